From an optimization exercise on the open Yosys and OpenROAD flow, aimed at small area, a short achievable clock period and few clock cycles; shortcuts taken in it are not production practice.
Function was checked by simulation only, so behaviour that the tests miss may differ from the original.
The runs stand in the order in which they began. Some may have run side by side, so a run need not build on the results above it, and the first need not be the original design.
Not every run is shown, and edits may drop behaviour that the tests do not exercise.

## flow/design.v

```verilog
module processor (clk,rst,imem_addr,imem_data,dmem_addr,dmem_wdata,dmem_we,dmem_re,dmem_rdata,stat);
    input clk;
    input rst;                   
    output [7:0] imem_addr;      
    input [79:0] imem_data;      
    output [7:0] dmem_addr;
    output [63:0] dmem_wdata;
    output dmem_we;
    output dmem_re;
    input [63:0] dmem_rdata;
    output [3:0] stat;           
    reg [63:0] F_predPC;
    wire [63:0] f_predPC,f_pc;
    wire [0:3] D_stat,E_stat,M_stat,W_stat,m_stat;
    wire [3:0] D_icode,E_icode,M_icode,W_icode;
    wire [3:0] D_ifun,E_ifun;
    wire [3:0] D_rA,D_rB;
    wire [63:0] D_valC,D_valP;
    wire [3:0] d_srcA,d_srcB;
    wire [63:0] E_valC,E_valA,E_valB,e_valE;
    wire [63:0] M_valE,M_valA,m_valM;
    wire [63:0] W_valE,W_valM;
    wire [3:0] E_dstE,E_dstM,E_srcA,E_srcB,e_dstE;
    wire [3:0] M_dstE,M_dstM;
    wire [3:0] W_dstE,W_dstM;
    wire M_cnd;
    wire e_cnd;
    wire F_stall,D_stall,D_bubble,E_bubble,M_bubble,W_stall,set_cc;
    fetch fetch(clk,rst,F_predPC,M_icode,M_cnd,M_valA,W_icode,W_valM,imem_data,D_stall,D_bubble,
                f_pc,f_predPC,D_stat,D_icode,D_ifun,D_rA,D_rB,D_valC,D_valP);
    decode decode (clk,rst,D_icode,D_ifun,D_rA,D_rB,D_stat,D_valC,D_valP,E_bubble,W_stat,e_dstE,M_dstE,M_dstM,W_dstE,W_dstM,e_valE,M_valE,m_valM,W_valE,W_valM,E_stat,E_icode,E_ifun,E_valC,E_valA,E_valB,E_dstE,E_dstM,E_srcA,E_srcB,d_srcA,d_srcB);
    execute execute(clk,rst,E_icode,E_ifun,E_valC,E_valA,E_valB,E_dstE,E_dstM,E_stat,set_cc,M_bubble,M_stat,M_icode,M_cnd,M_valE,M_valA,M_dstE,M_dstM,e_dstE,e_valE,e_cnd);
    memory memory (clk,rst,M_stat,M_icode,M_valE,M_valA,M_dstE,M_dstM,W_stall,dmem_addr,dmem_wdata,dmem_we,dmem_re,dmem_rdata,W_stat,W_icode,W_valE,W_valM,W_dstE,W_dstM,m_valM,m_stat);
    pipe_control pipe_control (m_stat,W_stat,D_icode,E_icode,M_icode,d_srcA,d_srcB,E_dstM,e_cnd,F_stall,D_stall,D_bubble,E_bubble,M_bubble,W_stall,set_cc);
    assign imem_addr = f_pc[7:0];
    assign stat = W_stat;
    always @(posedge clk)
    begin
        if(rst)
            F_predPC <= 64'd0;
        else if(!F_stall)
            F_predPC <= f_predPC;
    end
endmodule
module fetch(clk,rst,F_predPC,M_icode,M_cnd,M_valA,W_icode,W_valM,imem_data,D_stall,D_bubble,
             f_pc,f_predPC,D_stat,D_icode,D_ifun,D_rA,D_rB,D_valC,D_valP);
input clk;
input rst;
input [63:0] F_predPC;  
input M_cnd;
input [3:0] M_icode,W_icode;
input [63:0] M_valA,W_valM;
input [79:0] imem_data;
input D_stall;  
input D_bubble;  
output reg [63:0] f_pc;
output reg [63:0] f_predPC;   
output reg [0:3] D_stat;  
output reg [3:0] D_icode,D_ifun;
output reg [3:0] D_rA,D_rB;
output reg [63:0] D_valC,D_valP;
reg [3:0] icode,ifun;
reg [3:0] rA,rB;
reg [63:0] valC,valP;
reg memory_error, instr_valid;
reg [0:3] stat;
reg [0:79] instr;
always @(*) begin
    if(M_icode==4'h7 && !M_cnd)  
        f_pc = M_valA;
    else if(W_icode==4'h9)  
        f_pc = W_valM;
    else  
        f_pc = F_predPC;
end
always @(*)
begin
    instr = imem_data;
    memory_error = (f_pc > 64'd255);
    instr_valid = 1'b1;
    icode = instr[0:3];
    ifun = instr[4:7];
    if(memory_error)
    begin
        icode = 4'h1;
        ifun = 4'h0;
    end
    rA = 4'hF;
    rB = 4'hF;
    valC = 64'd0;
    valP = f_pc + 64'd1;
    f_predPC = valP;
    case(icode)
    4'b0000:  
    begin
        valP = f_pc;
        f_predPC = valP;
    end
    4'b0001:  
    begin
        valP = f_pc + 64'd1;
        f_predPC = valP;
    end
    4'b0010:  
    begin
        rA = instr[8:11];
        rB = instr[12:15];
        valP = f_pc + 64'd2;
        f_predPC = valP;
    end
    4'b0011:  
    begin
        rA = instr[8:11];
        rB = instr[12:15];
        valC = instr[16:79];
        valP = f_pc + 64'd10;
        f_predPC = valP;
    end
    4'b0100:  
    begin
        rA = instr[8:11];
        rB = instr[12:15];
        valC = instr[16:79];
        valP = f_pc + 64'd10;
        f_predPC = valP;
    end
    4'b0101:  
    begin
        rA = instr[8:11];
        rB = instr[12:15];
        valC = instr[16:79];
        valP = f_pc + 64'd10;
        f_predPC = valP;
    end
    4'b0110:  
    begin
        rA = instr[8:11];
        rB = instr[12:15];
        valP = f_pc + 64'd2;
        f_predPC = valP;
    end
    4'b0111:  
    begin
        valC = instr[8:71];
        valP = f_pc + 64'd9;
        f_predPC = valC;  
    end
    4'b1000:  
    begin
        valC = instr[8:71];
        valP = f_pc + 64'd9;
        f_predPC = valC;
    end
    4'b1001:  
    begin
        valP = f_pc + 64'd1;
        f_predPC = valP;
    end
    4'hA:  
    begin
        rA = instr[8:11];
        rB = instr[12:15];
        valP = f_pc + 64'd2;
        f_predPC = valP;
    end
    4'hB:  
    begin
        rA = instr[8:11];
        rB = instr[12:15];
        valP = f_pc + 64'd2;
        f_predPC = valP;
    end
    default:
        instr_valid = 1'b0;
    endcase
    if(memory_error)  
        stat = 4'b0010;
    else if(instr_valid==1'b0)  
        stat = 4'b0001;
    else if(icode==4'b0000)  
        stat = 4'b0100;
    else             
        stat = 4'b1000;
end
always @(posedge clk)
begin
    if(rst || D_bubble)  
    begin
        D_icode <= 4'b0001;
        D_ifun <= 4'b0000;
        D_stat <= 4'b1000;  
    end
    else if(!D_stall)
    begin
        D_icode <= icode;
        D_ifun <= ifun;
        D_stat <= stat;
    end
end
always @(posedge clk)
begin
    if(!D_stall)
    begin
        D_rA <= rA;
        D_rB <= rB;
        D_valC <= valC;
        D_valP <= valP;
    end
end
endmodule
module decode (clk,rst,D_icode,D_ifun,D_rA,D_rB,D_stat,D_valC,D_valP,E_bubble,W_stat,e_dstE,M_dstE,M_dstM,W_dstE,W_dstM,e_valE,M_valE,m_valM,W_valE,W_valM,E_stat,E_icode,E_ifun,E_valC,E_valA,E_valB,E_dstE,E_dstM,E_srcA,E_srcB,d_srcA,d_srcB);
input clk;
input rst;
input [3:0] D_icode,D_ifun,D_rA,D_rB;
input [63:0] D_valC,D_valP;
input E_bubble;
input [0:3] D_stat;  
input [0:3] W_stat;
input [3:0] e_dstE,M_dstE,M_dstM,W_dstE,W_dstM;
input [63:0] e_valE,M_valE,m_valM,W_valE,W_valM;
output reg [0:3] E_stat;
output reg [3:0] E_icode,E_ifun;
output reg [63:0] E_valC,E_valA,E_valB;
output reg [3:0] E_dstE,E_dstM,E_srcA,E_srcB;
output reg [3:0] d_srcA,d_srcB;
reg [63:0] register_memory[0:14];
reg [3:0] d_dstE,d_dstM;
reg [63:0] d_rvalA,d_rvalB;
reg [63:0] d_valA,d_valB;
integer i;
always @(*)begin
    d_srcA = 4'hF;
    d_srcB = 4'hF;
    d_dstE = 4'hF;
    d_dstM = 4'hF;
    case(D_icode)
        4'h2: begin  
          d_srcA = D_rA;
          d_dstE = D_rB;
        end
        4'h3: begin  
          d_dstE = D_rB;
        end
        4'h4: begin  
          d_srcA = D_rA;
          d_srcB = D_rB;
        end
        4'h5: begin  
          d_srcB = D_rB;
          d_dstM = D_rA;
        end
        4'h6: begin  
          d_srcA = D_rA;
          d_srcB = D_rB;
          d_dstE = D_rB;
        end
        4'h8:begin  
          d_srcB = 4;
          d_dstE = 4;
        end
        4'h9:begin  
          d_srcA = 4;
          d_srcB = 4;
          d_dstE = 4;
        end
        4'hA: begin  
          d_srcA = D_rA;
          d_srcB = 4;
          d_dstE = 4;
        end
        4'hB: begin  
          d_srcA = 4;
          d_srcB = 4;
          d_dstE = 4;
          d_dstM = D_rA;
        end
        default: begin
        end
    endcase
    d_rvalA = (d_srcA==4'hF) ? 64'd0 : register_memory[d_srcA];
    d_rvalB = (d_srcB==4'hF) ? 64'd0 : register_memory[d_srcB];
    if(D_icode==4'h7 | D_icode == 4'h8)  
      d_valA = D_valP;
    else if(d_srcA==e_dstE & e_dstE!=4'hF)
      d_valA = e_valE;
    else if(d_srcA==M_dstM & M_dstM!=4'hF)
      d_valA = m_valM;
    else if(d_srcA==M_dstE & M_dstE!=4'hF)
      d_valA = M_valE;
    else if(d_srcA==W_dstM & W_dstM!=4'hF)
      d_valA = W_valM;
    else if(d_srcA==W_dstE & W_dstE!=4'hF)
      d_valA = W_valE;
    else
      d_valA = d_rvalA;
    if(d_srcB==e_dstE & e_dstE!=4'hF)
      d_valB = e_valE;
    else if(d_srcB==M_dstM & M_dstM!=4'hF)
      d_valB = m_valM;
    else if(d_srcB==M_dstE & M_dstE!=4'hF)
      d_valB = M_valE;
    else if(d_srcB==W_dstM & W_dstM!=4'hF)
      d_valB = W_valM;
    else if(d_srcB==W_dstE & W_dstE!=4'hF)
      d_valB = W_valE;
    else
      d_valB = d_rvalB;
end
always @(posedge clk)
begin
    if(rst || E_bubble)
    begin
      E_stat <= 4'b1000;
      E_icode <= 4'b0001;
      E_ifun <= 4'b0000;
      E_dstE <= 4'hF;
      E_dstM <= 4'hF;
      E_srcA <= 4'hF;
      E_srcB <= 4'hF;
    end
    else
    begin
      E_stat <= D_stat;
      E_icode <= D_icode;
      E_ifun <= D_ifun;
      E_srcA <= d_srcA;
      E_srcB <= d_srcB;
      E_dstE <= d_dstE;
      E_dstM <= d_dstM;
    end
end
always @(posedge clk)
begin
    E_valC <= D_valC;
    E_valA <= d_valA;
    E_valB <= d_valB;
end
always @(posedge clk)
begin
    if(rst)
    begin
        register_memory[0] <= 64'd0;
        register_memory[1] <= 64'd1;
        register_memory[2] <= 64'd2;
        register_memory[3] <= 64'd3;
        register_memory[4] <= 64'd14;
        register_memory[5] <= 64'd0;
        register_memory[6] <= 64'd0;
        register_memory[7] <= 64'd18;
        register_memory[8] <= 64'd30;
        register_memory[9] <= 64'd20;
        register_memory[10] <= 64'd22;
        register_memory[11] <= 64'd0;
        register_memory[12] <= 64'd0;
        register_memory[13] <= 64'd1;
        register_memory[14] <= 64'd10;
    end
    else if(W_stat == 4'b1000)
    begin
        for(i=0;i<15;i=i+1)
        begin
            if(W_dstM == i)
                register_memory[i] <= W_valM;
            else if(W_dstE == i)
                register_memory[i] <= W_valE;
        end
    end
end
endmodule
module execute(clk,rst,E_icode,E_ifun,E_valC,E_valA,E_valB,E_dstE,E_dstM,E_stat,set_cc,M_bubble,M_stat,M_icode,M_cnd,M_valE,M_valA,M_dstE,M_dstM,e_dstE,e_valE,e_cnd);
input clk;
input rst;
input [3:0] E_icode,E_ifun;
input [63:0] E_valA,E_valB,E_valC;
input [3:0] E_dstE,E_dstM;
input [0:3] E_stat;   
input set_cc;    
input M_bubble;  
output reg [0:3] M_stat;
output reg [3:0] M_icode;
output reg M_cnd;
output reg [63:0] M_valE,M_valA;
output reg [3:0] M_dstE,M_dstM;
output reg [3:0] e_dstE;  
output reg [63:0] e_valE;  
output reg e_cnd;
reg [2:0] CC;
wire ZF,SF,OF;
assign ZF=CC[0];
assign SF=CC[1];
assign OF=CC[2];
reg [1:0] control;  
reg signed [63:0] a;
reg signed [63:0] b;
wire signed [63:0] out;
wire overflow;
always @(*)
begin
    case (E_ifun)
        4'h0: e_cnd = 1;               
        4'h1: e_cnd = (OF^SF)|ZF;      
        4'h2: e_cnd = OF^SF;            
        4'h3: e_cnd = ZF;              
        4'h4: e_cnd = ~ZF;             
        4'h5: e_cnd = ~(SF^OF);         
        4'h6: e_cnd = ~(SF^OF)&~ZF;    
        default:
            e_cnd=0;
    endcase
    if(E_icode==2)
        e_dstE = e_cnd ? E_dstE : 4'hF;
    else
        e_dstE = E_dstE;
end
ALU alu(out,overflow,b,a,control);
always @(*)
begin
      if(E_icode == 4'b0011)  
      begin
           a=64'd0;
           b=E_valC;
           control=2'b00;
      end
      else if(E_icode==4'b0100)  
      begin
            a=E_valC;
            b=E_valB;
            control=2'b00;
      end
      else if(E_icode == 4'b0101)  
      begin
           a=E_valC;
           b=E_valB;
           control=2'b00;
      end
    else if(E_icode == 4'b0110)  
    begin
        a=E_valA;
        b=E_valB;
        control=E_ifun[1:0];  
    end
    else if(E_icode==4'b1000)  
    begin
        b=E_valB;
        a=64'd8;
        control=2'b01;
    end
    else if(E_icode==4'b1001) 
    begin
        a=64'd8;
        b=E_valB;
        control=2'b00;
    end
    else if(E_icode==4'hA) 
    begin
        b=E_valB;
        a=64'd8;
        control=2'b01;
    end
    else if(E_icode==4'hB) 
    begin
        a=64'd8;
        b=E_valB;
        control=2'b00;
    end
    else if(E_icode == 4'b0010)  
    begin
        a=E_valA;
        b=64'd0;
        control=2'b00;
    end
    else
    begin
        a=64'd0;
        b=64'd0;
        control=2'b00;
    end
    e_valE=out;
end
always @(posedge clk)
begin
    if(rst)
        CC <= 3'b000;
    else if(set_cc)
    begin
        CC[0] <= (e_valE==64'd0);  
        CC[1] <= e_valE[63];  
        CC[2] <= overflow;  
    end
end
always @(posedge clk)
begin
    if(rst || M_bubble)
    begin
        M_stat <= 4'b1000;
        M_icode <= 4'b0001;
        M_cnd <= 1'b1;
        M_dstE <= 4'hF;
        M_dstM <= 4'hF;
    end
    else
    begin
        M_stat <= E_stat;
        M_icode <= E_icode;
        M_cnd <= e_cnd;
        M_dstE <= e_dstE;
        M_dstM <= E_dstM;
    end
end
always @(posedge clk)
begin
    M_valE <= e_valE;
    M_valA <= E_valA;
end
endmodule
module memory (clk,rst,M_stat,M_icode,M_valE,M_valA,M_dstE,M_dstM,W_stall,dmem_addr,dmem_wdata,dmem_we,dmem_re,dmem_rdata,W_stat,W_icode,W_valE,W_valM,W_dstE,W_dstM,m_valM,m_stat);
input clk;
input rst;
input [0:3] M_stat;
input [3:0] M_icode;
input [63:0] M_valE,M_valA;
input [3:0] M_dstE,M_dstM;
input W_stall;
output [7:0] dmem_addr;
output [63:0] dmem_wdata;
output dmem_we;
output dmem_re;
input [63:0] dmem_rdata;
output reg [0:3] W_stat;
output reg [3:0] W_icode;
output reg [63:0] W_valE,W_valM;
output reg [3:0] W_dstE,W_dstM;
output reg [63:0] m_valM;
output reg [0:3] m_stat;
reg memory_error;  
reg check_valE,check_valA;
reg mem_read,mem_write;
reg [63:0] mem_addr;
always @(*)
begin
    check_valE = (M_icode==4'b0100 | M_icode==4'b0101 | M_icode==4'b1000 | M_icode==4'hA);
    check_valA = (M_icode==4'b1001 | M_icode==4'hB);
    mem_read = (M_icode==4'b0101 | M_icode==4'b1001 | M_icode==4'hB);
    mem_write = (M_icode==4'b0100 | M_icode==4'b1000 | M_icode==4'hA);
    mem_addr = check_valA ? M_valA : M_valE;
    memory_error = (check_valE | check_valA) & (mem_addr > 64'd255);
    if(memory_error)
        m_stat = 4'b0010;
    else
        m_stat = M_stat;
    m_valM = dmem_rdata;
end
assign dmem_addr = mem_addr[7:0];
assign dmem_wdata = M_valA;
assign dmem_we = mem_write & ~memory_error;
assign dmem_re = mem_read & ~memory_error;
always @(posedge clk)
begin
    if(rst)
    begin
        W_stat <= 4'b1000;
        W_icode <= 4'b0001;
        W_dstE <= 4'hF;
        W_dstM <= 4'hF;
    end
    else if(!W_stall)
    begin
        W_stat <= m_stat;
        W_icode <= M_icode;
        W_dstE <= M_dstE;
        W_dstM <= M_dstM;
    end
end
always @(posedge clk)
begin
    if(!W_stall)
    begin
        W_valE <= M_valE;
        W_valM <= m_valM;
    end
end
endmodule
module pipe_control (m_stat,W_stat,D_icode,E_icode,M_icode,d_srcA,d_srcB,E_dstM,e_cnd,F_stall,D_stall,D_bubble,E_bubble,M_bubble,W_stall,set_cc);
    input [0:3] m_stat,W_stat;
    input [3:0] D_icode,E_icode,M_icode;
    input [3:0] d_srcA,d_srcB,E_dstM;
    input e_cnd;
    output reg F_stall, D_stall, D_bubble, E_bubble, M_bubble, W_stall, set_cc;
    reg load_use, ret_in_pipe, mispredict, m_exc, W_exc;
    always @(*)
    begin
        load_use = (E_icode == 4'h5 | E_icode==4'hB) & (E_dstM==d_srcA | E_dstM==d_srcB);
        ret_in_pipe = (D_icode == 4'h9 | E_icode == 4'h9 | M_icode == 4'h9);
        mispredict = (E_icode == 4'h7) & ~e_cnd;
        m_exc = (m_stat != 4'b1000);
        W_exc = (W_stat != 4'b1000);
        F_stall = load_use | ret_in_pipe;
        D_stall = load_use;
        D_bubble = mispredict | (~load_use & ret_in_pipe);
        E_bubble = mispredict | load_use;
        M_bubble = m_exc | W_exc;
        W_stall = W_exc;
        set_cc = (E_icode == 4'h6) & ~m_exc & ~W_exc;
    end
endmodule
module ALU(out,overflow,a,b,control);
input signed [63:0]a;
input signed [63:0]b;
input [1:0] control;  
output reg signed [63:0]out;
output reg overflow;
wire signed [63:0] out1;
wire overflow1;
wire signed [63:0] out2;
wire overflow2;
wire signed [63:0] out3;
wire signed [63:0] out4;
add_64bit w1(out1,overflow1,a,b);
sub_64bit w2(out2,overflow2,a,b);
and_64bit w3(out3,a,b);
xor_64bit w4(out4,a,b);
always@(*)
	begin
		case(control)
			2'b00:begin  
				out = out1;
				overflow = overflow1;
			end
			2'b01:begin  
			out = out2;
			overflow = overflow2;
			end
			2'b10:begin  
			out = out3;
            overflow=0;
			end
			2'b11:begin  
			out = out4;
            overflow=0;
			end
		endcase
	end
endmodule
module add_64bit(sum,overflow,a,b);
input signed [63:0]a;
input signed [63:0]b;
output signed [63:0]sum;
output overflow;  
wire [64:0]carry;
assign carry[0]=1'b0;  
genvar count;
generate for(count=0 ;count<64;count=count+1)
begin
    add_1bit w1(sum[count],carry[count+1],a[count],b[count],carry[count]);
end
endgenerate
xor w2(overflow,carry[64],carry[63]);  
endmodule
module add_1bit(sum,carry_out,a,b,carry_in);
output sum,carry_out;
input a,b,carry_in;
wire x,y,z;
xor(sum,a,b,carry_in);
xor(x,a,b);
and(y,a,b);
and(z,x,carry_in);
or(carry_out,y,z);
endmodule
module sub_64bit(out,overflow,a,b);
input signed [63:0]a;
input signed [63:0]b;
output signed [63:0]out;
output overflow;
wire [63:0] NOT;
genvar i;
generate
    for(i=0;i<64;i=i+1)begin
        not(NOT[i],b[i]);
    end
endgenerate
wire [63:0]one =64'b1;
wire [63:0]addone;
wire temp;
add_64bit w2(addone,temp,one,NOT);
add_64bit w3(out,overflow,a,addone);
endmodule
module and_64bit(
	output signed [63:0] out, 
	input signed [63:0]a,
	input signed [63:0]b
);
genvar count;
generate for(count = 0; count<64;count=count+1)
begin
	and_1bit w1(out[count],a[count],b[count]);
end
endgenerate
endmodule
module and_1bit(out,a,b);
input a ,b ;
output reg out;
always @(a or b ) 
begin
	if (a == 1'b1) 
	begin
		if(b == 1'b1)
			out = 1'b1;
		else
			out = 1'b0;
	end
	else
		out = 1'b0;
end
endmodule
module xor_64bit(
    output signed [63:0] out,
	input signed [63:0]a,
	input signed [63:0]b
);
genvar count;
generate 
    for(count = 0; count<64;count=count+1)
	begin
		xor_1bit w1(out[count],a[count],b[count]);
	end
endgenerate
endmodule
module xor_1bit(out,a,b);
input a ,b ;
output reg out;
always @(a or b ) 
begin
    out=1'b0;
	if (a == 1'b1) 
	begin
		if(b == 1'b0)
			out = 1'b1;
		else
			out = 1'b0;
	end
	if (b == 1'b1) 
	begin
		if(a == 1'b0)
			out = 1'b1;
		else
			out = 1'b0;
	end
end
endmodule
```

## flow/run.sh

```bash
#!/bin/bash
# synth_recipe.tcl (not shown) runs the flow's synth.tcl, then flattens the netlist and writes it again
# the make line also repeats each setting of config.mk as NAME=value (left out here)
make -C /OpenROAD-flow-scripts/flow DESIGN_CONFIG=/design/flow/config.mk WORK_HOME=/design/flow/orfs CLKGATE_MAP_FILE= SYNTH_SCRIPT=/design/flow/synth_recipe.tcl finish
```

## flow/config.mk

```make
export PLATFORM = sky130hd
export DESIGN_NAME = processor
export DESIGN_NICKNAME = processor
export VERILOG_FILES = /design/flow/design.v
export SDC_FILE = /design/flow/constraint.sdc
export NUM_CORES = 8
export LEC_CHECK = 0
export CAP_MARGIN = 40
export CORE_MARGIN = 2
export CORE_UTILIZATION = 40
export SLEW_MARGIN = 40
```

## flow/constraint.sdc

```tcl
create_clock -name core_clock -period 32.0 [get_ports {clk}]
set_input_delay 6.4000 -clock core_clock [delete_from_list [all_inputs] [get_ports {clk}]]
set_output_delay 6.4000 -clock core_clock [all_outputs]
set_load 0.01 [all_outputs]
```

==> flow_metrics.py, run 1 <==
metrics = {
    "timing": {
        "setup_viol": 0,
        "period_share": 0.923,
        "slew-limit-headroom": 0.259,
        "fin_crit_ns": 29.53,
        "worst_slew_pin_slew_ns": 1.11,
        "clock_skew_ns": 0.0415,
        "fmax_ghz": 0.0339,
        "rsz0062_at_grt": "no",
        "drv_slew": 0,
        "finalHoldViolations": 0,
        "setup_tns_ns": 0,
    },
    "die": {
        "pin_count": 232,
        "die_area_um2": 241000,
        "start_util": 0.403,
        "core_um2": 235000,
        "dieWidth_um": 491,
        "rows": 178,
        "die_y_um": 491,
    },
    "clocking": {
        "cts_resized": 0,
        "cts_tree": "built",
        "cts_sinks": 1676,
        "clock_latency_ns": 0.92,
        "cts_buffer_depth": 3,
        "clk_pin_slew_ns": 0.06,
        "root_buffer": "clkbuf_16",
        "h-tree-depth": 4,
        "cts_setup_buffers": 0,
        "cts_hold_buffers": 0,
        "cts_buffers": 188,
    },
    "yosys": {
        "synth_area_um2": 94800,
        "yosysTopAreaCell": "dfxtp_1",
        "synth_async_sr_flop_share": 0,
        "syn_nets": 11100,
        "synthTopCellsByArea": "dfxtp_1, mux2i_1, edfxtp_1, a211oi_1, nor2_1",
        "synth_top_area_share": 0.298,
        "synthCells": 10700,
        "synth_seq_cells": 1676,
        "yosysWarnings": 10,
        "synth_edf_count": 264,
        "synth_flop_cell": "dfxtp_1",
        "avgSynthCellArea_um2": 8.88,
        "synth_cell_types": 103,
        "yosysSeqAreaShare": 0.382,
    },
    "grt": {
        "grt_max_degree": 129,
        "grtUsageTotal": 0.427,
        "grt-ovfl-total": 0,
        "grt_pass1_vias": 90300,
        "grt_pass1_wl_um": 736000,
        "antenna_found_initial": 65,
    },
    "run_status": {
        "status": "no timing/DRC/antenna violations",
    },
    "route": {
        "drc": 0,
        "drt-initial-drc-count": 16900,
        "dr_total_vias": 98700,
        "topRoutingLayerUsed": "met5",
        "drt-total-wl_um": 540000,
        "wl_per_cell_um": 39.7,
        "wl_met3_um": 82100,
        "ant_nets": 0,
        "routed_via_density": 7.26,
        "dr_wl_met2_um": 211000,
        "drt_pass1_iterations": 13,
        "wl_met1_um": 195000,
    },
    "worst_setup_path": {
        "cp_slowest_stage_delay_ns": 0.63,
        "cpMaxStageDelayCell": "nor4_2",
        "path_class": "reg -> reg",
        "cpMostUsedCell": "fa_1",
        "endpoint_kind": "flop",
        "crit_buf_inv": 1,
        "cp_data_arrival_time_ns": 30.33,
        "cpLargestDelayFamily": "adder cells",
        "cp.required_ns": 32.81,
        "cp_max_fo": 31,
        "start_kind": "flop",
    },
    "cells_and_area": {
        "final_common_cell": "dfxtp_1",
        "seq_area_um2": 36200,
        "nNetsFinal": 10700,
        "num-fill-cells": 22400,
        "multi_input_comb_area_um2": 53800,
        "layout_common_cells": "dfxtp_1, nor2_1, mux2i_1",
        "drive_gt1_frac": 0.0928,
        "area_growth_pct": 13.5,
    },
    "placed_design": {
        "numPortBuffers": 231,
        "place.gp.congestion": 1.01,
        "dp_hpwl_um": 348000,
    },
    "min_path": {
        "min_path_type": "reg -> reg",
    },
    "job": {
        "maxCapViolCount": 0,
    },
}
## synthesized netlist by cell type (99+ instances only)
master	instances
dfxtp_1	1412
nor2_1	1189
mux2i_1	1073
a211oi_1	1010
clkbuf_1	910
nand2_1	650
a22oi_1	479
a21oi_1	401
inv_1	294
o21ai_0	276
edfxtp_1	264
a22o_1	224
buf_1	200
nand3_1	150
nor3_1	147
ha_1	129
fa_1	124
a31oi_1	118
buf_2	114
o211ai_1	114
a221oi_1	112
a222oi_1	100
nand4_1	99
## cell type report
type,instances,area share
Clock inverter,59,0.00567
Timing Repair Buffer,626,0.0566
Sequential cell,1676,0.336
Inverter,300,0.0106
Tap cell,3150,0.0366
Multi-Input combinational cell,7461,0.500
Antenna cell,42,0.000977
Clock buffer,287,0.0531
## routing by layer
layer,vias to the layer above,global-route usage
met5,-,0.00813
met4,55,0.315
met3,2730,0.165
met2,9173,0.591
met1,47500,0.533
li1,39200,-
## metrics by stage
stage               cells  setup slack, ns  utilization  hold slack, ns  cell area [µm²]
floorplan           10700             5.09            -           0.323            94800
global route        13600             1.94        0.457           0.346           108000
finish              13600             2.47        0.457           0.341           108000
detailed placement  13200             2.82        0.428           0.328           101000
global placement    13100             2.80        0.423           0.325            99700
CTS                 13500             2.72        0.455           0.342           107000
## cells by family after synthesis
family                   share of synthesized area
AO/OA/AOI/OAI                                0.259
XOR/XNOR                                   0.00989
adder cells (fa/ha/maj)                     0.0433
buffers and inverters                       0.0629
flip-flops                                   0.382
multiplexers                                 0.122
AND/OR/NAND/NOR                              0.121
## registers in the layout, summed over array words and instances, names as in the netlist, 64 cells and up
signal,cells
execute.M_valE,64
memory.W_valE,64
fetch.D_valC,64
decode.E_valA,64
decode.E_valB,64
execute.M_valA,64
F_predPC,64
memory.W_valM,64
decode.E_valC,64
decode.register_memory,960
fetch.D_valP,64
## worst paths after layout
kind / cells after the start / slack [ns] / start / end
setup / recovery: 73 / 2.47 / decode.E_icode[2] / execute.CC[0]
hold / removal: 0 / 0.34 / fetch.D_valC[4] / decode.E_valC[4]
setup reg to reg: 73 / 2.47 / decode.E_icode[2] / execute.CC[0]
hold reg to reg: 0 / 0.34 / fetch.D_valC[4] / decode.E_valC[4]
Testbench counts, summed over its fixed seeds: cycles 44,990.
Power of run 1 is not shown: the default activity estimate is doubtful for this run.
==> run 2, diff against run 1 <==
==> flow/design.v (replaced) <==
module processor (clk,rst,imem_addr,imem_data,dmem_addr,dmem_wdata,dmem_we,dmem_re,dmem_rdata,stat);
    input clk;
    input rst;                   
    output [7:0] imem_addr;
    input [79:0] imem_data;
    output [7:0] dmem_addr;
    output [63:0] dmem_wdata;
    output dmem_we;
    output dmem_re;
    input [63:0] dmem_rdata;
    output [3:0] stat;           
    localparam [3:0] S_AOK = 4'b1000, S_HLT = 4'b0100, S_ADR = 4'b0010, S_INS = 4'b0001;
    integer i;
    reg [7:0]  pc;
    reg        pc_bad;
    reg        x_live;           
    reg [3:0]  x_stat;           
    reg        x_cmov, x_irmov, x_rm, x_mr, x_opq, x_call, x_ret, x_push, x_pop;
    reg [3:0]  x_fn;
    reg [3:0]  x_srcA, x_srcB, x_dst;
    reg        x_wmem;           
    reg [63:0] x_valC;           
    reg [8:0]  x_valP;           
    reg [2:0]  cc;               
    reg        stopped;
    reg [3:0]  stop_stat;
    reg [63:0] rf [0:14];
    reg [14:0] rf_wr;            
    function [63:0] rf_init(input integer k);
        case (k)
            1: rf_init = 64'd1;   2: rf_init = 64'd2;   3: rf_init = 64'd3;
            4: rf_init = 64'd14;  7: rf_init = 64'd18;  8: rf_init = 64'd30;
            9: rf_init = 64'd20;  10: rf_init = 64'd22; 13: rf_init = 64'd1;
            14: rf_init = 64'd10;
            default: rf_init = 64'd0;
        endcase
    endfunction
    reg [63:0] valA, valB;
    always @(*) begin
        valA = 64'd0;
        valB = 64'd0;
        for (i = 0; i < 15; i = i + 1) begin
            valA = valA | ({64{x_srcA == i}} & (rf_wr[i] ? rf[i] : rf_init(i)));
            valB = valB | ({64{x_srcB == i}} & (rf_wr[i] ? rf[i] : rf_init(i)));
        end
    end
    function cond(input [3:0] fn, input zf, input sf, input of);
        case (fn)
            4'h0: cond = 1'b1;
            4'h1: cond = (sf ^ of) | zf;
            4'h2: cond = sf ^ of;
            4'h3: cond = zf;
            4'h4: cond = ~zf;
            4'h5: cond = ~(sf ^ of);
            4'h6: cond = ~(sf ^ of) & ~zf;
            default: cond = 1'b0;
        endcase
    endfunction
    wire        x_sub = x_opq & (x_fn[1:0] == 2'd1);
    wire [63:0] aluY = x_opq ? (valA ^ {64{x_sub}}) : x_valC;
    wire [63:0] sum = valB + aluY + {63'd0, x_sub};
    reg [63:0] valE;
    always @(*) begin
        if (x_opq)
            case (x_fn[1:0])
                2'd2: valE = valB & valA;
                2'd3: valE = valB ^ valA;
                default: valE = sum;
            endcase
        else if (x_irmov)
            valE = x_valC;
        else if (x_cmov)
            valE = valA;
        else
            valE = sum;
    end
    wire n63 = x_sub ? (~valA[63] ^ (valA[62:0] == 63'd0)) : valA[63];
    wire e_zf = (valE == 64'd0);
    wire e_sf = valE[63];
    wire e_of = (x_fn[1] == 1'b0) & (n63 == valB[63]) & (sum[63] != valB[63]);
    wire [8:0]  lo_sum = {1'b0, valB[7:0]} + {1'b0, aluY[7:0]};
    wire [63:0] pr = valB ^ aluY;
    wire [63:0] gp = valB | aluY;
    wire        sum_ok = (pr[8] == lo_sum[8]) & ((pr[63:9] ^ gp[62:8]) == 55'd0);
    wire        x_addr_rsp = x_pop | x_ret;
    wire        x_memop = x_rm | x_mr | x_call | x_ret | x_push | x_pop;
    wire        addr_ok = x_addr_rsp ? (valB[63:8] == 56'd0) : sum_ok;
    wire        mem_bad = x_memop & ~addr_ok;
    wire x_go = x_live & ~stopped & (x_stat == S_AOK);
    assign dmem_addr  = x_addr_rsp ? valB[7:0] : lo_sum[7:0];
    assign dmem_wdata = x_call ? {55'd0, x_valP} : valA;
    assign dmem_we    = x_go & (x_rm | x_push | x_call) & addr_ok;
    assign dmem_re    = x_mr | x_pop | x_ret;
    wire [63:0] wval = x_wmem ? dmem_rdata : valE;
    wire        we1 = x_go & ~mem_bad & (x_dst != 4'hF) &
                      (~x_cmov | cond(x_fn, cc[2], cc[1], cc[0]));
    wire        we2 = x_go & x_pop & ~mem_bad;       
    always @(posedge clk) begin
        for (i = 0; i < 15; i = i + 1) begin
            if (we1 && x_dst == i)
                rf[i] <= wval;
            else if (i == 4 && we2)
                rf[i] <= valE;
        end
    end
    always @(posedge clk) begin
        if (rst)
            rf_wr <= 15'd0;
        else
            for (i = 0; i < 15; i = i + 1)
                if ((we1 && x_dst == i) || (i == 4 && we2))
                    rf_wr[i] <= 1'b1;
    end
    always @(posedge clk) begin
        if (rst)
            cc <= 3'b000;
        else if (x_go & x_opq)
            cc <= {e_zf, e_sf, e_of};
    end
    always @(posedge clk) begin
        if (rst) begin
            stopped <= 1'b0;
            stop_stat <= S_AOK;
        end else if (x_live & ~stopped & ((x_stat != S_AOK) | mem_bad)) begin
            stopped <= 1'b1;
            stop_stat <= (x_stat != S_AOK) ? x_stat : S_ADR;
        end
    end
    assign stat = stopped ? stop_stat : (x_live ? x_stat : S_AOK);
    assign imem_addr = pc;
    wire [3:0]  f_icode = imem_data[79:76];
    wire [3:0]  f_ifun  = imem_data[75:72];
    wire [3:0]  f_rA    = imem_data[71:68];
    wire [3:0]  f_rB    = imem_data[67:64];
    wire [63:0] f_valC  = imem_data[63:0];
    wire [63:0] f_dest  = imem_data[71:8];
    wire f_ok = ~pc_bad & (f_icode != 4'h0) & (f_icode < 4'hC);
    wire [3:0] f_stat = pc_bad ? S_ADR : (f_icode >= 4'hC) ? S_INS :
                        (f_icode == 4'h0) ? S_HLT : S_AOK;
    wire [2:0] cc_next = (x_live & x_opq) ? {e_zf, e_sf, e_of} : cc;
    wire f_taken = (f_icode == 4'h8) |
                   ((f_icode == 4'h7) & cond(f_ifun, cc_next[2], cc_next[1], cc_next[0]));
    reg [3:0] f_len;
    always @(*) begin
        case (f_icode)
            4'h2, 4'h6, 4'hA, 4'hB: f_len = 4'd2;
            4'h3, 4'h4, 4'h5: f_len = 4'd10;
            4'h7, 4'h8: f_len = 4'd9;
            default: f_len = 4'd1;
        endcase
    end
    wire [8:0] f_valP = {1'b0, pc} + {5'd0, f_len};
    always @(posedge clk) begin
        if (rst) begin
            pc <= 8'd0;
            pc_bad <= 1'b0;
        end else if (x_live & x_ret) begin
            pc <= dmem_rdata[7:0];
            pc_bad <= (dmem_rdata[63:8] != 56'd0);
        end else if (f_taken) begin
            pc <= f_dest[7:0];
            pc_bad <= (f_dest[63:8] != 56'd0);
        end else begin
            pc <= f_valP[7:0];
            pc_bad <= f_valP[8];
        end
    end
    always @(posedge clk) begin
        if (rst)
            x_live <= 1'b0;
        else
            x_live <= ~(x_live & x_ret);
    end
    always @(posedge clk) begin
        x_stat  <= f_stat;
        x_cmov  <= f_ok & (f_icode == 4'h2);
        x_irmov <= f_ok & (f_icode == 4'h3);
        x_rm    <= f_ok & (f_icode == 4'h4);
        x_mr    <= f_ok & (f_icode == 4'h5);
        x_opq   <= f_ok & (f_icode == 4'h6);
        x_call  <= f_ok & (f_icode == 4'h8);
        x_ret   <= f_ok & (f_icode == 4'h9);
        x_push  <= f_ok & (f_icode == 4'hA);
        x_pop   <= f_ok & (f_icode == 4'hB);
        x_fn    <= f_ifun;
        x_valP  <= f_valP;
        case (f_icode)
            4'h2, 4'h6: begin x_srcA <= f_rA; x_srcB <= f_rB; end
            4'h4:       begin x_srcA <= f_rA; x_srcB <= f_rB; end
            4'h5:       begin x_srcA <= 4'hF; x_srcB <= f_rB; end
            4'h8, 4'h9, 4'hB: begin x_srcA <= 4'hF; x_srcB <= 4'd4; end
            4'hA:       begin x_srcA <= f_rA; x_srcB <= 4'd4; end
            default:    begin x_srcA <= 4'hF; x_srcB <= 4'hF; end
        endcase
        case (f_icode)
            4'h2, 4'h3, 4'h6: x_dst <= f_rB;
            4'h5, 4'hB:       x_dst <= f_rA;
            4'h8, 4'h9, 4'hA: x_dst <= 4'd4;
            default:          x_dst <= 4'hF;
        endcase
        x_wmem <= (f_icode == 4'h5) | (f_icode == 4'hB);
        case (f_icode)
            4'h8, 4'hA: x_valC <= 64'hFFFF_FFFF_FFFF_FFF8;    
            4'h9, 4'hB: x_valC <= 64'd8;
            default:    x_valC <= f_valC;
        endcase
    end
endmodule
==> flow_metrics.py, run 2 <==
metrics = {
    "yosys": {
        "synthTopCellsByArea": "edfxtp_1, a22oi_1, dfxtp_1, ha_1, nand2_1",
        "yosysTopAreaCell": "edfxtp_1",
        "avgSynthCellArea_um2": 10.9,
        "synth_edf_count": 960,
        "yosysMostFrequentCell": "edfxtp_1",
        "synth_area_um2": 59800,
        "synthCells": 5509,
        "yosysSeqAreaShare": 0.528,
        "synth_top_area_share": 0.482,
        "syn_nets": 5844,
        "yosysWarnings": 2,
        "synth_cell_types": 88,
        "synth_common_cells": "edfxtp_1, a22oi_1, nand2_1",
        "synth_async_sr_flop_share": 0,
        "synth_seq_cells": 1096,
        "synth_flop_cell": "edfxtp_1",
    },
    "clocking": {
        "cts_setup_buffers": 0,
        "clk_pin_slew_ns": 0.07,
        "root_buffer": "clkbuf_16",
        "cts_tree": "built",
        "cts_buffer_depth": 3,
        "cts_resized": 0,
        "cts_hold_buffers": 0,
        "cts_sinks": 1096,
        "cts_buffers": 114,
        "h-tree-depth": 3,
        "clock_latency_ns": 0.80,
    },
    "die": {
        "die_area_um2": 153000,
        "start_util": 0.404,
        "die_y_um": 391,
        "dieWidth_um": 391,
        "rows": 141,
        "core_um2": 148000,
        "pin_count": 232,
    },
    "timing": {
        "finalHoldViolations": 0,
        "period_share": 0.480,
        "clock_skew_ns": 0.0650,
        "setup_tns_ns": 0,
        "drv_slew": 0,
        "hold_slack_ns": 0.468,
        "fmax_ghz": 0.0651,
        "rsz0062_at_grt": "no",
        "setup_viol": 0,
        "slew-limit-headroom": 0.292,
        "worst_slew_pin_slew_ns": 1.05,
        "fin_crit_ns": 15.35,
    },
    "run_status": {
        "status": "no timing/DRC/antenna violations",
    },
    "route": {
        "drt-initial-drc-count": 12700,
        "ant_nets": 0,
        "drt_pass1_iterations": 9,
        "drc": 0,
        "routed_via_density": 7.32,
        "drt-total-wl_um": 329000,
        "dr_total_vias": 56400,
        "wl_per_cell_um": 42.7,
    },
    "grt": {
        "antenna_found_initial": 36,
        "grt_pass1_wl_um": 437000,
        "grt-ovfl-total": 0,
        "grtUsageTotal": 0.417,
        "grt_pass1_vias": 51700,
        "grt_max_degree": 81,
    },
    "cells_and_area": {
        "top_regs": "rf (960), x_valC (64), rf_wr (15)",
        "largest_reg_flops": 960,
        "final_common_cell": "edfxtp_1",
        "nNetsFinal": 5997,
        "layout_common_cells": "edfxtp_1, a22oi_1, nand2_1",
        "largest_register": "rf",
        "area_growth_pct": 15.9,
        "drive_gt1_frac": 0.126,
    },
    "worst_setup_path": {
        "rr_startpoint": "x_srcA[0]",
        "critPathLaunch": "x_srcA[0]",
        "r2r_cells": 29,
        "path_class": "reg -> out",
        "cp.required_ns": 25.60,
        "start_kind": "flop",
        "r2r_setup_slack_ns": 20.24,
        "cp_max_fo": 30,
        "endpoint_kind": "output port",
        "cp_data_arrival_time_ns": 8.95,
        "reg2reg_to": "pc[1]",
    },
    "min_path": {
        "hold-path-endpoint": "stop_stat[3]",
        "min_from": "stop_stat[3]",
        "min_path_cells": 2,
        "min_path_type": "reg -> reg",
    },
    "job": {
        "maxCapViolCount": 0,
    },
    "placed_design": {
        "numPortBuffers": 231,
        "place.gp.congestion": 1.05,
        "dp_hpwl_um": 221000,
    },
}
## run 2: worst max path at each step
stage | endpoint | slack [ns] | cells past startpoint
5_1_grt | dmem_we | 16.62 | 20
3_3_place_gp | dmem_we | 17.46 | 19
3_5_place_dp | dmem_we | 17.62 | 20
6_report | dmem_we | 16.65 | 20
4_1_cts | dmem_we | 16.79 | 20
2_1_floorplan | rf[11][0] | 18.14 | 25
## run 2: metal layers
| metal | global-route usage | share of wire | vias up |
|---|---|---|---|
| met5 | 0.00861 | 0.0011 | - |
| met4 | 0.278 | 0.085 | 24 |
| met3 | 0.199 | 0.18 | 1222 |
| met2 | 0.556 | 0.38 | 5842 |
| met1 | 0.530 | 0.35 | 27400 |
| li1 | - | - | 21800 |
## run 2: area by class of cell
cell class                      count  area, µm²
Fill cell                       13500      78700
Clock buffer                      132       2930
Tap cell                         1930       2410
Inverter                          186        698
Multi-Input combinational cell   3798      26500
Antenna cell                       13       32.5
Sequential cell                  1096      31600
Clock inverter                     81        943
Timing Repair Buffer              466       4180
## run 2: cell families (layout without fill, tap and decap cells)
family | count (synthesis) | in the layout | share of synthesized area
AO/OA/AOI/OAI | 1644 | 1644 | 0.196
XOR/XNOR | 155 | 155 | 0.0227
adder cells (fa/ha/maj) | 189 | 189 | 0.0401
buffers and inverters | 615 | 865 | 0.0390
flip-flops | 1096 | 1096 | 0.528
multiplexers | 181 | 181 | 0.0330
other | 0 | 13 | 0
AND/OR/NAND/NOR | 1629 | 1629 | 0.142
## run 2: per-stage QoR
stage	util	cell area [µm²]	setup WS, ns	instances
2_1_floorplan	-	59800	18.14	5509
3_5_place_dp	0.441	65300	17.62	7472
4_1_cts	0.467	69100	16.79	7685
6_report	0.468	69300	16.65	7702
5_1_grt	0.468	69200	16.62	7690
3_3_place_gp	0.438	64900	17.46	7467
## run 2: worst max-delay path, stage by stage, from the launching register on
cell	delay, ns
dfxtp_1	0.55
and3b_1	0.88
buf_4	0.43
and2_2	0.46
buf_4	0.33
buf_4	0.67
a22oi_1	0.18
and4_1	0.23
nand4_1	0.32
xnor2_1	0.12
mux2_2	0.31
ha_1	0.47
o21ai_0	0.21
a211oi_1	0.24
o2111ai_1	0.18
nor4_1	0.36
nand3_1	0.17
or4_1	0.58
nor4b_2	0.62
o2111a_1	0.27
clkdlybuf4s50_1	0.55
Testbench counts for the RTL of run 2, summed over its fixed seeds: cycles 36,695.
Power of run 2 is not shown: the default activity estimate is doubtful for this run.
==> run 3, diff against run 2 <==
--- a/flow/design.v
+++ b/flow/design.v
@@ -16,10 +16,11 @@
     reg        x_live;           
     reg [3:0]  x_stat;           
-    reg        x_cmov, x_irmov, x_rm, x_mr, x_opq, x_call, x_ret, x_push, x_pop;
+    reg        x_cmov, x_rm, x_mr, x_opq, x_call, x_ret, x_push, x_pop;
     reg [3:0]  x_fn;
-    reg [3:0]  x_srcA, x_srcB, x_dst;
+    reg [3:0]  x_dst;
     reg        x_wmem;           
+    reg [63:0] x_valA;           
+    reg [63:0] x_valB;           
     reg [63:0] x_valC;           
-    reg [8:0]  x_valP;           
     reg [2:0]  cc;               
     reg        stopped;
@@ -27,22 +28,4 @@
     reg [63:0] rf [0:14];
     reg [14:0] rf_wr;            
-    function [63:0] rf_init(input integer k);
-        case (k)
-            1: rf_init = 64'd1;   2: rf_init = 64'd2;   3: rf_init = 64'd3;
-            4: rf_init = 64'd14;  7: rf_init = 64'd18;  8: rf_init = 64'd30;
-            9: rf_init = 64'd20;  10: rf_init = 64'd22; 13: rf_init = 64'd1;
-            14: rf_init = 64'd10;
-            default: rf_init = 64'd0;
-        endcase
-    endfunction
-    reg [63:0] valA, valB;
-    always @(*) begin
-        valA = 64'd0;
-        valB = 64'd0;
-        for (i = 0; i < 15; i = i + 1) begin
-            valA = valA | ({64{x_srcA == i}} & (rf_wr[i] ? rf[i] : rf_init(i)));
-            valB = valB | ({64{x_srcB == i}} & (rf_wr[i] ? rf[i] : rf_init(i)));
-        end
-    end
     function cond(input [3:0] fn, input zf, input sf, input of);
         case (fn)
@@ -58,42 +41,30 @@
     endfunction
     wire        x_sub = x_opq & (x_fn[1:0] == 2'd1);
-    wire [63:0] aluY = x_opq ? (valA ^ {64{x_sub}}) : x_valC;
-    wire [63:0] sum = valB + aluY + {63'd0, x_sub};
-    reg [63:0] valE;
-    always @(*) begin
-        if (x_opq)
-            case (x_fn[1:0])
-                2'd2: valE = valB & valA;
-                2'd3: valE = valB ^ valA;
-                default: valE = sum;
-            endcase
-        else if (x_irmov)
-            valE = x_valC;
-        else if (x_cmov)
-            valE = valA;
-        else
-            valE = sum;
-    end
-    wire n63 = x_sub ? (~valA[63] ^ (valA[62:0] == 63'd0)) : valA[63];
+    wire        x_usea = x_opq | x_cmov;
+    wire [63:0] aluY = x_usea ? (x_valA ^ {64{x_sub}}) : x_valC;
+    wire [63:0] sum = x_valB + aluY + {63'd0, x_sub};
+    wire [63:0] valE = (x_opq & x_fn[1]) ? (x_fn[0] ? (x_valB ^ x_valA) : (x_valB & x_valA)) : sum;
+    wire n63 = x_sub ? (~x_valA[63] ^ (x_valA[62:0] == 63'd0)) : x_valA[63];
     wire e_zf = (valE == 64'd0);
     wire e_sf = valE[63];
-    wire e_of = (x_fn[1] == 1'b0) & (n63 == valB[63]) & (sum[63] != valB[63]);
-    wire [8:0]  lo_sum = {1'b0, valB[7:0]} + {1'b0, aluY[7:0]};
-    wire [63:0] pr = valB ^ aluY;
-    wire [63:0] gp = valB | aluY;
+    wire e_of = (x_fn[1] == 1'b0) & (n63 == x_valB[63]) & (sum[63] != x_valB[63]);
+    wire [8:0]  lo_sum = {1'b0, x_valB[7:0]} + {1'b0, x_valC[7:0]};
+    wire [63:0] pr = x_valB ^ x_valC;
+    wire [63:0] gp = x_valB | x_valC;
     wire        sum_ok = (pr[8] == lo_sum[8]) & ((pr[63:9] ^ gp[62:8]) == 55'd0);
     wire        x_addr_rsp = x_pop | x_ret;
     wire        x_memop = x_rm | x_mr | x_call | x_ret | x_push | x_pop;
-    wire        addr_ok = x_addr_rsp ? (valB[63:8] == 56'd0) : sum_ok;
+    wire        addr_ok = x_addr_rsp ? (x_valB[63:8] == 56'd0) : sum_ok;
     wire        mem_bad = x_memop & ~addr_ok;
     wire x_go = x_live & ~stopped & (x_stat == S_AOK);
-    assign dmem_addr  = x_addr_rsp ? valB[7:0] : lo_sum[7:0];
-    assign dmem_wdata = x_call ? {55'd0, x_valP} : valA;
+    assign dmem_addr  = x_addr_rsp ? x_valB[7:0] : lo_sum[7:0];
+    assign dmem_wdata = x_valA;
     assign dmem_we    = x_go & (x_rm | x_push | x_call) & addr_ok;
     assign dmem_re    = x_mr | x_pop | x_ret;
     wire [63:0] wval = x_wmem ? dmem_rdata : valE;
-    wire        we1 = x_go & ~mem_bad & (x_dst != 4'hF) &
-                      (~x_cmov | cond(x_fn, cc[2], cc[1], cc[0]));
-    wire        we2 = x_go & x_pop & ~mem_bad;       
+    wire        w1 = x_go & (x_dst != 4'hF) & (~x_cmov | cond(x_fn, cc[2], cc[1], cc[0]));
+    wire        w2 = x_go & x_pop;                   
+    wire        we1 = w1 & ~mem_bad;
+    wire        we2 = w2 & ~mem_bad;
     always @(posedge clk) begin
         for (i = 0; i < 15; i = i + 1) begin
@@ -138,4 +109,29 @@
     wire [3:0] f_stat = pc_bad ? S_ADR : (f_icode >= 4'hC) ? S_INS :
                         (f_icode == 4'h0) ? S_HLT : S_AOK;
+    wire f_stack = (f_icode == 4'h8) | (f_icode == 4'h9) | (f_icode == 4'hA) | (f_icode == 4'hB);
+    wire f_usesA = (f_icode == 4'h2) | (f_icode == 4'h4) | (f_icode == 4'h6) | (f_icode == 4'hA);
+    wire f_usesB = (f_icode == 4'h4) | (f_icode == 4'h5) | (f_icode == 4'h6);
+    wire [3:0] f_srcA = f_usesA ? f_rA : 4'hF;
+    wire [3:0] f_srcB = f_stack ? 4'd4 : f_usesB ? f_rB : 4'hF;
+    function [63:0] rf_init(input integer k);
+        case (k)
+            1: rf_init = 64'd1;   2: rf_init = 64'd2;   3: rf_init = 64'd3;
+            4: rf_init = 64'd14;  7: rf_init = 64'd18;  8: rf_init = 64'd30;
+            9: rf_init = 64'd20;  10: rf_init = 64'd22; 13: rf_init = 64'd1;
+            14: rf_init = 64'd10;
+            default: rf_init = 64'd0;
+        endcase
+    endfunction
+    reg [63:0] rdA, rdB;
+    always @(*) begin
+        rdA = 64'd0;
+        rdB = 64'd0;
+        for (i = 0; i < 15; i = i + 1) begin
+            rdA = rdA | ({64{f_srcA == i}} & (rf_wr[i] ? rf[i] : rf_init(i)));
+            rdB = rdB | ({64{f_srcB == i}} & (rf_wr[i] ? rf[i] : rf_init(i)));
+        end
+    end
+    wire [63:0] fwdA = (w1 & (f_srcA == x_dst)) ? wval : (w2 & (f_srcA == 4'd4)) ? valE : rdA;
+    wire [63:0] fwdB = (w1 & (f_srcB == x_dst)) ? wval : (w2 & (f_srcB == 4'd4)) ? valE : rdB;
     wire [2:0] cc_next = (x_live & x_opq) ? {e_zf, e_sf, e_of} : cc;
     wire f_taken = (f_icode == 4'h8) |
@@ -175,5 +171,4 @@
         x_stat  <= f_stat;
         x_cmov  <= f_ok & (f_icode == 4'h2);
-        x_irmov <= f_ok & (f_icode == 4'h3);
         x_rm    <= f_ok & (f_icode == 4'h4);
         x_mr    <= f_ok & (f_icode == 4'h5);
@@ -184,13 +179,4 @@
         x_pop   <= f_ok & (f_icode == 4'hB);
         x_fn    <= f_ifun;
-        x_valP  <= f_valP;
-        case (f_icode)
-            4'h2, 4'h6: begin x_srcA <= f_rA; x_srcB <= f_rB; end
-            4'h4:       begin x_srcA <= f_rA; x_srcB <= f_rB; end
-            4'h5:       begin x_srcA <= 4'hF; x_srcB <= f_rB; end
-            4'h8, 4'h9, 4'hB: begin x_srcA <= 4'hF; x_srcB <= 4'd4; end
-            4'hA:       begin x_srcA <= f_rA; x_srcB <= 4'd4; end
-            default:    begin x_srcA <= 4'hF; x_srcB <= 4'hF; end
-        endcase
         case (f_icode)
             4'h2, 4'h3, 4'h6: x_dst <= f_rB;
@@ -200,4 +186,6 @@
         endcase
         x_wmem <= (f_icode == 4'h5) | (f_icode == 4'hB);
+        x_valA <= (f_icode == 4'h8) ? {55'd0, f_valP} : fwdA;
+        x_valB <= fwdB;
         case (f_icode)
             4'h8, 4'hA: x_valC <= 64'hFFFF_FFFF_FFFF_FFF8;    
==> flow_metrics.py, run 3 <==
metrics = {
    "worst_setup_path": {
        "start_kind": "flop",
        "cpMaxStageDelayCell": "dfxtp_1",
        "cp_slowest_stage_delay_ns": 0.92,
        "path_cells": "inv_1 -> ha_1 -> xor2_1 -> o221ai_1 -> a2111oi_0 -> nand4_1 -> nor4_1 -> a41o_1 -> and3_1 -> clkdlybuf4s50_1",
        "crit_buf_inv": 2,
        "cp.required_ns": 25.60,
        "path_class": "reg -> out",
        "endpoint_kind": "output port",
        "cpLargestDelayFamily": "compound AO/OA/AOI/OAI gates",
        "r2r_setup_slack_ns": 22.31,
        "cp_max_fo": 4,
        "cp_data_arrival_time_ns": 4.52,
    },
    "timing": {
        "setup_tns_ns": 0,
        "setup_viol": 0,
        "worst_slew_pin_slew_ns": 1.07,
        "rsz0062_at_grt": "no",
        "period_share": 0.341,
        "slew-limit-headroom": 0.286,
        "hold_slack_ns": 0.447,
        "finalHoldViolations": 0,
        "fmax_ghz": 0.0916,
        "clock_skew_ns": 0.0422,
        "drv_slew": 0,
        "fin_crit_ns": 10.92,
    },
    "cells_and_area": {
        "largest_reg_flops": 960,
        "nNetsFinal": 7156,
        "largest_register": "rf",
        "area_growth_pct": 14.7,
        "num-fill-cells": 15400,
        "drive_gt1_frac": 0.0952,
        "layout_common_cells": "nand3_1, edfxtp_1, nand2_1",
        "final_common_cell": "nand3_1",
        "stdcell_count": 9135,
    },
    "clocking": {
        "cts_hold_buffers": 0,
        "clk_pin_slew_ns": 0.06,
        "cts_buffer_depth": 3,
        "clock_latency_ns": 0.83,
        "h-tree-depth": 4,
        "cts_resized": 0,
        "cts_sinks": 1206,
        "cts_setup_buffers": 0,
        "root_buffer": "clkbuf_16",
        "cts_buffers": 131,
        "cts_tree": "built",
    },
    "placed_design": {
        "dp_hpwl_um": 244000,
        "numPlacedInstances": 8867,
        "numPortBuffers": 231,
        "place.gp.congestion": 1.02,
    },
    "grt": {
        "grt_pass1_vias": 61200,
        "grt-ovfl-total": 0,
        "antenna_found_initial": 32,
        "grtUsageTotal": 0.434,
        "grt_pass1_wl_um": 505000,
        "grt_max_degree": 122,
    },
    "yosys": {
        "yosysWarnings": 2,
        "yosysMostFrequentCell": "nand3_1",
        "avgSynthCellArea_um2": 9.70,
        "synth_seq_cells": 1206,
        "synthCells": 6811,
        "synthTopCellsByArea": "edfxtp_1, nand3_1, dfxtp_1, ha_1, nand4_1",
        "synth_common_cells": "nand3_1, edfxtp_1, clkbuf_1",
        "syn_nets": 7153,
        "synth_cell_types": 91,
        "synth_top_area_share": 0.436,
        "synth_edf_count": 960,
        "yosysSeqAreaShare": 0.511,
        "yosysTopAreaCell": "edfxtp_1",
        "synth_flop_cell": "edfxtp_1",
        "synth_async_sr_flop_share": 0,
        "synth_area_um2": 66100,
    },
    "job": {
        "maxCapViolCount": 0,
    },
    "route": {
        "ant_nets": 0,
        "dr_total_vias": 66500,
        "drt-initial-drc-count": 13700,
        "drt-total-wl_um": 377000,
        "wl_per_cell_um": 41.3,
        "drc": 0,
        "routed_via_density": 7.28,
        "drt_pass1_iterations": 9,
    },
    "die": {
        "rows": 149,
        "dieWidth_um": 410,
        "die_y_um": 410,
        "start_util": 0.402,
        "core_um2": 164000,
        "pin_count": 232,
        "die_area_um2": 168000,
    },
    "run_status": {
        "status": "no timing/DRC/antenna violations",
    },
    "min_path": {
        "min_path_type": "reg -> reg",
    },
}
==> run 3: cell families (layout without fill, tap and decap cells) <==
group / Yosys count / in the layout / share of synthesized area
and+or+nand+nor: 2812 / 2812 / 0.214
adders and majority gates: 196 / 196 / 0.0376
AOI/OAI and AO/OA: 1574 / 1574 / 0.159
other: 0 / 24 / 0
xor gates and xnor gates: 94 / 94 / 0.0125
DFF: 1206 / 1206 / 0.511
muxes: 140 / 140 / 0.0216
buffers and inverters: 789 / 900 / 0.0453
==> run 3: metrics by stage <==
step                cell area, µm²  setup slack [ns]   util
floorplan                    66100             23.00      -
global placement             71100             20.93  0.432
detailed placement           71400             20.81  0.434
CTS                          75600             21.17  0.460
global route                 75800             20.92  0.461
finish                       75800             21.08  0.461
==> run 3: layout make-up <==
class / count / area, µm² / share of cell area
antenna: 24 / 60.1 / 0.000792
sequential: 1206 / 33800 / 0.446
tap: 2189 / 2740 / 0.0361
clock buffer: 173 / 3580 / 0.0472
inverter: 206 / 773 / 0.0102
timing repair buffer: 453 / 4220 / 0.0556
clock inverter: 68 / 682 / 0.00899
multi-input combinational: 4816 / 29900 / 0.395
==> run 3: path summary, 6_finish.rpt <==
kind | cells past startpoint | start | end
setup / recovery | 10 | x_valB[45] | dmem_we
hold / removal | 2 | stop_stat[3] | stop_stat[3]
setup reg to reg | 21 | x_fn[0] | pc[2]
hold reg to reg | 2 | stop_stat[3] | stop_stat[3]
==> run 3: tightest hold or removal path, delay by kind of cell, from the launching register on <==
kind | cells | cell delay [ns]
flip-flops | 1 | 0.31
AND/OR/NAND/NOR | 2 | 0.09
==> run 3: layer usage <==
layer | global-route usage | share of wire | vias up
met4 | 0.343 | 0.10 | 26
met5 | 0 | 0.00059 | -
met3 | 0.202 | 0.16 | 1960
met2 | 0.614 | 0.40 | 6604
li1 | - | - | 26300
met1 | 0.502 | 0.33 | 31600
Testbench counts for the RTL of run 3, summed over its fixed seeds: cycles 36,695.
Power of run 3 is not shown: the default activity estimate is doubtful for this run.
==> run 4, diff against run 3 <==
--- a/flow/design.v
+++ b/flow/design.v
@@ -27,5 +27,4 @@
     reg [3:0]  stop_stat;
     reg [63:0] rf [0:14];
-    reg [14:0] rf_wr;            
     function cond(input [3:0] fn, input zf, input sf, input of);
         case (fn)
@@ -67,19 +66,23 @@
     wire        we1 = w1 & ~mem_bad;
     wire        we2 = w2 & ~mem_bad;
+    function [63:0] rf_init(input integer k);
+        case (k)
+            1: rf_init = 64'd1;   2: rf_init = 64'd2;   3: rf_init = 64'd3;
+            4: rf_init = 64'd14;  7: rf_init = 64'd18;  8: rf_init = 64'd30;
+            9: rf_init = 64'd20;  10: rf_init = 64'd22; 13: rf_init = 64'd1;
+            14: rf_init = 64'd10;
+            default: rf_init = 64'd0;
+        endcase
+    endfunction
+    wire [63:0] wd0 = wval & {64{~rst}};
+    wire [63:0] wd1 = wval | {64{rst}};
+    wire [63:0] wr4 = valE & {64{~rst}};
     always @(posedge clk) begin
         for (i = 0; i < 15; i = i + 1) begin
-            if (we1 && x_dst == i)
-                rf[i] <= wval;
+            if (rst || (we1 && x_dst == i))
+                rf[i] <= (rf_init(i) & wd1) | (~rf_init(i) & wd0);
             else if (i == 4 && we2)
-                rf[i] <= valE;
+                rf[i] <= wr4;
         end
-    end
-    always @(posedge clk) begin
-        if (rst)
-            rf_wr <= 15'd0;
-        else
-            for (i = 0; i < 15; i = i + 1)
-                if ((we1 && x_dst == i) || (i == 4 && we2))
-                    rf_wr[i] <= 1'b1;
     end
     always @(posedge clk) begin
@@ -114,13 +117,4 @@
     wire [3:0] f_srcA = f_usesA ? f_rA : 4'hF;
     wire [3:0] f_srcB = f_stack ? 4'd4 : f_usesB ? f_rB : 4'hF;
-    function [63:0] rf_init(input integer k);
-        case (k)
-            1: rf_init = 64'd1;   2: rf_init = 64'd2;   3: rf_init = 64'd3;
-            4: rf_init = 64'd14;  7: rf_init = 64'd18;  8: rf_init = 64'd30;
-            9: rf_init = 64'd20;  10: rf_init = 64'd22; 13: rf_init = 64'd1;
-            14: rf_init = 64'd10;
-            default: rf_init = 64'd0;
-        endcase
-    endfunction
     reg [63:0] rdA, rdB;
     always @(*) begin
@@ -128,6 +122,6 @@
         rdB = 64'd0;
         for (i = 0; i < 15; i = i + 1) begin
-            rdA = rdA | ({64{f_srcA == i}} & (rf_wr[i] ? rf[i] : rf_init(i)));
-            rdB = rdB | ({64{f_srcB == i}} & (rf_wr[i] ? rf[i] : rf_init(i)));
+            rdA = rdA | ({64{f_srcA == i}} & rf[i]);
+            rdB = rdB | ({64{f_srcB == i}} & rf[i]);
         end
     end
==> flow_metrics.py, run 4 <==
metrics = {
    "clocking": {
        "root_buffer": "clkbuf_16",
        "clk_pin_slew_ns": 0.07,
        "cts_setup_buffers": 0,
        "cts_resized": 0,
        "cts_sinks": 1191,
        "cts_tree": "built",
        "cts_buffer_depth": 3,
        "cts_buffers": 120,
        "clock_latency_ns": 0.80,
        "cts_hold_buffers": 0,
        "h-tree-depth": 3,
    },
    "cells_and_area": {
        "area_growth_pct": 16.1,
        "final_common_cell": "edfxtp_1",
        "largest_register": "rf",
        "nNetsFinal": 5900,
        "drive_gt1_frac": 0.118,
        "layout_common_cells": "edfxtp_1, nor2_1, nand2_1",
        "largest_reg_flops": 960,
    },
    "timing": {
        "clock_skew_ns": 0.0619,
        "rsz0062_at_grt": "no",
        "layout_setup_ws_ns": 20.65,
        "finalHoldViolations": 0,
        "fmax_ghz": 0.0881,
        "slew-limit-headroom": 0.294,
        "period_share": 0.355,
        "worst_slew_pin_slew_ns": 1.05,
        "setup_viol": 0,
        "setup_tns_ns": 0,
        "drv_slew": 0,
        "fin_crit_ns": 11.35,
        "hold_slack_ns": 0.480,
    },
    "yosys": {
        "synthCells": 5449,
        "synth_area_um2": 60900,
        "synth_top_area_share": 0.473,
        "yosysSeqAreaShare": 0.549,
        "synth_async_sr_flop_share": 0,
        "synth_flop_cell": "edfxtp_1",
        "synth_seq_cells": 1191,
        "yosysWarnings": 2,
        "synth_common_cells": "edfxtp_1, nor2_1, clkbuf_1",
        "synth_cell_types": 90,
        "synth_edf_count": 960,
        "syn_nets": 5791,
        "yosysTopAreaCell": "edfxtp_1",
        "synthTopCellsByArea": "edfxtp_1, dfxtp_1, ha_1, a22oi_1, a21oi_1",
        "avgSynthCellArea_um2": 11.2,
        "yosysMostFrequentCell": "edfxtp_1",
    },
    "route": {
        "drt_pass1_iterations": 12,
        "wl_per_cell_um": 42.4,
        "dr_total_vias": 56800,
        "drt-initial-drc-count": 12400,
        "drt-total-wl_um": 327000,
        "drc": 0,
        "routed_via_density": 7.37,
        "ant_nets": 0,
    },
    "grt": {
        "grt_pass1_wl_um": 438000,
        "grtUsageTotal": 0.404,
        "grt_max_degree": 75,
        "grt_pass1_vias": 52800,
        "antenna_found_initial": 22,
        "grt-ovfl-total": 0,
    },
    "worst_setup_path": {
        "cpMaxStageDelayCell": "dfxtp_1",
        "cp_max_fo": 4,
        "path_cells": "ha_1 -> nor2b_1 -> o21ai_0 -> a21boi_0 -> o21ai_0 -> nand2b_1 -> a21o_1 -> a21oi_1 -> xnor2_1 -> o21ai_2 -> and3_1 -> clkdlybuf4s50_1",
        "start_kind": "flop",
        "path_class": "reg -> out",
        "cp_data_arrival_time_ns": 4.95,
        "cp.required_ns": 25.60,
        "endpoint_kind": "output port",
        "cpMostUsedCell": "o21ai_0",
        "cp_slowest_stage_delay_ns": 0.65,
    },
    "job": {
        "maxCapViolCount": 0,
    },
    "placed_design": {
        "place_ws_ns": 20.84,
        "place.gp.congestion": 1.02,
        "dp_hpwl_um": 211000,
        "numPortBuffers": 231,
    },
    "die": {
        "die_y_um": 394,
        "start_util": 0.402,
        "pin_count": 232,
        "core_um2": 152000,
        "rows": 143,
        "dieWidth_um": 394,
        "die_area_um2": 156000,
    },
    "run_status": {
        "status": "no timing/DRC/antenna violations",
    },
    "min_path": {
        "min_path_type": "reg -> reg",
    },
}
[run 4: final timing paths]
kind / depth (start not counted) / endpoint / from / slack [ns]
setup / recovery: 12 / dmem_we / x_valB[2] / 20.65
hold reg to reg: 0 / x_stat[1] / pc_bad / 0.48
hold / removal: 0 / x_stat[1] / pc_bad / 0.48
setup reg to reg: 22 / pc[4] / x_opq / 23.15
[run 4: metrics by stage]
step | instances | instance area [µm²] | util
floorplan | 5449 | 60900 | -
global placement | 7460 | 66000 | 0.435
detailed placement | 7463 | 66200 | 0.437
CTS | 7692 | 70600 | 0.466
global route | 7696 | 70700 | 0.467
finish | 7713 | 70800 | 0.467
[run 4: final cells by class]
type / instances / area [µm²]
flip-flops and latches: 1191 / 33500
repair buffers: 403 / 3680
multi-input cells: 3697 / 26200
clock inverters: 72 / 862
fillers: 13800 / 80800
clock buffers: 157 / 3460
diodes: 18 / 45.0
well taps: 2030 / 2540
inverters: 145 / 544
[run 4: critical path, delay by kind of cell, from the launching register on]
kind	cells	cell delay (ns)
AO/OA/AOI/OAI	6	1.75
XOR/XNOR	1	0.33
adder cells (fa/ha/maj)	1	0.36
buffers and inverters	1	0.54
flip-flops	1	0.65
AND/OR/NAND/NOR	3	0.50
[run 4: logic make-up after synthesis]
group | after synthesis | share of synthesized area
buf+inv | 561 | 0.0351
flops | 1191 | 0.549
compound gates | 1892 | 0.229
simple gates | 1357 | 0.106
fa+ha+maj | 196 | 0.0407
xor+xnor | 92 | 0.0134
mux | 160 | 0.0272
[run 4: per-layer routing]
metal | track usage | routed length [µm]
met5 | 0.00893 | 292
met4 | 0.303 | 30700
met3 | 0.172 | 51500
met2 | 0.584 | 134000
met1 | 0.476 | 110000
Testbench counts for the RTL of run 4, summed over its fixed seeds: cycles 36,695.
Power of run 4 is not shown: the default activity estimate is doubtful for this run.
==> run 5, diff against run 4 <==
--- a/flow/design.v
+++ b/flow/design.v
@@ -17,4 +17,5 @@
     reg [3:0]  x_stat;           
     reg        x_cmov, x_rm, x_mr, x_opq, x_call, x_ret, x_push, x_pop;
+    reg        x_sub, x_and, x_xor;
     reg [3:0]  x_fn;
     reg [3:0]  x_dst;
@@ -22,34 +23,32 @@
     reg [63:0] x_valA;           
     reg [63:0] x_valB;           
-    reg [63:0] x_valC;           
-    reg [2:0]  cc;               
+    reg [63:0] x_valY;           
+    reg        cc_zf, cc_lt;     
     reg        stopped;
     reg [3:0]  stop_stat;
     reg [63:0] rf [0:14];
-    function cond(input [3:0] fn, input zf, input sf, input of);
+    function cond(input [3:0] fn, input zf, input lt);
         case (fn)
             4'h0: cond = 1'b1;
-            4'h1: cond = (sf ^ of) | zf;
-            4'h2: cond = sf ^ of;
+            4'h1: cond = lt | zf;
+            4'h2: cond = lt;
             4'h3: cond = zf;
             4'h4: cond = ~zf;
-            4'h5: cond = ~(sf ^ of);
-            4'h6: cond = ~(sf ^ of) & ~zf;
+            4'h5: cond = ~lt;
+            4'h6: cond = ~lt & ~zf;
             default: cond = 1'b0;
         endcase
     endfunction
-    wire        x_sub = x_opq & (x_fn[1:0] == 2'd1);
-    wire        x_usea = x_opq | x_cmov;
-    wire [63:0] aluY = x_usea ? (x_valA ^ {64{x_sub}}) : x_valC;
-    wire [63:0] sum = x_valB + aluY + {63'd0, x_sub};
-    wire [63:0] valE = (x_opq & x_fn[1]) ? (x_fn[0] ? (x_valB ^ x_valA) : (x_valB & x_valA)) : sum;
-    wire n63 = x_sub ? (~x_valA[63] ^ (x_valA[62:0] == 63'd0)) : x_valA[63];
-    wire e_zf = (valE == 64'd0);
-    wire e_sf = valE[63];
-    wire e_of = (x_fn[1] == 1'b0) & (n63 == x_valB[63]) & (sum[63] != x_valB[63]);
-    wire [8:0]  lo_sum = {1'b0, x_valB[7:0]} + {1'b0, x_valC[7:0]};
-    wire [63:0] pr = x_valB ^ x_valC;
-    wire [63:0] gp = x_valB | x_valC;
-    wire        sum_ok = (pr[8] == lo_sum[8]) & ((pr[63:9] ^ gp[62:8]) == 55'd0);
+    wire [63:0] sum = x_valB + x_valY + {63'd0, x_sub};
+    wire [63:0] pp = x_valB ^ x_valY;
+    wire [63:0] gg = x_valB & x_valY;
+    wire [63:0] oo = x_valB | x_valY;
+    wire [63:0] valE = x_and ? gg : x_xor ? pp : sum;
+    wire zf_sum = (pp == {oo[62:0], x_sub});
+    wire e_zf = x_and ? (gg == 64'd0) : x_xor ? (pp == 64'd0) : zf_sum;
+    wire n63 = x_sub ? (x_valY[63] ^ (&x_valY[62:0])) : x_valY[63];
+    wire e_lt = x_and ? gg[63] : x_xor ? pp[63] : ((n63 == x_valB[63]) ? x_valB[63] : sum[63]);
+    wire [8:0]  lo_sum = {1'b0, x_valB[7:0]} + {1'b0, x_valY[7:0]};
+    wire        sum_ok = (pp[8] == lo_sum[8]) & (pp[63:9] == oo[62:8]);
     wire        x_addr_rsp = x_pop | x_ret;
     wire        x_memop = x_rm | x_mr | x_call | x_ret | x_push | x_pop;
@@ -62,5 +61,5 @@
     assign dmem_re    = x_mr | x_pop | x_ret;
     wire [63:0] wval = x_wmem ? dmem_rdata : valE;
-    wire        w1 = x_go & (x_dst != 4'hF) & (~x_cmov | cond(x_fn, cc[2], cc[1], cc[0]));
+    wire        w1 = x_go & (x_dst != 4'hF) & (~x_cmov | cond(x_fn, cc_zf, cc_lt));
     wire        w2 = x_go & x_pop;                   
     wire        we1 = w1 & ~mem_bad;
@@ -87,8 +86,11 @@
     end
     always @(posedge clk) begin
-        if (rst)
-            cc <= 3'b000;
-        else if (x_go & x_opq)
-            cc <= {e_zf, e_sf, e_of};
+        if (rst) begin
+            cc_zf <= 1'b0;
+            cc_lt <= 1'b0;
+        end else if (x_go & x_opq) begin
+            cc_zf <= e_zf;
+            cc_lt <= e_lt;
+        end
     end
     always @(posedge clk) begin
@@ -112,9 +114,11 @@
     wire [3:0] f_stat = pc_bad ? S_ADR : (f_icode >= 4'hC) ? S_INS :
                         (f_icode == 4'h0) ? S_HLT : S_AOK;
-    wire f_stack = (f_icode == 4'h8) | (f_icode == 4'h9) | (f_icode == 4'hA) | (f_icode == 4'hB);
-    wire f_usesA = (f_icode == 4'h2) | (f_icode == 4'h4) | (f_icode == 4'h6) | (f_icode == 4'hA);
-    wire f_usesB = (f_icode == 4'h4) | (f_icode == 4'h5) | (f_icode == 4'h6);
-    wire [3:0] f_srcA = f_usesA ? f_rA : 4'hF;
-    wire [3:0] f_srcB = f_stack ? 4'd4 : f_usesB ? f_rB : 4'hF;
+    wire f_cmov = f_icode == 4'h2;
+    wire f_opq  = f_icode == 4'h6;
+    wire f_call = f_icode == 4'h8;
+    wire f_usesB = (f_icode == 4'h4) | (f_icode == 4'h5) | f_opq;
+    wire f_stack = f_call | (f_icode == 4'h9) | (f_icode == 4'hA) | (f_icode == 4'hB);
+    wire f_down  = f_call | (f_icode == 4'hA);
+    wire f_sub   = f_opq & (f_ifun[1:0] == 2'd1);
     reg [63:0] rdA, rdB;
     always @(*) begin
@@ -122,23 +126,27 @@
         rdB = 64'd0;
         for (i = 0; i < 15; i = i + 1) begin
-            rdA = rdA | ({64{f_srcA == i}} & rf[i]);
-            rdB = rdB | ({64{f_srcB == i}} & rf[i]);
+            rdA = rdA | ({64{f_rA == i}} & rf[i]);
+            rdB = rdB | ({64{f_rB == i}} & rf[i]);
         end
     end
-    wire [63:0] fwdA = (w1 & (f_srcA == x_dst)) ? wval : (w2 & (f_srcA == 4'd4)) ? valE : rdA;
-    wire [63:0] fwdB = (w1 & (f_srcB == x_dst)) ? wval : (w2 & (f_srcB == 4'd4)) ? valE : rdB;
-    wire [2:0] cc_next = (x_live & x_opq) ? {e_zf, e_sf, e_of} : cc;
-    wire f_taken = (f_icode == 4'h8) |
-                   ((f_icode == 4'h7) & cond(f_ifun, cc_next[2], cc_next[1], cc_next[0]));
-    reg [3:0] f_len;
+    wire [63:0] fwdA = (w1 & (f_rA == x_dst)) ? wval : (w2 & (f_rA == 4'd4)) ? valE : rdA;
+    wire [63:0] fwdB = (w1 & (f_rB == x_dst)) ? wval : (w2 & (f_rB == 4'd4)) ? valE : rdB;
+    wire [63:0] fwdS = (w1 & (x_dst == 4'd4)) ? wval : w2 ? valE : rf[4];
+    wire nz = (x_live & x_opq) ? e_zf : cc_zf;
+    wire nl = (x_live & x_opq) ? e_lt : cc_lt;
+    wire f_taken = f_call | ((f_icode == 4'h7) & cond(f_ifun, nz, nl));
+    wire [8:0] pc1  = {1'b0, pc} + 9'd1;
+    wire [8:0] pc2  = {1'b0, pc} + 9'd2;
+    wire [8:0] pc9  = {1'b0, pc} + 9'd9;
+    wire [8:0] pc10 = {1'b0, pc} + 9'd10;
+    reg  [8:0] f_valP;
     always @(*) begin
         case (f_icode)
-            4'h2, 4'h6, 4'hA, 4'hB: f_len = 4'd2;
-            4'h3, 4'h4, 4'h5: f_len = 4'd10;
-            4'h7, 4'h8: f_len = 4'd9;
-            default: f_len = 4'd1;
+            4'h2, 4'h6, 4'hA, 4'hB: f_valP = pc2;
+            4'h3, 4'h4, 4'h5: f_valP = pc10;
+            4'h7, 4'h8: f_valP = pc9;
+            default: f_valP = pc1;
         endcase
     end
-    wire [8:0] f_valP = {1'b0, pc} + {5'd0, f_len};
     always @(posedge clk) begin
         if (rst) begin
@@ -164,12 +172,15 @@
     always @(posedge clk) begin
         x_stat  <= f_stat;
-        x_cmov  <= f_ok & (f_icode == 4'h2);
+        x_cmov  <= f_ok & f_cmov;
         x_rm    <= f_ok & (f_icode == 4'h4);
         x_mr    <= f_ok & (f_icode == 4'h5);
-        x_opq   <= f_ok & (f_icode == 4'h6);
-        x_call  <= f_ok & (f_icode == 4'h8);
+        x_opq   <= f_ok & f_opq;
+        x_call  <= f_ok & f_call;
         x_ret   <= f_ok & (f_icode == 4'h9);
         x_push  <= f_ok & (f_icode == 4'hA);
         x_pop   <= f_ok & (f_icode == 4'hB);
+        x_sub   <= f_sub;
+        x_and   <= f_opq & (f_ifun[1:0] == 2'd2);
+        x_xor   <= f_opq & (f_ifun[1:0] == 2'd3);
         x_fn    <= f_ifun;
         case (f_icode)
@@ -180,11 +191,9 @@
         endcase
         x_wmem <= (f_icode == 4'h5) | (f_icode == 4'hB);
-        x_valA <= (f_icode == 4'h8) ? {55'd0, f_valP} : fwdA;
-        x_valB <= fwdB;
-        case (f_icode)
-            4'h8, 4'hA: x_valC <= 64'hFFFF_FFFF_FFFF_FFF8;    
-            4'h9, 4'hB: x_valC <= 64'd8;
-            default:    x_valC <= f_valC;
-        endcase
+        x_valA <= f_call ? {55'd0, f_valP} : fwdA;
+        x_valB <= f_stack ? fwdS : f_usesB ? fwdB : 64'd0;
+        x_valY <= (f_opq | f_cmov) ? (fwdA ^ {64{f_sub}}) :
+                  f_down ? 64'hFFFF_FFFF_FFFF_FFF8 :
+                  f_stack ? 64'd8 : f_valC;
     end
 endmodule
==> flow_metrics.py, run 5 <==
metrics = {
    "worst_setup_path": {
        "rr_startpoint": "x_valY[2]",
        "path_cells": "ha_1 -> inv_1 -> fa_1 -> nor2b_1 -> o21ai_0 -> a21boi_0 -> o21ai_0 -> a21boi_0 -> o21ai_0 -> a21boi_0 -> nor2_1 -> o31ai_1 -> and3_1 -> clkdlybuf4s50_1",
        "cp_data_arrival_time_ns": 5.45,
        "r2r_cells": 14,
        "reg2reg_to": "rf[7][45]",
        "r2r_setup_slack_ns": 25.23,
        "cp_max_fo": 4,
        "endpoint_kind": "output port",
        "path_class": "reg -> out",
        "cpMaxStageDelayCell": "dfxtp_1",
        "start_kind": "flop",
        "cp_slowest_stage_delay_ns": 0.74,
        "cp.required_ns": 25.60,
    },
    "timing": {
        "setup_viol": 0,
        "worst_slew_pin_slew_ns": 1.03,
        "period_share": 0.370,
        "fmax_ghz": 0.0844,
        "drv_slew": 0,
        "finalHoldViolations": 0,
        "rsz0062_at_grt": "no",
        "slew-limit-headroom": 0.308,
        "clock_skew_ns": 0.0300,
        "fin_crit_ns": 11.85,
        "setup_tns_ns": 0,
    },
    "min_path": {
        "min_from": "stop_stat[3]",
        "min_path_cells": 2,
        "min_path_type": "reg -> reg",
        "hold-path-endpoint": "stop_stat[3]",
    },
    "run_status": {
        "status": "no timing/DRC/antenna violations",
    },
    "yosys": {
        "yosysWarnings": 2,
        "synthCells": 5694,
        "yosysSeqAreaShare": 0.542,
        "synth_area_um2": 61700,
        "synth-adder-area-share": 0.0275,
        "synth_compound_area_frac": 0.231,
        "synth_edf_count": 960,
        "yosysTopAreaCell": "edfxtp_1",
        "synth_top_family_by_area": "compound AO/OA/AOI/OAI gates",
        "synth_async_sr_flop_share": 0,
        "synthTopCellsByArea": "edfxtp_1, dfxtp_1, a22oi_1, ha_1, nor2_1",
        "syn_nets": 5974,
        "synth_xor_area_frac": 0.0217,
        "synth_flop_cell": "edfxtp_1",
        "synth_top_area_share": 0.467,
        "synth.mux.area_fraction": 0.0207,
        "synth_cell_types": 92,
        "synth_seq_cells": 1193,
        "yosysMostFrequentCell": "edfxtp_1",
        "synth_common_cells": "edfxtp_1, a22oi_1, nor2_1",
        "avgSynthCellArea_um2": 10.8,
        "synth-simple-area-share": 0.118,
    },
    "die": {
        "pin_count": 232,
        "start_util": 0.402,
        "dieWidth_um": 397,
        "die_area_um2": 158000,
        "die_y_um": 397,
        "core_um2": 154000,
        "rows": 144,
    },
    "clocking": {
        "cts_setup_buffers": 0,
        "cts_buffer_depth": 3,
        "cts_resized": 0,
        "clk_pin_slew_ns": 0.06,
        "cts_sinks": 1193,
        "cts_tree": "built",
        "h-tree-depth": 3,
        "clock_latency_ns": 0.77,
        "cts_buffers": 121,
        "root_buffer": "clkbuf_16",
        "cts_hold_buffers": 0,
    },
    "route": {
        "drc": 0,
        "ant_nets": 0,
        "drt-initial-drc-count": 11600,
        "topRoutingLayerUsed": "met5",
        "wl_per_cell_um": 40.9,
        "drt_pass1_iterations": 13,
        "dr_total_vias": 56600,
        "routed_via_density": 7.15,
        "wl_met1_um": 115000,
        "wl_met3_um": 48200,
        "drt-total-wl_um": 323000,
        "dr_wl_met2_um": 136000,
    },
    "cells_and_area": {
        "drive_gt1_frac": 0.0998,
        "nNetsFinal": 6054,
        "largest_reg_flops": 960,
        "final_common_cell": "edfxtp_1",
        "layout_common_cells": "edfxtp_1, a22oi_1, nor2_1",
        "area_growth_pct": 15.4,
        "largest_register": "rf",
    },
    "grt": {
        "grt_max_degree": 66,
        "antenna_found_initial": 17,
        "grtUsageTotal": 0.396,
        "grt_pass1_vias": 51900,
        "grt_pass1_wl_um": 436000,
        "grt-ovfl-total": 0,
    },
    "job": {
        "maxCapViolCount": 0,
    },
    "placed_design": {
        "place.gp.congestion": 1.09,
        "dp_hpwl_um": 218000,
        "numPortBuffers": 231,
    },
}
[run 5: worst max-delay path by stage]
stage               slack, ns          start    endpoint  depth (start not counted)
CTS                     20.20      x_valY[0]     dmem_we                         14
floorplan               22.16     x_valB[54]    rf[5][0]                         12
global placement        20.99      x_valY[0]     dmem_we                         14
global route            20.03      x_valY[0]     dmem_we                         14
finish                  20.15      x_valY[0]     dmem_we                         14
detailed placement      20.93  imem_data[70]  x_valY[41]                         12
[run 5: layout make-up]
type / instances / area [µm²]
tap: 2044 / 2560
multi-input combinational: 3869 / 26700
fill: 14100 / 82400
clock buffer: 152 / 3290
timing repair buffer: 417 / 3900
clock inverter: 67 / 683
inverter: 172 / 647
antenna: 3 / 7.51
sequential: 1193 / 33500
[run 5: through the flow]
stage                     cell area (µm²)   util  setup WS, ns  instances  hold WS, ns
after floorplan                     61700      -         22.16       5694        0.329
after global placement              66800  0.435         20.99       7688        0.464
after detailed placement            67100  0.436         20.93       7691        0.472
after CTS                           71000  0.462         20.20       7910        0.480
after global routing                71300  0.464         20.03       7914        0.507
final                               71300  0.464         20.15       7917        0.478
[run 5: layer usage]
metal,vias up,track usage
li1,22700,-
met1,27700,0.504
met2,5203,0.576
met3,957,0.140
met4,20,0.237
met5,-,0.00739
[run 5: critical path: cells and delay by family (launching register included)]
| kind | cells | cell delay (ns) |
|---|---|---|
| and+or+nand+nor | 3 | 0.51 |
| buffers and inverters | 2 | 0.65 |
| adders and majority gates | 2 | 0.98 |
| DFF | 1 | 0.74 |
| AOI/OAI and AO/OA | 7 | 1.80 |
[run 5: logic make-up after synthesis]
group / Yosys count
flops: 1193
mux: 125
buf+inv: 632
compound gates: 1973
simple gates: 1484
fa+ha+maj: 134
xor+xnor: 153
Testbench counts for the RTL of run 5, summed over its fixed seeds: cycles 36,695.
Power of run 5 is not shown: the default activity estimate is doubtful for this run.

## what the ideal ports hide
The results above use ideal ports. As a check the final layouts listed here were re-extracted and re-timed, cells and wires unchanged. Step 1 (the two cells are an assumption about what drives the block):
set clk [get_ports {clk}]
set_driving_cell -lib_cell sky130_fd_sc_hd__clkbuf_16 $clk
set_driving_cell -lib_cell sky130_fd_sc_hd__buf_2 [delete_from_list [all_inputs] $clk]
Step 2 adds t to the input delays and takes it off the output delays; t is the mean of the earliest and latest rising clock arrival at the registers after step 1. Input paths then give back, and output paths get back, about the clock's delay inside the block. a / b / c = no drivers / after step 1 / after step 2; a / b = the first two.
| run | shift t [ns] | setup WS [ns] | worst hold slack (ns) | clock arrival spread, ns |
|---|---|---|---|---|
| run 1 | 0.990 | 2.472 / 2.472 / 2.472 | 0.341 / 0.341 / 0.341 | 0.065 / 0.066 |
| run 2 | 0.853 | 16.647 / 16.564 / 17.417 | 0.468 / 0.468 / 0.468 | 0.065 / 0.065 |
| run 3 | 0.897 | 21.081 / 20.990 / 20.395 | 0.447 / 0.447 / 0.447 | 0.043 / 0.043 |
| run 4 | 0.850 | 20.652 / 20.572 / 20.573 | 0.480 / 0.480 / 0.480 | 0.063 / 0.062 |
| run 5 | 0.844 | 20.146 / 20.059 / 20.664 | 0.478 / 0.478 / 0.478 | 0.031 / 0.030 |
After both steps setup and hold are still met in every run listed. For run 3, which loses most, drivers alone change the setup slack by -0.091 ns; drivers and shift together by -0.686 ns.
